What follows belongs to an exercise in optimizing a design on an open flow for small area and a short achievable clock period; a production flow would make more cautious choices. RTL that was checked went through simulation tests only; none was proved equivalent to the original. Order is by start time. A run may have started before the one above it ended, and the first run may already hold edits. Some runs may be left out. An edit can pass the tests and still lose a function that they never use. Only the layout flow was run in run 1; the RTL was not checked for function there. Power and IR drop assume default switching activity.

[run.sh]
#!/bin/bash
# synth_recipe.tcl (not shown) runs the flow's synth.tcl, then flattens the netlist and writes it again
# the make line also repeats each setting of config.mk as NAME=value (left out here)
make -C /OpenROAD-flow-scripts/flow DESIGN_CONFIG=/design/flow/config.mk WORK_HOME=/design/flow/orfs CLKGATE_MAP_FILE= SYNTH_SCRIPT=/design/flow/synth_recipe.tcl finish
[config.mk]
export PLATFORM = sky130hd
export DESIGN_NAME = a25_execute
export DESIGN_NICKNAME = a25_execute
export VERILOG_FILES = /design/flow/design.v
export SDC_FILE = /design/flow/constraint.sdc
export NUM_CORES = 4
export LEC_CHECK = 0
export ABC_CLOCK_PERIOD_IN_PS = 12000
export CAP_MARGIN = 20
export CORE_MARGIN = 2
export CORE_UTILIZATION = 45
export PLACE_DENSITY = 0.6
export SETUP_SLACK_MARGIN = 5
export SLEW_MARGIN = 20
[constraint.sdc]
create_clock -name core_clock -period 18.0 [get_ports {i_clk}]
set_input_delay 3.6000 -clock core_clock [delete_from_list [all_inputs] [get_ports {i_clk}]]
set_output_delay 3.6000 -clock core_clock [all_outputs]
set_load 0.01 [all_outputs]
[design.v]
localparam [3:0]    REGOP       = 4'h0,  
                    MULT        = 4'h1,  
                    SWAP        = 4'h2,  
                    TRANS       = 4'h3,  
                    MTRANS      = 4'h4,  
                    BRANCH      = 4'h5,  
                    CODTRANS    = 4'h6,  
                    COREGOP     = 4'h7,  
                    CORTRANS    = 4'h8,  
                    SWI         = 4'h9;  
localparam [3:0] AND = 4'h0,         
                 EOR = 4'h1,         
                 SUB = 4'h2,         
                 RSB = 4'h3,         
                 ADD = 4'h4,         
                 ADC = 4'h5,         
                 SBC = 4'h6,         
                 RSC = 4'h7,         
                 TST = 4'h8,         
                 TEQ = 4'h9,         
                 CMP = 4'ha,        
                 CMN = 4'hb,        
                 ORR = 4'hc,        
                 MOV = 4'hd,        
                 BIC = 4'he,        
                 MVN = 4'hf;        
localparam [3:0] EQ  = 4'h0,         
                 NE  = 4'h1,         
                 CS  = 4'h2,         
                 CC  = 4'h3,         
                 MI  = 4'h4,         
                 PL  = 4'h5,         
                 VS  = 4'h6,         
                 VC  = 4'h7,         
                 HI  = 4'h8,         
                 LS  = 4'h9,         
                 GE  = 4'ha,         
                 LT  = 4'hb,         
                 GT  = 4'hc,         
                 LE  = 4'hd,         
                 AL  = 4'he,         
                 NV  = 4'hf;         
localparam [1:0] LSL = 2'h0,
                 LSR = 2'h1,
                 ASR = 2'h2,
                 RRX = 2'h3,
                 ROR = 2'h3; 
localparam [1:0] SVC  =  2'b11,   
                 IRQ  =  2'b10,   
                 FIRQ =  2'b01,   
                 USR  =  2'b00;   
localparam [5:0] OH_USR  = 0,
                 OH_IRQ  = 1,
                 OH_FIRQ = 2,
                 OH_SVC  = 3;
function [3:0] instruction_type;
input [31:0] instruction;
    begin
    casez ({instruction[27:20], instruction[7:4]})
        12'b00010?001001 : instruction_type = SWAP;
        12'b000000??1001 : instruction_type = MULT;
        12'b00?????????? : instruction_type = REGOP;
        12'b01?????????? : instruction_type = TRANS;   
        12'b100????????? : instruction_type = MTRANS;  
        12'b101????????? : instruction_type = BRANCH; 
        12'b110????????? : instruction_type = CODTRANS;
        12'b1110???????0 : instruction_type = COREGOP;         
        12'b1110???????1 : instruction_type = CORTRANS;       
        default:           instruction_type = SWI;
    endcase
    end
endfunction    
function [31:0] sel32_128;
input [1:0] select;
input [127:0] bus;
    begin
    sel32_128 = select==2'd0 ? bus[31:0] : select==2'd1 ? bus[63:32] : select==2'd2 ? bus[95:64] : bus[127:96];
    end
endfunction
function [31:0] pcf;
input [31:0] pc_reg;
    begin
    pcf = {6'd0, pc_reg[25:2], 2'd0};
    end
endfunction
function [14:0] decode;
input [3:0] reg_sel;
begin
case ( reg_sel )
    4'h0:    decode = 15'h0001;
    4'h1:    decode = 15'h0002;
    4'h2:    decode = 15'h0004;
    4'h3:    decode = 15'h0008;
    4'h4:    decode = 15'h0010;
    4'h5:    decode = 15'h0020;
    4'h6:    decode = 15'h0040;
    4'h7:    decode = 15'h0080;
    4'h8:    decode = 15'h0100;
    4'h9:    decode = 15'h0200;
    4'ha:    decode = 15'h0400;
    4'hb:    decode = 15'h0800;
    4'hc:    decode = 15'h1000;
    4'hd:    decode = 15'h2000;
    4'he:    decode = 15'h4000;
    default: decode = 15'h0000;
endcase
end
endfunction
function [3:0] oh_status_bits_mode;
input [1:0] fn_status_bits_mode;
begin
oh_status_bits_mode = 
    fn_status_bits_mode == SVC  ? 1'd1 << OH_SVC  :
    fn_status_bits_mode == IRQ  ? 1'd1 << OH_IRQ  :
    fn_status_bits_mode == FIRQ ? 1'd1 << OH_FIRQ :
                                  1'd1 << OH_USR  ;
end
endfunction
function [(14*8)-1:0]  mode_name;
input [4:0] mode;
begin
mode_name    = mode == USR  ? "User          " :
               mode == SVC  ? "Supervisor    " :
               mode == IRQ  ? "Interrupt     " :
               mode == FIRQ ? "Fast Interrupt" :
                              "UNKNOWN       " ;
end
endfunction
function conditional_execute;
input [3:0] condition;
input [3:0] flags;
begin
conditional_execute  
               = ( condition == AL                                        ) ||
                 ( condition == EQ  &&  flags[2]                          ) ||
                 ( condition == NE  && !flags[2]                          ) ||
                 ( condition == CS  &&  flags[1]                          ) ||
                 ( condition == CC  && !flags[1]                          ) ||
                 ( condition == MI  &&  flags[3]                          ) ||
                 ( condition == PL  && !flags[3]                          ) ||
                 ( condition == VS  &&  flags[0]                          ) ||
                 ( condition == VC  && !flags[0]                          ) ||
                 ( condition == HI  &&    flags[1] && !flags[2]           ) ||
                 ( condition == LS  &&  (!flags[1] ||  flags[2])          ) ||
                 ( condition == GE  &&  flags[3] == flags[0]              ) ||
                 ( condition == LT  &&  flags[3] != flags[0]              ) ||
                 ( condition == GT  &&  !flags[2] && flags[3] == flags[0] ) ||
                 ( condition == LE  &&  (flags[2] || flags[3] != flags[0])) ;
end
endfunction
function [31:0] log2;
input    [31:0] num;
integer i;
begin
  log2 = 32'd0;
  for (i=0; i<30; i=i+1)
    if ((2**i > num) && (log2 == 0))
      log2 = i-1;
end
endfunction
module a25_shifter #(
parameter FULL_BARREL = 1
)(
input       [31:0]          i_in,
input                       i_carry_in,
input       [7:0]           i_shift_amount,      
input                       i_shift_imm_zero,    
input       [1:0]           i_function,
output      [31:0]          o_out,
output                      o_carry_out
);
localparam [3:0]    REGOP       = 4'h0,  
                    MULT        = 4'h1,  
                    SWAP        = 4'h2,  
                    TRANS       = 4'h3,  
                    MTRANS      = 4'h4,  
                    BRANCH      = 4'h5,  
                    CODTRANS    = 4'h6,  
                    COREGOP     = 4'h7,  
                    CORTRANS    = 4'h8,  
                    SWI         = 4'h9;  
localparam [3:0] AND = 4'h0,         
                 EOR = 4'h1,         
                 SUB = 4'h2,         
                 RSB = 4'h3,         
                 ADD = 4'h4,         
                 ADC = 4'h5,         
                 SBC = 4'h6,         
                 RSC = 4'h7,         
                 TST = 4'h8,         
                 TEQ = 4'h9,         
                 CMP = 4'ha,        
                 CMN = 4'hb,        
                 ORR = 4'hc,        
                 MOV = 4'hd,        
                 BIC = 4'he,        
                 MVN = 4'hf;        
localparam [3:0] EQ  = 4'h0,         
                 NE  = 4'h1,         
                 CS  = 4'h2,         
                 CC  = 4'h3,         
                 MI  = 4'h4,         
                 PL  = 4'h5,         
                 VS  = 4'h6,         
                 VC  = 4'h7,         
                 HI  = 4'h8,         
                 LS  = 4'h9,         
                 GE  = 4'ha,         
                 LT  = 4'hb,         
                 GT  = 4'hc,         
                 LE  = 4'hd,         
                 AL  = 4'he,         
                 NV  = 4'hf;         
localparam [1:0] LSL = 2'h0,
                 LSR = 2'h1,
                 ASR = 2'h2,
                 RRX = 2'h3,
                 ROR = 2'h3; 
localparam [1:0] SVC  =  2'b11,   
                 IRQ  =  2'b10,   
                 FIRQ =  2'b01,   
                 USR  =  2'b00;   
localparam [5:0] OH_USR  = 0,
                 OH_IRQ  = 1,
                 OH_FIRQ = 2,
                 OH_SVC  = 3;
wire is_lsl = i_function == LSL;
wire is_lsr = i_function == LSR;
wire is_asr = i_function == ASR;
wire is_ror = i_function == ROR;
wire [32:0] pass_out = {i_carry_in, i_in};
wire [32:0] big_out  = {i_in[31], {32{is_asr & i_in[31]}}};
wire [32:0] rrx_out  = {i_in[0], i_carry_in, i_in[31:1]};
genvar i;
generate
if (FULL_BARREL == 1) begin : full
    wire [31:0] rev_in;
    for (i=0; i<32; i=i+1) begin : g_rev_in
        assign rev_in[i] = i_in[31-i];
    end
    wire [31:0] d    = is_lsl ? rev_in : i_in;
    wire        fill = is_asr & i_in[31];
    wire [32:0] z0 = {d, 1'd0};
    wire [32:0] z1, z2, z3, z4, z5;
    for (i=0; i<33; i=i+1) begin : g_stage
        assign z1[i] = !i_shift_amount[0] ? z0[i] : (i+1  <= 32) ? z0[(i+1 )%33] : is_ror ? z0[(i+1 -32)%33] : fill;
        assign z2[i] = !i_shift_amount[1] ? z1[i] : (i+2  <= 32) ? z1[(i+2 )%33] : is_ror ? z1[(i+2 -32)%33] : fill;
        assign z3[i] = !i_shift_amount[2] ? z2[i] : (i+4  <= 32) ? z2[(i+4 )%33] : is_ror ? z2[(i+4 -32)%33] : fill;
        assign z4[i] = !i_shift_amount[3] ? z3[i] : (i+8  <= 32) ? z3[(i+8 )%33] : is_ror ? z3[(i+8 -32)%33] : fill;
        assign z5[i] = !i_shift_amount[4] ? z4[i] : (i+16 <= 32) ? z4[(i+16)%33] : is_ror ? z4[(i+16-32)%33] : fill;
    end
    wire [31:0] r = z5[32:1];
    wire [31:0] rev_r;
    for (i=0; i<32; i=i+1) begin : g_rev_out
        assign rev_r[i] = r[31-i];
    end
    wire amt_zero = i_shift_amount == 8'd0;
    wire amt_ge32 = |i_shift_amount[7:5];
    wire amt_eq32 = i_shift_amount == 8'd32;
    assign {o_carry_out, o_out} =
        i_shift_imm_zero ? ( is_lsl ? pass_out : is_ror ? rrx_out : big_out ) :
        amt_zero         ? pass_out                                          :
        is_ror           ? {r[31], r}                                        :
        amt_ge32         ? {(is_asr & i_in[31]) | (amt_eq32 & d[31]), {32{fill}}} :
                           {z5[0], is_lsl ? rev_r : r}                       ;
end
else begin : quick
    wire lsl_q0 = i_shift_amount == 8'd0;
    wire lsl_q1 = i_shift_amount == 8'd1;
    wire lsl_q2 = i_shift_amount == 8'd2;
    wire [1:0] q = is_lsl ? ( lsl_q0 ? 2'd0 : lsl_q1 ? 2'd1 : lsl_q2 ? 2'd2 : 2'd3 ) :
                            i_shift_amount[1:0];
    wire        fill = is_asr & i_in[31];
    wire [34:0] rsrc = {is_ror ? i_in[2:0] : {3{fill}}, i_in};    
    wire [34:0] lsrc = {i_in, 3'd0};                               
    wire [31:0] sh_out;
    for (i=0; i<32; i=i+1) begin : g_bit
        assign sh_out[i] = q == 2'd1 ? ( is_lsl ? lsrc[i+2] : rsrc[i+1] ) :
                           q == 2'd2 ? ( is_lsl ? lsrc[i+1] : rsrc[i+2] ) :
                                       ( is_lsl ? lsrc[i  ] : rsrc[i+3] ) ;
    end
    wire sh_carry = q == 2'd1 ? ( is_lsl ? i_in[31] : i_in[0] ) :
                    q == 2'd2 ? ( is_lsl ? i_in[30] : i_in[1] ) :
                                ( is_lsl ? i_in[29] : i_in[2] ) ;
    assign {o_carry_out, o_out} =
        i_shift_imm_zero ? ( is_lsl ? pass_out : is_ror ? rrx_out : big_out ) :
        q == 2'd0        ? pass_out                                          :
                           {sh_carry, sh_out}                                ;
end
endgenerate
endmodule
module a25_barrel_shift (
input                       i_clk,
input                       i_rst,
input       [31:0]          i_in,
input                       i_carry_in,
input       [7:0]           i_shift_amount,      
input                       i_shift_imm_zero,    
input       [1:0]           i_function,
output      [31:0]          o_out,
output                      o_carry_out,
output                      o_stall
);
wire [31:0] quick_out;
wire        quick_carry_out;
wire [31:0] full_out;
wire        full_carry_out;
reg  [31:0] full_out_r;
reg         full_carry_out_r;
reg         use_quick_r;
assign o_stall      = (|i_shift_amount[7:2]) & use_quick_r;
assign o_out        = use_quick_r ? quick_out : full_out_r;
assign o_carry_out  = use_quick_r ? quick_carry_out : full_carry_out_r;
always @(posedge i_clk)
    if (i_rst)
        begin
        full_out_r       <= 'd0;
        full_carry_out_r <= 'd0;
        use_quick_r      <= 1'd1;
        end
    else
    begin
    full_out_r       <= full_out;
    full_carry_out_r <= full_carry_out;
    use_quick_r      <= !o_stall;
    end
a25_shifter #( 
    .FULL_BARREL (1)
    )
u_a25_shifter_full (
    .i_in               ( i_in             ),
    .i_carry_in         ( i_carry_in       ),
    .i_shift_amount     ( i_shift_amount   ),   
    .i_shift_imm_zero   ( i_shift_imm_zero ), 
    .i_function         ( i_function       ),
    .o_out              ( full_out         ),
    .o_carry_out        ( full_carry_out   )
);
a25_shifter #( 
    .FULL_BARREL        ( 0                ) 
    )
u_a25_shifter_quick (
    .i_in               ( i_in             ),
    .i_carry_in         ( i_carry_in       ),
    .i_shift_amount     ( i_shift_amount   ),   
    .i_shift_imm_zero   ( i_shift_imm_zero ), 
    .i_function         ( i_function       ),
    .o_out              ( quick_out        ),
    .o_carry_out        ( quick_carry_out  )
);
endmodule
module a25_alu (
input       [31:0]          i_a_in,
input       [31:0]          i_b_in,
input                       i_barrel_shift_carry,
input                       i_status_bits_carry,
input       [8:0]           i_function,
output      [31:0]          o_out,
output      [3:0]           o_flags,
output      [31:0]          o_out_plus4      
);
wire     [31:0]         a, b, b_not;
wire     [31:0]         and_out, or_out, xor_out;
wire     [31:0]         sign_ex8_out, sign_ex_16_out;
wire     [31:0]         zero_ex8_out, zero_ex_16_out;
wire     [32:0]         fadder_out;
wire                    swap_sel;
wire                    not_sel;
wire     [1:0]          cin_sel;
wire                    cout_sel;
wire     [3:0]          out_sel;
wire                    carry_in;
wire                    carry_out;
wire                    overflow_out;
wire                    fadder_carry_out;
assign  { swap_sel, not_sel, cin_sel, cout_sel, out_sel } = i_function;
assign a     = (swap_sel ) ? i_b_in : i_a_in ;
assign b     = (swap_sel ) ? i_a_in : i_b_in ;
assign b_not     = (not_sel ) ? ~b : b ;
assign carry_in  = (cin_sel==2'd0 ) ? 1'd0                   :
                   (cin_sel==2'd1 ) ? 1'd1                   :
                                      i_status_bits_carry    ;   
assign carry_out = (cout_sel==1'd0 ) ? fadder_carry_out     :
                                       i_barrel_shift_carry ;
assign  overflow_out    = out_sel == 4'd1 &&
                          ( (!a[31] && !b_not[31] && fadder_out[31]) ||
                            (a[31] && b_not[31] && !fadder_out[31])     );
assign fadder_out       = { 1'd0,a} + {1'd0,b_not} + {32'd0,carry_in};
assign fadder_carry_out = fadder_out[32];
assign and_out          = a & b_not;
assign or_out           = a | b_not;
assign xor_out          = a ^ b_not;
assign zero_ex8_out     = {24'd0,  b_not[7:0]};
assign zero_ex_16_out   = {16'd0,  b_not[15:0]};
assign sign_ex8_out     = {{24{b_not[7]}},  b_not[7:0]};
assign sign_ex_16_out   = {{16{b_not[15]}}, b_not[15:0]};
wire [31:0] logic_out   = out_sel == 4'd0 ? b_not            : 
                          out_sel == 4'd2 ? zero_ex_16_out   :
                          out_sel == 4'd3 ? zero_ex8_out     :
                          out_sel == 4'd4 ? sign_ex_16_out   :
                          out_sel == 4'd5 ? sign_ex8_out     :
                          out_sel == 4'd6 ? xor_out          :
                          out_sel == 4'd7 ? or_out           :
                                            and_out          ;
assign o_out = out_sel == 4'd1 ? fadder_out[31:0] : logic_out;
wire [31:0] p_bits = a ^ b_not;
wire [31:0] g_bits = a & b_not;
wire [31:0] t_bits = {p_bits[31:3] ^ g_bits[30:2], fadder_out[2], 2'b11};
wire [31:0] ones;    
wire [31:0] pre0 = t_bits;
wire [31:0] pre1, pre2, pre3, pre4, pre5;
genvar i;
generate
for (i=0; i<32; i=i+1) begin : g_pre
    assign pre1[i] = (i %  2) >=  1 ? pre0[i] & pre0[i - (i %  2) +  0] : pre0[i];
    assign pre2[i] = (i %  4) >=  2 ? pre1[i] & pre1[i - (i %  4) +  1] : pre1[i];
    assign pre3[i] = (i %  8) >=  4 ? pre2[i] & pre2[i - (i %  8) +  3] : pre2[i];
    assign pre4[i] = (i % 16) >=  8 ? pre3[i] & pre3[i - (i % 16) +  7] : pre3[i];
    assign pre5[i] = (i % 32) >= 16 ? pre4[i] & pre4[i - (i % 32) + 15] : pre4[i];
end
endgenerate
assign ones = {pre5[30:2], 3'b100};
wire [31:0] sum_plus4   = {fadder_out[31:2] ^ ones[31:2], fadder_out[1:0]};
wire [31:0] logic_plus4 = logic_out + 32'd4;
assign o_out_plus4 = out_sel == 4'd1 ? sum_plus4 : logic_plus4;
assign o_flags       = {  o_out[31],       
                         |o_out == 1'd0,   
                         carry_out,        
                         overflow_out      
                         };
endmodule
module a25_multiply (
input                       i_clk,
input                       i_rst,
input                       i_core_stall,
input       [31:0]          i_a_in,          
input       [31:0]          i_b_in,          
input       [1:0]           i_function,
input                       i_execute,
output      [31:0]          o_out,
output      [1:0]           o_flags,         
output reg                  o_done     
);
wire        enable;
wire        accumulate;
wire [33:0] multiplier;
wire [33:0] sum;
wire [33:0] sum34_b;
reg  [5:0]  count;
reg  [5:0]  count_nxt;
reg  [67:0] product;
reg  [67:0] product_nxt;
reg  [1:0]  flags_nxt;
wire [32:0] sum_acc1;            
assign enable         = i_function[0];
assign accumulate     = i_function[1];
wire        booth_add = product[1:0] == 2'b01;
wire        booth_sub = product[1:0] == 2'b10;
assign multiplier     = { 2'd0, i_a_in } ;
assign sum34_b        = (booth_add | booth_sub) ? ( multiplier ^ {34{booth_sub}} ) : 34'd0 ;
wire        acc_step = count == 6'd34;
wire [33:0] add_a    = acc_step ? {2'd0, product[32:1]} : product[67:34];
wire [33:0] add_b    = acc_step ? multiplier            : sum34_b;
wire        add_cin  = !acc_step && booth_sub;
wire [16:0] lo_sum, hi_sum0, hi_sum1;
wire        lo_co;
a25_rca #(.W(17)) u_add_lo  (.i_a(add_a[16:0]),  .i_b(add_b[16:0]),  .i_cin(add_cin), .o_sum(lo_sum),  .o_co(lo_co));
a25_rca #(.W(17)) u_add_hi0 (.i_a(add_a[33:17]), .i_b(add_b[33:17]), .i_cin(1'd0),    .o_sum(hi_sum0), .o_co());
a25_rca #(.W(17)) u_add_hi1 (.i_a(add_a[33:17]), .i_b(add_b[33:17]), .i_cin(1'd1),    .o_sum(hi_sum1), .o_co());
assign sum      = {lo_co ? hi_sum1 : hi_sum0, lo_sum};
assign sum_acc1 = sum[32:0];
always @*
    begin
    count_nxt           = count;
    product_nxt         = product;
    flags_nxt   = { product[32], product[32:1] == 32'd0 }; 
    if ( count == 6'd0 )
        product_nxt = {33'd0, 1'd0, i_b_in, 1'd0 } ;
    else if ( count <= 6'd33 )
        product_nxt = { sum[33], sum, product[33:1]} ;
    else if ( count == 6'd34 && accumulate )
        begin
        product_nxt         = { product[64:33], sum_acc1[31:0], 1'd0};  
        end
    if (count == 6'd0)   
        count_nxt   = enable ? 6'd1 : 6'd0;
    else if ((count == 6'd34 && !accumulate) ||   
             (count == 6'd35 &&  accumulate)  )   
        count_nxt   = 6'd0;
    else
        count_nxt   = count + 1'd1;
    end
always @ ( posedge i_clk )
    if ( i_rst )
        begin
        count           <= 'd0;
        product         <= 'd0;
        o_done          <= 'd0;
        end
    else if ( !i_core_stall )
        begin
        count           <= i_execute ? count_nxt          : count;           
        product         <= i_execute ? product_nxt        : product;        
        o_done          <= i_execute ? count == 6'd31     : o_done;          
        end
assign o_out   = product[32:1]; 
assign o_flags = flags_nxt;
endmodule
module a25_rca #(
parameter W = 8
)(
input       [W-1:0]         i_a,
input       [W-1:0]         i_b,
input                       i_cin,
output      [W-1:0]         o_sum,
output                      o_co
);
wire [W:0] carry;
assign carry[0] = i_cin;
genvar i;
generate
for (i=0; i<W; i=i+1) begin : g_bit
    assign o_sum[i]   = i_a[i] ^ i_b[i] ^ carry[i];
    assign carry[i+1] = (i_a[i] & i_b[i]) | (i_a[i] & carry[i]) | (i_b[i] & carry[i]);
end
endgenerate
assign o_co = carry[W];
endmodule
module a25_register_bank (
input                       i_clk,
input                       i_rst,
input                       i_core_stall,
input                       i_mem_stall,
input       [1:0]           i_mode_idec,             
input       [1:0]           i_mode_exec,             
input       [3:0]           i_mode_rds_exec,         
input                       i_firq_not_user_mode,
input       [3:0]           i_rm_sel,
input       [3:0]           i_rs_sel,
input       [3:0]           i_rn_sel,
input                       i_pc_wen,
input       [14:0]          i_reg_bank_wen,
input       [23:0]          i_pc,                    
input       [31:0]          i_reg,
input       [31:0]          i_wb_read_data,
input                       i_wb_read_data_valid,
input       [3:0]           i_wb_read_data_rd,
input       [1:0]           i_wb_mode,
input       [3:0]           i_status_bits_flags,
input                       i_status_bits_irq_mask,
input                       i_status_bits_firq_mask,
output      [31:0]          o_rm,
output      [31:0]          o_rs,
output      [31:0]          o_rd,
output      [31:0]          o_rn,
output      [31:0]          o_pc
);
localparam [3:0]    REGOP       = 4'h0,  
                    MULT        = 4'h1,  
                    SWAP        = 4'h2,  
                    TRANS       = 4'h3,  
                    MTRANS      = 4'h4,  
                    BRANCH      = 4'h5,  
                    CODTRANS    = 4'h6,  
                    COREGOP     = 4'h7,  
                    CORTRANS    = 4'h8,  
                    SWI         = 4'h9;  
localparam [3:0] AND = 4'h0,         
                 EOR = 4'h1,         
                 SUB = 4'h2,         
                 RSB = 4'h3,         
                 ADD = 4'h4,         
                 ADC = 4'h5,         
                 SBC = 4'h6,         
                 RSC = 4'h7,         
                 TST = 4'h8,         
                 TEQ = 4'h9,         
                 CMP = 4'ha,        
                 CMN = 4'hb,        
                 ORR = 4'hc,        
                 MOV = 4'hd,        
                 BIC = 4'he,        
                 MVN = 4'hf;        
localparam [3:0] EQ  = 4'h0,         
                 NE  = 4'h1,         
                 CS  = 4'h2,         
                 CC  = 4'h3,         
                 MI  = 4'h4,         
                 PL  = 4'h5,         
                 VS  = 4'h6,         
                 VC  = 4'h7,         
                 HI  = 4'h8,         
                 LS  = 4'h9,         
                 GE  = 4'ha,         
                 LT  = 4'hb,         
                 GT  = 4'hc,         
                 LE  = 4'hd,         
                 AL  = 4'he,         
                 NV  = 4'hf;         
localparam [1:0] LSL = 2'h0,
                 LSR = 2'h1,
                 ASR = 2'h2,
                 RRX = 2'h3,
                 ROR = 2'h3; 
localparam [1:0] SVC  =  2'b11,   
                 IRQ  =  2'b10,   
                 FIRQ =  2'b01,   
                 USR  =  2'b00;   
localparam [5:0] OH_USR  = 0,
                 OH_IRQ  = 1,
                 OH_FIRQ = 2,
                 OH_SVC  = 3;
function [3:0] instruction_type;
input [31:0] instruction;
    begin
    casez ({instruction[27:20], instruction[7:4]})
        12'b00010?001001 : instruction_type = SWAP;
        12'b000000??1001 : instruction_type = MULT;
        12'b00?????????? : instruction_type = REGOP;
        12'b01?????????? : instruction_type = TRANS;   
        12'b100????????? : instruction_type = MTRANS;  
        12'b101????????? : instruction_type = BRANCH; 
        12'b110????????? : instruction_type = CODTRANS;
        12'b1110???????0 : instruction_type = COREGOP;         
        12'b1110???????1 : instruction_type = CORTRANS;       
        default:           instruction_type = SWI;
    endcase
    end
endfunction    
function [31:0] sel32_128;
input [1:0] select;
input [127:0] bus;
    begin
    sel32_128 = select==2'd0 ? bus[31:0] : select==2'd1 ? bus[63:32] : select==2'd2 ? bus[95:64] : bus[127:96];
    end
endfunction
function [31:0] pcf;
input [31:0] pc_reg;
    begin
    pcf = {6'd0, pc_reg[25:2], 2'd0};
    end
endfunction
function [14:0] decode;
input [3:0] reg_sel;
begin
case ( reg_sel )
    4'h0:    decode = 15'h0001;
    4'h1:    decode = 15'h0002;
    4'h2:    decode = 15'h0004;
    4'h3:    decode = 15'h0008;
    4'h4:    decode = 15'h0010;
    4'h5:    decode = 15'h0020;
    4'h6:    decode = 15'h0040;
    4'h7:    decode = 15'h0080;
    4'h8:    decode = 15'h0100;
    4'h9:    decode = 15'h0200;
    4'ha:    decode = 15'h0400;
    4'hb:    decode = 15'h0800;
    4'hc:    decode = 15'h1000;
    4'hd:    decode = 15'h2000;
    4'he:    decode = 15'h4000;
    default: decode = 15'h0000;
endcase
end
endfunction
function [3:0] oh_status_bits_mode;
input [1:0] fn_status_bits_mode;
begin
oh_status_bits_mode = 
    fn_status_bits_mode == SVC  ? 1'd1 << OH_SVC  :
    fn_status_bits_mode == IRQ  ? 1'd1 << OH_IRQ  :
    fn_status_bits_mode == FIRQ ? 1'd1 << OH_FIRQ :
                                  1'd1 << OH_USR  ;
end
endfunction
function [(14*8)-1:0]  mode_name;
input [4:0] mode;
begin
mode_name    = mode == USR  ? "User          " :
               mode == SVC  ? "Supervisor    " :
               mode == IRQ  ? "Interrupt     " :
               mode == FIRQ ? "Fast Interrupt" :
                              "UNKNOWN       " ;
end
endfunction
function conditional_execute;
input [3:0] condition;
input [3:0] flags;
begin
conditional_execute  
               = ( condition == AL                                        ) ||
                 ( condition == EQ  &&  flags[2]                          ) ||
                 ( condition == NE  && !flags[2]                          ) ||
                 ( condition == CS  &&  flags[1]                          ) ||
                 ( condition == CC  && !flags[1]                          ) ||
                 ( condition == MI  &&  flags[3]                          ) ||
                 ( condition == PL  && !flags[3]                          ) ||
                 ( condition == VS  &&  flags[0]                          ) ||
                 ( condition == VC  && !flags[0]                          ) ||
                 ( condition == HI  &&    flags[1] && !flags[2]           ) ||
                 ( condition == LS  &&  (!flags[1] ||  flags[2])          ) ||
                 ( condition == GE  &&  flags[3] == flags[0]              ) ||
                 ( condition == LT  &&  flags[3] != flags[0]              ) ||
                 ( condition == GT  &&  !flags[2] && flags[3] == flags[0] ) ||
                 ( condition == LE  &&  (flags[2] || flags[3] != flags[0])) ;
end
endfunction
function [31:0] log2;
input    [31:0] num;
integer i;
begin
  log2 = 32'd0;
  for (i=0; i<30; i=i+1)
    if ((2**i > num) && (log2 == 0))
      log2 = i-1;
end
endfunction
reg  [31:0] r0, r1, r2, r3, r4, r5, r6, r7, r8, r9, r10, r11, r12, r13, r14, r8_firq, r9_firq, r10_firq, r11_firq, r12_firq, r13_svc, r14_svc, r13_irq, r14_irq, r13_firq, r14_firq;
reg  [23:0] r15;
wire        usr_exec  = i_mode_exec == USR;
wire        svc_exec  = i_mode_exec == SVC;
wire        irq_exec  = i_mode_exec == IRQ;
wire        firq_exec = i_mode_exec == FIRQ;
wire        usr_idec  = i_mode_idec == USR;
wire        svc_idec  = i_mode_idec == SVC;
wire        irq_idec  = i_mode_idec == IRQ;
wire        firq_idec = i_firq_not_user_mode;
wire [14:0] read_data_wen  = {15{i_wb_read_data_valid & ~i_mem_stall}} & decode (i_wb_read_data_rd);
wire [14:0] reg_bank_wen_c = {15{~i_core_stall}} & i_reg_bank_wen;
wire        pc_wen_c       = ~i_core_stall & i_pc_wen;
wire        pc_dmem_wen    = i_wb_read_data_valid & ~i_mem_stall & i_wb_read_data_rd == 4'd15;
wire [31:0] wdata    = i_rst ? 32'hdead_beef : i_reg;
wire [23:0] wdata_pc = i_rst ? 24'hc0_ffee   : i_pc;
wire r0_w1        = i_rst || (reg_bank_wen_c[0]);
wire r0_w2        = read_data_wen[0];
wire r1_w1        = i_rst || (reg_bank_wen_c[1]);
wire r1_w2        = read_data_wen[1];
wire r2_w1        = i_rst || (reg_bank_wen_c[2]);
wire r2_w2        = read_data_wen[2];
wire r3_w1        = i_rst || (reg_bank_wen_c[3]);
wire r3_w2        = read_data_wen[3];
wire r4_w1        = i_rst || (reg_bank_wen_c[4]);
wire r4_w2        = read_data_wen[4];
wire r5_w1        = i_rst || (reg_bank_wen_c[5]);
wire r5_w2        = read_data_wen[5];
wire r6_w1        = i_rst || (reg_bank_wen_c[6]);
wire r6_w2        = read_data_wen[6];
wire r7_w1        = i_rst || (reg_bank_wen_c[7]);
wire r7_w2        = read_data_wen[7];
wire r8_w1        = i_rst || (reg_bank_wen_c[8] && !firq_idec);
wire r8_w2        = read_data_wen[8] && i_wb_mode != FIRQ;
wire r9_w1        = i_rst || (reg_bank_wen_c[9] && !firq_idec);
wire r9_w2        = read_data_wen[9] && i_wb_mode != FIRQ;
wire r10_w1       = i_rst || (reg_bank_wen_c[10] && !firq_idec);
wire r10_w2       = read_data_wen[10] && i_wb_mode != FIRQ;
wire r11_w1       = i_rst || (reg_bank_wen_c[11] && !firq_idec);
wire r11_w2       = read_data_wen[11] && i_wb_mode != FIRQ;
wire r12_w1       = i_rst || (reg_bank_wen_c[12] && !firq_idec);
wire r12_w2       = read_data_wen[12] && i_wb_mode != FIRQ;
wire r13_w1       = i_rst || (reg_bank_wen_c[13] && usr_idec);
wire r13_w2       = read_data_wen[13] && i_wb_mode == USR;
wire r14_w1       = i_rst || (reg_bank_wen_c[14] && usr_idec);
wire r14_w2       = read_data_wen[14] && i_wb_mode == USR;
wire r8_firq_w1   = i_rst || (reg_bank_wen_c[8] && firq_idec);
wire r8_firq_w2   = read_data_wen[8] && i_wb_mode == FIRQ;
wire r9_firq_w1   = i_rst || (reg_bank_wen_c[9] && firq_idec);
wire r9_firq_w2   = read_data_wen[9] && i_wb_mode == FIRQ;
wire r10_firq_w1  = i_rst || (reg_bank_wen_c[10] && firq_idec);
wire r10_firq_w2  = read_data_wen[10] && i_wb_mode == FIRQ;
wire r11_firq_w1  = i_rst || (reg_bank_wen_c[11] && firq_idec);
wire r11_firq_w2  = read_data_wen[11] && i_wb_mode == FIRQ;
wire r12_firq_w1  = i_rst || (reg_bank_wen_c[12] && firq_idec);
wire r12_firq_w2  = read_data_wen[12] && i_wb_mode == FIRQ;
wire r13_svc_w1   = i_rst || (reg_bank_wen_c[13] && svc_idec);
wire r13_svc_w2   = read_data_wen[13] && i_wb_mode == SVC;
wire r14_svc_w1   = i_rst || (reg_bank_wen_c[14] && svc_idec);
wire r14_svc_w2   = read_data_wen[14] && i_wb_mode == SVC;
wire r13_irq_w1   = i_rst || (reg_bank_wen_c[13] && irq_idec);
wire r13_irq_w2   = read_data_wen[13] && i_wb_mode == IRQ;
wire r14_irq_w1   = i_rst || (reg_bank_wen_c[14] && irq_idec);
wire r14_irq_w2   = read_data_wen[14] && i_wb_mode == IRQ;
wire r13_firq_w1  = i_rst || (reg_bank_wen_c[13] && firq_idec);
wire r13_firq_w2  = read_data_wen[13] && i_wb_mode == FIRQ;
wire r14_firq_w1  = i_rst || (reg_bank_wen_c[14] && firq_idec);
wire r14_firq_w2  = read_data_wen[14] && i_wb_mode == FIRQ;
wire r15_w1       = i_rst || pc_wen_c;
wire r15_w2       = pc_dmem_wen;
always @ ( posedge i_clk )
    begin
    r0       <= ({32{r0_w1}} & wdata) | ({32{!r0_w1 &&  r0_w2}} & i_wb_read_data) | ({32{!r0_w1 && !r0_w2}} & r0);
    r1       <= ({32{r1_w1}} & wdata) | ({32{!r1_w1 &&  r1_w2}} & i_wb_read_data) | ({32{!r1_w1 && !r1_w2}} & r1);
    r2       <= ({32{r2_w1}} & wdata) | ({32{!r2_w1 &&  r2_w2}} & i_wb_read_data) | ({32{!r2_w1 && !r2_w2}} & r2);
    r3       <= ({32{r3_w1}} & wdata) | ({32{!r3_w1 &&  r3_w2}} & i_wb_read_data) | ({32{!r3_w1 && !r3_w2}} & r3);
    r4       <= ({32{r4_w1}} & wdata) | ({32{!r4_w1 &&  r4_w2}} & i_wb_read_data) | ({32{!r4_w1 && !r4_w2}} & r4);
    r5       <= ({32{r5_w1}} & wdata) | ({32{!r5_w1 &&  r5_w2}} & i_wb_read_data) | ({32{!r5_w1 && !r5_w2}} & r5);
    r6       <= ({32{r6_w1}} & wdata) | ({32{!r6_w1 &&  r6_w2}} & i_wb_read_data) | ({32{!r6_w1 && !r6_w2}} & r6);
    r7       <= ({32{r7_w1}} & wdata) | ({32{!r7_w1 &&  r7_w2}} & i_wb_read_data) | ({32{!r7_w1 && !r7_w2}} & r7);
    r8       <= ({32{r8_w1}} & wdata) | ({32{!r8_w1 &&  r8_w2}} & i_wb_read_data) | ({32{!r8_w1 && !r8_w2}} & r8);
    r9       <= ({32{r9_w1}} & wdata) | ({32{!r9_w1 &&  r9_w2}} & i_wb_read_data) | ({32{!r9_w1 && !r9_w2}} & r9);
    r10      <= ({32{r10_w1}} & wdata) | ({32{!r10_w1 &&  r10_w2}} & i_wb_read_data) | ({32{!r10_w1 && !r10_w2}} & r10);
    r11      <= ({32{r11_w1}} & wdata) | ({32{!r11_w1 &&  r11_w2}} & i_wb_read_data) | ({32{!r11_w1 && !r11_w2}} & r11);
    r12      <= ({32{r12_w1}} & wdata) | ({32{!r12_w1 &&  r12_w2}} & i_wb_read_data) | ({32{!r12_w1 && !r12_w2}} & r12);
    r13      <= ({32{r13_w1}} & wdata) | ({32{!r13_w1 &&  r13_w2}} & i_wb_read_data) | ({32{!r13_w1 && !r13_w2}} & r13);
    r14      <= ({32{r14_w1}} & wdata) | ({32{!r14_w1 &&  r14_w2}} & i_wb_read_data) | ({32{!r14_w1 && !r14_w2}} & r14);
    r8_firq  <= ({32{r8_firq_w1}} & wdata) | ({32{!r8_firq_w1 &&  r8_firq_w2}} & i_wb_read_data) | ({32{!r8_firq_w1 && !r8_firq_w2}} & r8_firq);
    r9_firq  <= ({32{r9_firq_w1}} & wdata) | ({32{!r9_firq_w1 &&  r9_firq_w2}} & i_wb_read_data) | ({32{!r9_firq_w1 && !r9_firq_w2}} & r9_firq);
    r10_firq <= ({32{r10_firq_w1}} & wdata) | ({32{!r10_firq_w1 &&  r10_firq_w2}} & i_wb_read_data) | ({32{!r10_firq_w1 && !r10_firq_w2}} & r10_firq);
    r11_firq <= ({32{r11_firq_w1}} & wdata) | ({32{!r11_firq_w1 &&  r11_firq_w2}} & i_wb_read_data) | ({32{!r11_firq_w1 && !r11_firq_w2}} & r11_firq);
    r12_firq <= ({32{r12_firq_w1}} & wdata) | ({32{!r12_firq_w1 &&  r12_firq_w2}} & i_wb_read_data) | ({32{!r12_firq_w1 && !r12_firq_w2}} & r12_firq);
    r13_svc  <= ({32{r13_svc_w1}} & wdata) | ({32{!r13_svc_w1 &&  r13_svc_w2}} & i_wb_read_data) | ({32{!r13_svc_w1 && !r13_svc_w2}} & r13_svc);
    r14_svc  <= ({32{r14_svc_w1}} & wdata) | ({32{!r14_svc_w1 &&  r14_svc_w2}} & i_wb_read_data) | ({32{!r14_svc_w1 && !r14_svc_w2}} & r14_svc);
    r13_irq  <= ({32{r13_irq_w1}} & wdata) | ({32{!r13_irq_w1 &&  r13_irq_w2}} & i_wb_read_data) | ({32{!r13_irq_w1 && !r13_irq_w2}} & r13_irq);
    r14_irq  <= ({32{r14_irq_w1}} & wdata) | ({32{!r14_irq_w1 &&  r14_irq_w2}} & i_wb_read_data) | ({32{!r14_irq_w1 && !r14_irq_w2}} & r14_irq);
    r13_firq <= ({32{r13_firq_w1}} & wdata) | ({32{!r13_firq_w1 &&  r13_firq_w2}} & i_wb_read_data) | ({32{!r13_firq_w1 && !r13_firq_w2}} & r13_firq);
    r14_firq <= ({32{r14_firq_w1}} & wdata) | ({32{!r14_firq_w1 &&  r14_firq_w2}} & i_wb_read_data) | ({32{!r14_firq_w1 && !r14_firq_w2}} & r14_firq);
    r15      <= ({24{r15_w1}} & wdata_pc) | ({24{!r15_w1 &&  r15_w2}} & i_wb_read_data[25:2]) | ({24{!r15_w1 && !r15_w2}} & r15);
    end
wire [31:0] r15_out_rm     = { i_status_bits_flags, 
                              i_status_bits_irq_mask, 
                              i_status_bits_firq_mask, 
                              r15, 
                              i_mode_exec};
wire [31:0] r15_out_rm_nxt = { i_status_bits_flags, 
                              i_status_bits_irq_mask, 
                              i_status_bits_firq_mask, 
                              i_pc, 
                              i_mode_exec};
wire [31:0] r15_out_rn     = {6'd0, r15, 2'd0};
wire        rds_usr  = i_mode_rds_exec[OH_USR];
wire        rds_svc  = !i_mode_rds_exec[OH_USR] &&  i_mode_rds_exec[OH_SVC];
wire        rds_irq  = !i_mode_rds_exec[OH_USR] && !i_mode_rds_exec[OH_SVC] &&  i_mode_rds_exec[OH_IRQ];
wire        rds_firq = !i_mode_rds_exec[OH_USR] && !i_mode_rds_exec[OH_SVC] && !i_mode_rds_exec[OH_IRQ];
wire        rds_f8   = i_mode_rds_exec[OH_FIRQ];
wire [15:0] rm_dec = 16'd1 << i_rm_sel;
wire [31:0] rm_bank = ({32{rm_dec[0]}} & r0)
                     | ({32{rm_dec[1]}} & r1)
                     | ({32{rm_dec[2]}} & r2)
                     | ({32{rm_dec[3]}} & r3)
                     | ({32{rm_dec[4]}} & r4)
                     | ({32{rm_dec[5]}} & r5)
                     | ({32{rm_dec[6]}} & r6)
                     | ({32{rm_dec[7]}} & r7)
                     | ({32{rm_dec[8] & !firq_exec}} & r8)
                     | ({32{rm_dec[8] &  firq_exec}} & r8_firq)
                     | ({32{rm_dec[9] & !firq_exec}} & r9)
                     | ({32{rm_dec[9] &  firq_exec}} & r9_firq)
                     | ({32{rm_dec[10] & !firq_exec}} & r10)
                     | ({32{rm_dec[10] &  firq_exec}} & r10_firq)
                     | ({32{rm_dec[11] & !firq_exec}} & r11)
                     | ({32{rm_dec[11] &  firq_exec}} & r11_firq)
                     | ({32{rm_dec[12] & !firq_exec}} & r12)
                     | ({32{rm_dec[12] &  firq_exec}} & r12_firq)
                     | ({32{rm_dec[13] & usr_exec}} & r13)
                     | ({32{rm_dec[13] & svc_exec}} & r13_svc)
                     | ({32{rm_dec[13] & irq_exec}} & r13_irq)
                     | ({32{rm_dec[13] & firq_exec}} & r13_firq)
                     | ({32{rm_dec[14] & usr_exec}} & r14)
                     | ({32{rm_dec[14] & svc_exec}} & r14_svc)
                     | ({32{rm_dec[14] & irq_exec}} & r14_irq)
                     | ({32{rm_dec[14] & firq_exec}} & r14_firq)
                     | ({32{rm_dec[15]}} & r15_out_rm);
wire [15:0] rn_dec = 16'd1 << i_rn_sel;
wire [31:0] rn_bank = ({32{rn_dec[0]}} & r0)
                     | ({32{rn_dec[1]}} & r1)
                     | ({32{rn_dec[2]}} & r2)
                     | ({32{rn_dec[3]}} & r3)
                     | ({32{rn_dec[4]}} & r4)
                     | ({32{rn_dec[5]}} & r5)
                     | ({32{rn_dec[6]}} & r6)
                     | ({32{rn_dec[7]}} & r7)
                     | ({32{rn_dec[8] & !firq_exec}} & r8)
                     | ({32{rn_dec[8] &  firq_exec}} & r8_firq)
                     | ({32{rn_dec[9] & !firq_exec}} & r9)
                     | ({32{rn_dec[9] &  firq_exec}} & r9_firq)
                     | ({32{rn_dec[10] & !firq_exec}} & r10)
                     | ({32{rn_dec[10] &  firq_exec}} & r10_firq)
                     | ({32{rn_dec[11] & !firq_exec}} & r11)
                     | ({32{rn_dec[11] &  firq_exec}} & r11_firq)
                     | ({32{rn_dec[12] & !firq_exec}} & r12)
                     | ({32{rn_dec[12] &  firq_exec}} & r12_firq)
                     | ({32{rn_dec[13] & usr_exec}} & r13)
                     | ({32{rn_dec[13] & svc_exec}} & r13_svc)
                     | ({32{rn_dec[13] & irq_exec}} & r13_irq)
                     | ({32{rn_dec[13] & firq_exec}} & r13_firq)
                     | ({32{rn_dec[14] & usr_exec}} & r14)
                     | ({32{rn_dec[14] & svc_exec}} & r14_svc)
                     | ({32{rn_dec[14] & irq_exec}} & r14_irq)
                     | ({32{rn_dec[14] & firq_exec}} & r14_firq)
                     | ({32{rn_dec[15]}} & r15_out_rn);
wire [15:0] rs_dec = 16'd1 << i_rs_sel;
wire [31:0] rs_bank = ({32{rs_dec[0]}} & r0)
                     | ({32{rs_dec[1]}} & r1)
                     | ({32{rs_dec[2]}} & r2)
                     | ({32{rs_dec[3]}} & r3)
                     | ({32{rs_dec[4]}} & r4)
                     | ({32{rs_dec[5]}} & r5)
                     | ({32{rs_dec[6]}} & r6)
                     | ({32{rs_dec[7]}} & r7)
                     | ({32{rs_dec[8] & !rds_f8}} & r8)
                     | ({32{rs_dec[8] &  rds_f8}} & r8_firq)
                     | ({32{rs_dec[9] & !rds_f8}} & r9)
                     | ({32{rs_dec[9] &  rds_f8}} & r9_firq)
                     | ({32{rs_dec[10] & !rds_f8}} & r10)
                     | ({32{rs_dec[10] &  rds_f8}} & r10_firq)
                     | ({32{rs_dec[11] & !rds_f8}} & r11)
                     | ({32{rs_dec[11] &  rds_f8}} & r11_firq)
                     | ({32{rs_dec[12] & !rds_f8}} & r12)
                     | ({32{rs_dec[12] &  rds_f8}} & r12_firq)
                     | ({32{rs_dec[13] & rds_usr}} & r13)
                     | ({32{rs_dec[13] & rds_svc}} & r13_svc)
                     | ({32{rs_dec[13] & rds_irq}} & r13_irq)
                     | ({32{rs_dec[13] & rds_firq}} & r13_firq)
                     | ({32{rs_dec[14] & rds_usr}} & r14)
                     | ({32{rs_dec[14] & rds_svc}} & r14_svc)
                     | ({32{rs_dec[14] & rds_irq}} & r14_irq)
                     | ({32{rs_dec[14] & rds_firq}} & r14_firq)
                     | ({32{rs_dec[15]}} & r15_out_rn);
assign o_rm = rm_bank;
assign o_rn = rn_bank;
assign o_rs = rs_bank;
assign o_rd = i_rs_sel == 4'd15 ? r15_out_rm_nxt : rs_bank;
assign o_pc = r15_out_rn;
endmodule
module a25_execute (
input                       i_clk,
input                       i_rst,                       
input                       i_core_stall,                
input                       i_mem_stall,                 
output                      o_exec_stall,                
input       [31:0]          i_wb_read_data,              
input                       i_wb_read_data_valid,        
input       [10:0]          i_wb_load_rd,                
input       [31:0]          i_copro_read_data,           
input                       i_decode_iaccess,            
input                       i_decode_daccess,            
input       [7:0]           i_decode_load_rd,            
output reg  [31:0]          o_copro_write_data,
output reg  [31:0]          o_write_data,
output reg  [31:0]          o_iaddress,
output      [31:0]          o_iaddress_nxt,              
output reg                  o_iaddress_valid,      
output reg  [31:0]          o_daddress,          
output      [31:0]          o_daddress_nxt,              
output reg                  o_daddress_valid,      
output reg                  o_adex,                
output reg                  o_priviledged,         
output reg                  o_exclusive,           
output reg                  o_write_enable,
output reg  [3:0]           o_byte_enable,
output reg  [8:0]           o_exec_load_rd,        
output      [31:0]          o_status_bits,               
output                      o_multiply_done,
input      [1:0]            i_status_bits_mode,
input                       i_status_bits_irq_mask,
input                       i_status_bits_firq_mask,
input      [31:0]           i_imm32,
input      [4:0]            i_imm_shift_amount,
input                       i_shift_imm_zero,
input      [3:0]            i_condition,
input                       i_decode_exclusive,        
input      [3:0]            i_rm_sel,
input      [3:0]            i_rs_sel,
input      [3:0]            i_rn_sel,
input      [1:0]            i_barrel_shift_amount_sel,
input      [1:0]            i_barrel_shift_data_sel,
input      [1:0]            i_barrel_shift_function,
input      [8:0]            i_alu_function,
input      [1:0]            i_multiply_function,
input      [2:0]            i_interrupt_vector_sel,
input      [3:0]            i_iaddress_sel,
input      [3:0]            i_daddress_sel,
input      [2:0]            i_pc_sel,
input      [1:0]            i_byte_enable_sel,
input      [2:0]            i_status_bits_sel,
input      [2:0]            i_reg_write_sel,
input                       i_user_mode_regs_store_nxt,
input                       i_firq_not_user_mode,
input                       i_write_data_wen,
input                       i_base_address_wen,      
input                       i_pc_wen,
input      [14:0]           i_reg_bank_wen,
input                       i_status_bits_flags_wen,
input                       i_status_bits_mode_wen,
input                       i_status_bits_irq_mask_wen,
input                       i_status_bits_firq_mask_wen,
input                       i_copro_write_data_wen,
input                       i_conflict,
input                       i_rn_use_read,
input                       i_rm_use_read,
input                       i_rs_use_read,
input                       i_rd_use_read
);
localparam [3:0]    REGOP       = 4'h0,  
                    MULT        = 4'h1,  
                    SWAP        = 4'h2,  
                    TRANS       = 4'h3,  
                    MTRANS      = 4'h4,  
                    BRANCH      = 4'h5,  
                    CODTRANS    = 4'h6,  
                    COREGOP     = 4'h7,  
                    CORTRANS    = 4'h8,  
                    SWI         = 4'h9;  
localparam [3:0] AND = 4'h0,         
                 EOR = 4'h1,         
                 SUB = 4'h2,         
                 RSB = 4'h3,         
                 ADD = 4'h4,         
                 ADC = 4'h5,         
                 SBC = 4'h6,         
                 RSC = 4'h7,         
                 TST = 4'h8,         
                 TEQ = 4'h9,         
                 CMP = 4'ha,        
                 CMN = 4'hb,        
                 ORR = 4'hc,        
                 MOV = 4'hd,        
                 BIC = 4'he,        
                 MVN = 4'hf;        
localparam [3:0] EQ  = 4'h0,         
                 NE  = 4'h1,         
                 CS  = 4'h2,         
                 CC  = 4'h3,         
                 MI  = 4'h4,         
                 PL  = 4'h5,         
                 VS  = 4'h6,         
                 VC  = 4'h7,         
                 HI  = 4'h8,         
                 LS  = 4'h9,         
                 GE  = 4'ha,         
                 LT  = 4'hb,         
                 GT  = 4'hc,         
                 LE  = 4'hd,         
                 AL  = 4'he,         
                 NV  = 4'hf;         
localparam [1:0] LSL = 2'h0,
                 LSR = 2'h1,
                 ASR = 2'h2,
                 RRX = 2'h3,
                 ROR = 2'h3; 
localparam [1:0] SVC  =  2'b11,   
                 IRQ  =  2'b10,   
                 FIRQ =  2'b01,   
                 USR  =  2'b00;   
localparam [5:0] OH_USR  = 0,
                 OH_IRQ  = 1,
                 OH_FIRQ = 2,
                 OH_SVC  = 3;
function [3:0] instruction_type;
input [31:0] instruction;
    begin
    casez ({instruction[27:20], instruction[7:4]})
        12'b00010?001001 : instruction_type = SWAP;
        12'b000000??1001 : instruction_type = MULT;
        12'b00?????????? : instruction_type = REGOP;
        12'b01?????????? : instruction_type = TRANS;   
        12'b100????????? : instruction_type = MTRANS;  
        12'b101????????? : instruction_type = BRANCH; 
        12'b110????????? : instruction_type = CODTRANS;
        12'b1110???????0 : instruction_type = COREGOP;         
        12'b1110???????1 : instruction_type = CORTRANS;       
        default:           instruction_type = SWI;
    endcase
    end
endfunction    
function [31:0] sel32_128;
input [1:0] select;
input [127:0] bus;
    begin
    sel32_128 = select==2'd0 ? bus[31:0] : select==2'd1 ? bus[63:32] : select==2'd2 ? bus[95:64] : bus[127:96];
    end
endfunction
function [31:0] pcf;
input [31:0] pc_reg;
    begin
    pcf = {6'd0, pc_reg[25:2], 2'd0};
    end
endfunction
function [14:0] decode;
input [3:0] reg_sel;
begin
case ( reg_sel )
    4'h0:    decode = 15'h0001;
    4'h1:    decode = 15'h0002;
    4'h2:    decode = 15'h0004;
    4'h3:    decode = 15'h0008;
    4'h4:    decode = 15'h0010;
    4'h5:    decode = 15'h0020;
    4'h6:    decode = 15'h0040;
    4'h7:    decode = 15'h0080;
    4'h8:    decode = 15'h0100;
    4'h9:    decode = 15'h0200;
    4'ha:    decode = 15'h0400;
    4'hb:    decode = 15'h0800;
    4'hc:    decode = 15'h1000;
    4'hd:    decode = 15'h2000;
    4'he:    decode = 15'h4000;
    default: decode = 15'h0000;
endcase
end
endfunction
function [3:0] oh_status_bits_mode;
input [1:0] fn_status_bits_mode;
begin
oh_status_bits_mode = 
    fn_status_bits_mode == SVC  ? 1'd1 << OH_SVC  :
    fn_status_bits_mode == IRQ  ? 1'd1 << OH_IRQ  :
    fn_status_bits_mode == FIRQ ? 1'd1 << OH_FIRQ :
                                  1'd1 << OH_USR  ;
end
endfunction
function [(14*8)-1:0]  mode_name;
input [4:0] mode;
begin
mode_name    = mode == USR  ? "User          " :
               mode == SVC  ? "Supervisor    " :
               mode == IRQ  ? "Interrupt     " :
               mode == FIRQ ? "Fast Interrupt" :
                              "UNKNOWN       " ;
end
endfunction
function conditional_execute;
input [3:0] condition;
input [3:0] flags;
begin
conditional_execute  
               = ( condition == AL                                        ) ||
                 ( condition == EQ  &&  flags[2]                          ) ||
                 ( condition == NE  && !flags[2]                          ) ||
                 ( condition == CS  &&  flags[1]                          ) ||
                 ( condition == CC  && !flags[1]                          ) ||
                 ( condition == MI  &&  flags[3]                          ) ||
                 ( condition == PL  && !flags[3]                          ) ||
                 ( condition == VS  &&  flags[0]                          ) ||
                 ( condition == VC  && !flags[0]                          ) ||
                 ( condition == HI  &&    flags[1] && !flags[2]           ) ||
                 ( condition == LS  &&  (!flags[1] ||  flags[2])          ) ||
                 ( condition == GE  &&  flags[3] == flags[0]              ) ||
                 ( condition == LT  &&  flags[3] != flags[0]              ) ||
                 ( condition == GT  &&  !flags[2] && flags[3] == flags[0] ) ||
                 ( condition == LE  &&  (flags[2] || flags[3] != flags[0])) ;
end
endfunction
function [31:0] log2;
input    [31:0] num;
integer i;
begin
  log2 = 32'd0;
  for (i=0; i<30; i=i+1)
    if ((2**i > num) && (log2 == 0))
      log2 = i-1;
end
endfunction
wire [31:0]         write_data_nxt;
wire [3:0]          byte_enable_nxt;
wire [31:0]         pc_plus4;
wire [31:0]         pc_minus4;
wire [31:0]         daddress_plus4;
wire [31:0]         alu_plus4;
wire [31:0]         rn_plus4;
wire [31:0]         alu_out;
wire [31:0]         alu_out_plus4;
wire [3:0]          alu_flags;
wire [31:0]         rm;
wire [31:0]         rs;
wire [31:0]         rd;
wire [31:0]         rn;
wire [31:0]         reg_bank_rn;
wire [31:0]         reg_bank_rm;
wire [31:0]         reg_bank_rs;
wire [31:0]         reg_bank_rd;
wire [31:0]         pc;
wire [31:0]         pc_nxt;
wire [31:0]         interrupt_vector;
wire [7:0]          shift_amount;
wire [31:0]         barrel_shift_in;
wire [31:0]         barrel_shift_out;
wire                barrel_shift_carry;
wire                barrel_shift_stall;
wire [3:0]          status_bits_flags_nxt;
reg  [3:0]          status_bits_flags;
wire [1:0]          status_bits_mode_nxt;
reg  [1:0]          status_bits_mode;
wire [3:0]          status_bits_mode_rds_oh_nxt;
reg  [3:0]          status_bits_mode_rds_oh;
wire                status_bits_mode_rds_oh_update;
wire                status_bits_irq_mask_nxt;
reg                 status_bits_irq_mask;
wire                status_bits_firq_mask_nxt;
reg                 status_bits_firq_mask;
wire [8:0]          exec_load_rd_nxt;
wire                execute;                     
wire [31:0]         reg_write_nxt;
wire                pc_wen;
wire [14:0]         reg_bank_wen;
wire [31:0]         multiply_out;
wire [1:0]          multiply_flags;
reg  [31:0]         base_address;              
wire [31:0]         read_data_filtered1;
wire [31:0]         read_data_filtered;
wire [31:0]         read_data_filtered_c;
reg  [31:0]         read_data_filtered_r;
reg  [3:0]          load_rd_r;
wire [3:0]          load_rd_c;
wire                write_enable_nxt;
wire                daddress_valid_nxt;
wire                iaddress_valid_nxt;
wire                priviledged_nxt;      
wire                priviledged_update;
wire                iaddress_update;
wire                daddress_update;
wire                base_address_update;
wire                write_data_update;
wire                copro_write_data_update;
wire                byte_enable_update;
wire                exec_load_rd_update;
wire                write_enable_update;
wire                exclusive_update;
wire                status_bits_flags_update;
wire                status_bits_mode_update;
wire                status_bits_irq_mask_update;
wire                status_bits_firq_mask_update;
wire [31:0]         alu_out_pc_filtered;
wire                adex_nxt;
wire [31:0]         save_int_pc;
wire [31:0]         save_int_pc_m4;
wire                ldm_flags;
wire                ldm_status_bits;
wire [1:0] status_bits_mode_out;
assign status_bits_mode_out = (i_status_bits_mode_wen && i_status_bits_sel == 3'd1 && !ldm_status_bits) ? 
                                    alu_out[1:0] : status_bits_mode ;
assign o_status_bits = {   status_bits_flags,            
                           status_bits_irq_mask,         
                           status_bits_firq_mask,        
                           24'd0,
                           status_bits_mode_out };       
assign ldm_flags                 = i_wb_read_data_valid & ~i_mem_stall & i_wb_load_rd[8];
assign ldm_status_bits           = i_wb_read_data_valid & ~i_mem_stall & i_wb_load_rd[7];
assign status_bits_flags_nxt     = ldm_flags                 ? read_data_filtered[31:28]           :
                                   i_status_bits_sel == 3'd0 ? alu_flags                           :
                                   i_status_bits_sel == 3'd1 ? alu_out          [31:28]            :
                                   i_status_bits_sel == 3'd3 ? i_copro_read_data[31:28]            :
                                                        { multiply_flags, status_bits_flags[1:0] } ;
assign status_bits_mode_nxt      = ldm_status_bits           ? read_data_filtered [1:0] :
                                   i_status_bits_sel == 3'd0 ? i_status_bits_mode       :
                                   i_status_bits_sel == 3'd1 ? alu_out            [1:0] :
                                                               i_copro_read_data  [1:0] ;
assign status_bits_mode_rds_oh_nxt    = i_user_mode_regs_store_nxt ? 1'd1 << OH_USR                            :
                                        status_bits_mode_update    ? oh_status_bits_mode(status_bits_mode_nxt) :
                                                                     oh_status_bits_mode(status_bits_mode)     ;
assign status_bits_irq_mask_nxt  = ldm_status_bits           ? read_data_filtered     [27] :
                                   i_status_bits_sel == 3'd0 ? i_status_bits_irq_mask      :
                                   i_status_bits_sel == 3'd1 ? alu_out                [27] :
                                                               i_copro_read_data      [27] ;
assign status_bits_firq_mask_nxt = ldm_status_bits           ? read_data_filtered     [26] :
                                   i_status_bits_sel == 3'd0 ? i_status_bits_firq_mask     :
                                   i_status_bits_sel == 3'd1 ? alu_out                [26] :
                                                               i_copro_read_data      [26] ;
assign pc_plus4       = pc         + 32'd4;
assign pc_minus4      = pc         - 32'd4;
assign daddress_plus4 = o_daddress + 32'd4;
assign alu_plus4      = alu_out_plus4;
assign rn_plus4       = rn         + 32'd4;
assign shift_amount = i_barrel_shift_amount_sel == 2'd0 ? 8'd0                         :
                      i_barrel_shift_amount_sel == 2'd1 ? rs[7:0]                      :
                                                          {3'd0, i_imm_shift_amount  } ;
assign barrel_shift_in = i_barrel_shift_data_sel == 2'd0 ? i_imm32 : rm ;
assign interrupt_vector =  
                          (i_interrupt_vector_sel == 3'd0) ? 32'h00000000 :  
                          (i_interrupt_vector_sel == 3'd1) ? 32'h00000010 :
                          (i_interrupt_vector_sel == 3'd2) ? 32'h0000001c :
                          (i_interrupt_vector_sel == 3'd3) ? 32'h00000018 :
                          (i_interrupt_vector_sel == 3'd5) ? 32'h0000000c :
                          (i_interrupt_vector_sel == 3'd6) ? 32'h00000004 :
                          (i_interrupt_vector_sel == 3'd7) ? 32'h00000008 :
                                                             32'h00000014 ;
assign pc_dmem_wen    = i_wb_read_data_valid & ~i_mem_stall & i_wb_load_rd[3:0] == 4'd15;
assign alu_out_pc_filtered = pc_wen && i_pc_sel == 3'd1 ? pcf(alu_out) : alu_out;
assign o_iaddress_nxt = (pc_dmem_wen)            ? pcf(read_data_filtered) :
                        (!execute)               ? pc_plus4                : 
                        (i_iaddress_sel == 4'd0) ? pc_plus4                :
                        (i_iaddress_sel == 4'd1) ? alu_out_pc_filtered     :
                        (i_iaddress_sel == 4'd2) ? interrupt_vector        :
                                                   pc                      ;
assign o_daddress_nxt = (i_daddress_sel == 4'd1) ? alu_out_pc_filtered   :
                        (i_daddress_sel == 4'd2) ? interrupt_vector      :
                        (i_daddress_sel == 4'd4) ? rn                    :
                        (i_daddress_sel == 4'd5) ? daddress_plus4        :   
                        (i_daddress_sel == 4'd6) ? alu_plus4             :   
                                                   rn_plus4              ;   
assign adex_nxt      = |o_iaddress_nxt[31:26] && i_decode_iaccess;
assign read_data_filtered1 = i_wb_load_rd[10:9] == 2'd0 ? i_wb_read_data                                :
                             i_wb_load_rd[10:9] == 2'd1 ? {i_wb_read_data[7:0],  i_wb_read_data[31:8]}  :
                             i_wb_load_rd[10:9] == 2'd2 ? {i_wb_read_data[15:0], i_wb_read_data[31:16]} :
                                                          {i_wb_read_data[23:0], i_wb_read_data[31:24]} ;
assign read_data_filtered  = i_wb_load_rd[4] ? {24'd0, read_data_filtered1[7:0]} : read_data_filtered1 ; 
assign pc_nxt = (!execute)       ? pc_plus4                :
                i_pc_sel == 3'd0 ? pc_plus4                :
                i_pc_sel == 3'd1 ? alu_out                 :
                i_pc_sel == 3'd2 ? interrupt_vector        :
                i_pc_sel == 3'd3 ? pcf(read_data_filtered) :
                                   pc_minus4               ;
assign save_int_pc    = { status_bits_flags, 
                          status_bits_irq_mask, 
                          status_bits_firq_mask, 
                          pc[25:2], 
                          status_bits_mode      };
assign save_int_pc_m4 = { status_bits_flags, 
                          status_bits_irq_mask, 
                          status_bits_firq_mask, 
                          pc_minus4[25:2], 
                          status_bits_mode      };
assign reg_write_nxt = i_reg_write_sel == 3'd0 ? alu_out               :
                       i_reg_write_sel == 3'd1 ? save_int_pc_m4        :
                       i_reg_write_sel == 3'd2 ? multiply_out          :
                       i_reg_write_sel == 3'd3 ? o_status_bits         :
                       i_reg_write_sel == 3'd5 ? i_copro_read_data     :   
                       i_reg_write_sel == 3'd6 ? base_address          :
                                                 save_int_pc           ;  
assign byte_enable_nxt = i_byte_enable_sel == 2'd0   ? 4'b1111 :   
                         i_byte_enable_sel == 2'd2   ?             
                         ( o_daddress_nxt[1] == 1'd0 ? 4'b0011 : 
                                                       4'b1100  ) :
                         o_daddress_nxt[1:0] == 2'd0 ? 4'b0001 :   
                         o_daddress_nxt[1:0] == 2'd1 ? 4'b0010 :
                         o_daddress_nxt[1:0] == 2'd2 ? 4'b0100 :
                                                       4'b1000 ;
assign write_data_nxt = i_byte_enable_sel == 2'd0 ? rd            :
                                                    {4{rd[ 7:0]}} ;
assign execute = conditional_execute ( i_condition, status_bits_flags );
assign pc_wen       = (i_pc_wen || !execute) && !i_conflict;
assign reg_bank_wen = {{15{execute}} & i_reg_bank_wen};
assign priviledged_nxt  = ( i_status_bits_mode_wen ? status_bits_mode_nxt : status_bits_mode ) != USR ;
assign write_enable_nxt = execute && i_write_data_wen;
assign daddress_valid_nxt = execute && i_decode_daccess && !i_core_stall;
assign iaddress_valid_nxt = i_decode_iaccess || !execute;
assign rn = i_rn_use_read && i_rn_sel == load_rd_c ? read_data_filtered_c : reg_bank_rn;
assign rm = i_rm_use_read && i_rm_sel == load_rd_c ? read_data_filtered_c : reg_bank_rm;
assign rs = i_rs_use_read && i_rs_sel == load_rd_c ? read_data_filtered_c : reg_bank_rs;
assign rd = i_rd_use_read && i_rs_sel == load_rd_c ? read_data_filtered_c : reg_bank_rd;
always@( posedge i_clk )
    if ( i_rst )
        begin
        read_data_filtered_r <= 'd0;
        load_rd_r            <= 'd0;
        end
    else if ( i_wb_read_data_valid )
        begin
        read_data_filtered_r <= read_data_filtered;
        load_rd_r            <= i_wb_load_rd[3:0];
        end
assign read_data_filtered_c = i_wb_read_data_valid ? read_data_filtered : read_data_filtered_r;
assign load_rd_c            = i_wb_read_data_valid ? i_wb_load_rd[3:0]  : load_rd_r;
assign  exec_load_rd_nxt   = { i_decode_load_rd[7:6], 
                               i_decode_load_rd[5] ? USR : status_bits_mode,   
                               i_decode_load_rd[4:0] };
assign o_exec_stall                    = barrel_shift_stall;
assign daddress_update                 = !i_core_stall;
assign exec_load_rd_update             = !i_core_stall && execute;
assign priviledged_update              = !i_core_stall;       
assign exclusive_update                = !i_core_stall && execute;
assign write_enable_update             = !i_core_stall;
assign write_data_update               = !i_core_stall && execute && i_write_data_wen;
assign byte_enable_update              = !i_core_stall && execute && i_write_data_wen;
assign iaddress_update                 = pc_dmem_wen || (!i_core_stall && !i_conflict);
assign copro_write_data_update         = !i_core_stall && execute && i_copro_write_data_wen;
assign base_address_update             = !i_core_stall && execute && i_base_address_wen; 
assign status_bits_flags_update        = ldm_flags       || (!i_core_stall && execute && i_status_bits_flags_wen);
assign status_bits_mode_update         = ldm_status_bits || (!i_core_stall && execute && i_status_bits_mode_wen);
assign status_bits_mode_rds_oh_update  = !i_core_stall;
assign status_bits_irq_mask_update     = ldm_status_bits || (!i_core_stall && execute && i_status_bits_irq_mask_wen);
assign status_bits_firq_mask_update    = ldm_status_bits || (!i_core_stall && execute && i_status_bits_firq_mask_wen);
always @( posedge i_clk )
    if ( i_rst )
        begin
        o_daddress              <= 32'h0;
        o_daddress_valid        <= 'd0;
        o_exec_load_rd          <= 'd0;
        o_priviledged           <= 'd0;
        o_exclusive             <= 'd0;
        o_write_enable          <= 'd0;
        o_write_data            <= 'd0;
        o_byte_enable           <= 'd0;
        o_iaddress              <= 32'hdead_dead;
        o_iaddress_valid        <= 'd0;
        o_adex                  <= 'd0;
        o_copro_write_data      <= 'd0;
        base_address            <= 'd0;
        status_bits_flags       <= 'd0;
        status_bits_mode        <= SVC;
        status_bits_mode_rds_oh <= 1'd1 << OH_SVC;
        status_bits_irq_mask    <= 1'd1;
        status_bits_firq_mask   <= 1'd1;
        end
    else
    begin                                                                                                             
    o_daddress              <= daddress_update                ? o_daddress_nxt               : o_daddress;    
    o_daddress_valid        <= daddress_update                ? daddress_valid_nxt           : o_daddress_valid;
    o_exec_load_rd          <= exec_load_rd_update            ? exec_load_rd_nxt             : o_exec_load_rd;
    o_priviledged           <= priviledged_update             ? priviledged_nxt              : o_priviledged;
    o_exclusive             <= exclusive_update               ? i_decode_exclusive           : o_exclusive;
    o_write_enable          <= write_enable_update            ? write_enable_nxt             : o_write_enable;
    o_write_data            <= write_data_update              ? write_data_nxt               : o_write_data; 
    o_byte_enable           <= byte_enable_update             ? byte_enable_nxt              : o_byte_enable;
    o_iaddress              <= iaddress_update                ? o_iaddress_nxt               : o_iaddress;    
    o_iaddress_valid        <= iaddress_update                ? iaddress_valid_nxt           : o_iaddress_valid;
    o_adex                  <= iaddress_update                ? adex_nxt                     : o_adex;    
    o_copro_write_data      <= copro_write_data_update        ? write_data_nxt               : o_copro_write_data; 
    base_address            <= base_address_update            ? rn                           : base_address;    
    status_bits_flags       <= status_bits_flags_update       ? status_bits_flags_nxt        : status_bits_flags;
    status_bits_mode        <= status_bits_mode_update        ? status_bits_mode_nxt         : status_bits_mode;
    status_bits_mode_rds_oh <= status_bits_mode_rds_oh_update ? status_bits_mode_rds_oh_nxt  : status_bits_mode_rds_oh;
    status_bits_irq_mask    <= status_bits_irq_mask_update    ? status_bits_irq_mask_nxt     : status_bits_irq_mask;
    status_bits_firq_mask   <= status_bits_firq_mask_update   ? status_bits_firq_mask_nxt    : status_bits_firq_mask;
    end
a25_barrel_shift u_barrel_shift  (
    .i_clk            ( i_clk                     ),
    .i_rst            ( i_rst                     ),
    .i_in             ( barrel_shift_in           ),
    .i_carry_in       ( status_bits_flags[1]      ),
    .i_shift_amount   ( shift_amount              ),
    .i_shift_imm_zero ( i_shift_imm_zero          ),
    .i_function       ( i_barrel_shift_function   ),
    .o_out            ( barrel_shift_out          ),
    .o_carry_out      ( barrel_shift_carry        ),
    .o_stall          ( barrel_shift_stall        )
);
a25_alu u_alu (
    .i_a_in                 ( rn                    ),
    .i_b_in                 ( barrel_shift_out      ),
    .i_barrel_shift_carry   ( barrel_shift_carry    ),
    .i_status_bits_carry    ( status_bits_flags[1]  ),
    .i_function             ( i_alu_function        ),
    .o_out                  ( alu_out               ),
    .o_flags                ( alu_flags             ),
    .o_out_plus4            ( alu_out_plus4         )
);
a25_multiply u_multiply (
    .i_clk          ( i_clk                 ),
    .i_rst          ( i_rst                 ),
    .i_core_stall   ( i_core_stall          ),
    .i_a_in         ( rs                    ),
    .i_b_in         ( rm                    ),
    .i_function     ( i_multiply_function   ),
    .i_execute      ( execute               ),
    .o_out          ( multiply_out          ),
    .o_flags        ( multiply_flags        ),   
    .o_done         ( o_multiply_done       )     
);
a25_register_bank u_register_bank(
    .i_clk                   ( i_clk                     ),
    .i_rst                   ( i_rst                     ),
    .i_core_stall            ( i_core_stall              ),
    .i_mem_stall             ( i_mem_stall               ),
    .i_rm_sel                ( i_rm_sel                  ),
    .i_rs_sel                ( i_rs_sel                  ),
    .i_rn_sel                ( i_rn_sel                  ),
    .i_pc_wen                ( pc_wen                    ),
    .i_reg_bank_wen          ( reg_bank_wen              ),
    .i_pc                    ( pc_nxt[25:2]              ),
    .i_reg                   ( reg_write_nxt             ),
    .i_mode_idec             ( i_status_bits_mode        ),
    .i_mode_exec             ( status_bits_mode          ),
    .i_wb_read_data          ( read_data_filtered        ),
    .i_wb_read_data_valid    ( i_wb_read_data_valid      ),
    .i_wb_read_data_rd       ( i_wb_load_rd[3:0]         ),
    .i_wb_mode               ( i_wb_load_rd[6:5]         ),
    .i_status_bits_flags     ( status_bits_flags         ),
    .i_status_bits_irq_mask  ( status_bits_irq_mask      ),
    .i_status_bits_firq_mask ( status_bits_firq_mask     ),
    .i_firq_not_user_mode    ( i_firq_not_user_mode      ),
    .i_mode_rds_exec         ( status_bits_mode_rds_oh   ),  
    .o_rm                    ( reg_bank_rm               ),
    .o_rs                    ( reg_bank_rs               ),
    .o_rd                    ( reg_bank_rd               ),
    .o_rn                    ( reg_bank_rn               ),
    .o_pc                    ( pc                        )
);
wire    [(2*8)-1:0]    xCONDITION;
wire    [(4*8)-1:0]    xMODE;
assign  xCONDITION           = i_condition == EQ ? "EQ"  :
                               i_condition == NE ? "NE"  :
                               i_condition == CS ? "CS"  :
                               i_condition == CC ? "CC"  :
                               i_condition == MI ? "MI"  :
                               i_condition == PL ? "PL"  :
                               i_condition == VS ? "VS"  :
                               i_condition == VC ? "VC"  :
                               i_condition == HI ? "HI"  :
                               i_condition == LS ? "LS"  :
                               i_condition == GE ? "GE"  :
                               i_condition == LT ? "LT"  :
                               i_condition == GT ? "GT"  :
                               i_condition == LE ? "LE"  :
                               i_condition == AL ? "AL"  :
                                                   "NV " ;
assign  xMODE  =  status_bits_mode == SVC  ? "SVC"  :
                  status_bits_mode == IRQ  ? "IRQ"  :
                  status_bits_mode == FIRQ ? "FIRQ" :
                  status_bits_mode == USR  ? "USR"  :
                                             "XXX"  ;
endmodule
==> results of run 1 <==
stage by stage:
stage | std cells | setup slack [ns] | power, mW | hold WS (ns) | util, %
detailed placement | 15141 | 0.702 | 7.62 | 0.443 | 50.9
global placement | 15137 | 0.642 | 7.59 | 0.438 | 50.9
floorplan | 12453 | 3.33 | 5.35 | 0.431 | -
CTS | 15644 | 2.84 | 11.1 | 0.451 | 56.1
cell usage after synthesis, drive strengths merged (49+ instances only):
cell | number | area, µm²
and2 | 80 | 505
a22oi | 531 | 4000
a31oi | 102 | 659
or3 | 50 | 313
a21o | 49 | 375
and3 | 299 | 1880
o21a | 61 | 458
nor3 | 190 | 1000
o22ai | 269 | 1680
a311oi | 51 | 447
a22o | 128 | 1120
a21oi | 1406 | 7040
mux2 | 101 | 1140
o21ai | 462 | 2320
nor2 | 1627 | 6110
nor4 | 62 | 437
a221oi | 145 | 1290
xor2 | 87 | 762
a2111oi | 72 | 671
clkbuf | 1053 | 3950
ha | 93 | 1160
nand2 | 951 | 3570
nand2b | 66 | 413
a211oi | 759 | 5750
inv | 167 | 627
buf | 265 | 1500
o211ai | 103 | 778
a222oi | 111 | 1110
nand4 | 210 | 1310
dfxtp | 1191 | 23800
nand3b | 52 | 394
mux2i | 284 | 2860
nor2b | 53 | 332
nand3 | 351 | 1760
xnor2 | 171 | 1500
worst max-delay path by stage:
stage | from | endpoint | slack, ns
global placement | i_rm_sel[1] | o_daddress_nxt[31] | 0.64
CTS | i_rs_sel[0] | o_daddress_nxt[28] | 2.84
floorplan | i_wb_read_data_valid | o_daddress_nxt[31] | 3.33
detailed placement | i_rm_sel[1] | o_daddress_nxt[31] | 0.70
layer usage:
metal / GRT overflow / track usage, %
met1: 0 / 78.2
met3: 4 / 60.8
met2: 41 / 93.3
met5: 1 / 37.3
met4: 35 / 78.5
logic make-up after synthesis:
| group | synth area share [%] |
|---|---|
| multiplexers | 5.16 |
| adder cells (fa/ha/maj) | 2.31 |
| other | 0.00412 |
| buffers and inverters | 6.70 |
| AO/OA/AOI/OAI | 35.2 |
| flip-flops | 26.2 |
| AND/OR/NAND/NOR | 21.9 |
| XOR/XNOR | 2.49 |
power by group through the flow:
stage | clock network, mW | registers [mW] | logic (mW)
4_1_cts | 3.12 | 3.38 | 4.63
3_5_place_dp | 0 | 3.43 | 4.19
3_3_place_gp | 0 | 3.44 | 4.16
2_1_floorplan | 0 | 3.18 | 2.18
repair_timing:
action / in CTS
pin swaps: 186
setup buffers: 231
endpoints found under the setup margin: 96
gates resized for setup: 825
cloned: 14
==> flow_metrics.py, run 1 <==
metrics = {
    "place": {
        "placed_area_mm2": 0.102,
        "dp_hpwl_um": 551000,
        "finalWeightedCongestion": 1.25,
        "portBuffers": 438,
    },
    "outcome": {
        "error": "[ERROR GRT-0116] Global routing finished with congestion. Check the congestion regions in the DRC Viewer.",
        "status": "aborted with a tool error",
        "haltStage": "5_1_grt",
    },
    "yosys": {
        "ys_ff_latch": 1191,
        "synth_edf_count": 0,
        "synth_cells": 12430,
        "synth_area_mm2": 0.0909,
        "yosys_most_used_dff": "dfxtp_1",
        "ys_warn_count": 5,
        "async_flop_share_pct": 0,
        "syn_area_per_cell_um2": 7.32,
        "yosysSeqAreaShare_pct": 26.2,
        "synth.distinct_cells": 132,
    },
    "global_routing": {
        "grt.overflow.total": 81,
        "grt_max_degree": 81,
        "groute.usage.overall_pct": 77.6,
        "grt_pass1_vias": 126536,
        "grt_pass1_wl_um": 1120000,
    },
    "cts": {
        "cts.path.max_buffers": 3,
        "cts_buffers": 142,
        "clock_sinks": 1191,
        "root_buffer": "clkbuf_16",
        "cts_hold_buf": 0,
        "htree_levels": 4,
    },
    "die": {
        "row_count": 164,
        "dieHeight_um": 454,
        "die_w_um": 454,
        "start_util_pct": 45.4,
        "ios": 463,
    },
}
==> run 2, diff against run 1 <==
--- a/design.v
+++ b/design.v
@@ -387,3 +387,4 @@
                             (a[31] && b_not[31] && !fadder_out[31])     );
-assign fadder_out       = { 1'd0,a} + {1'd0,b_not} + {32'd0,carry_in};
+wire [33:0] fadder_wide  = {1'd0, a, 1'd1} + {1'd0, b_not, carry_in};
+assign fadder_out       = fadder_wide[33:1];
 assign fadder_carry_out = fadder_out[32];
@@ -528,2 +529,20 @@
 endmodule
+module a25_inc #(
+parameter W = 8
+)(
+input       [W-1:0]         i_a,
+output      [W-1:0]         o_sum,
+output                      o_co
+);
+wire [W:0] carry;
+assign carry[0] = 1'd1;
+genvar i;
+generate
+for (i=0; i<W; i=i+1) begin : g_bit
+    assign o_sum[i]   = i_a[i] ^ carry[i];
+    assign carry[i+1] = i_a[i] & carry[i];
+end
+endgenerate
+assign o_co = carry[W];
+endmodule
 module a25_register_bank (
@@ -551,2 +570,5 @@
 input                       i_status_bits_firq_mask,
+input       [31:0]          i_fwd_data,              
+input                       i_fwd_rm,                
+input                       i_fwd_rn,                
 output      [31:0]          o_rm,
@@ -833,3 +855,3 @@
 wire        rds_f8   = i_mode_rds_exec[OH_FIRQ];
-wire [15:0] rm_dec = 16'd1 << i_rm_sel;
+wire [15:0] rm_dec = (16'd1 << i_rm_sel) & {16{!i_fwd_rm}};
 wire [31:0] rm_bank = ({32{rm_dec[0]}} & r0)
@@ -861,3 +883,3 @@
                      | ({32{rm_dec[15]}} & r15_out_rm);
-wire [15:0] rn_dec = 16'd1 << i_rn_sel;
+wire [15:0] rn_dec = (16'd1 << i_rn_sel) & {16{!i_fwd_rn}};
 wire [31:0] rn_bank = ({32{rn_dec[0]}} & r0)
@@ -917,4 +939,4 @@
                      | ({32{rs_dec[15]}} & r15_out_rn);
-assign o_rm = rm_bank;
-assign o_rn = rn_bank;
+assign o_rm = rm_bank | ({32{i_fwd_rm}} & i_fwd_data);
+assign o_rn = rn_bank | ({32{i_fwd_rn}} & i_fwd_data);
 assign o_rs = rs_bank;
@@ -1257,5 +1279,11 @@
                                                                i_copro_read_data      [26] ;
-assign pc_plus4       = pc         + 32'd4;
-assign pc_minus4      = pc         - 32'd4;
-assign daddress_plus4 = o_daddress + 32'd4;
+wire [23:0] pc_inc, pc_dec_n;
+wire        pc_inc_co, pc_dec_co;
+wire [29:0] daddress_inc;
+a25_inc #(.W(24)) u_pc_inc       (.i_a( pc[25:2]),         .o_sum(pc_inc),       .o_co(pc_inc_co));
+a25_inc #(.W(24)) u_pc_dec       (.i_a(~pc[25:2]),         .o_sum(pc_dec_n),     .o_co(pc_dec_co));
+a25_inc #(.W(30)) u_daddress_inc (.i_a(o_daddress[31:2]),  .o_sum(daddress_inc), .o_co());
+assign pc_plus4       = {5'd0, pc_inc_co, pc_inc, 2'd0};
+assign pc_minus4      = {{6{pc_dec_co}}, ~pc_dec_n, 2'd0};      
+assign daddress_plus4 = {daddress_inc, o_daddress[1:0]};
 assign alu_plus4      = alu_out_plus4;
@@ -1335,4 +1363,6 @@
 assign iaddress_valid_nxt = i_decode_iaccess || !execute;
-assign rn = i_rn_use_read && i_rn_sel == load_rd_c ? read_data_filtered_c : reg_bank_rn;
-assign rm = i_rm_use_read && i_rm_sel == load_rd_c ? read_data_filtered_c : reg_bank_rm;
+wire   fwd_rn = i_rn_use_read && i_rn_sel == load_rd_c;
+wire   fwd_rm = i_rm_use_read && i_rm_sel == load_rd_c;
+assign rn = reg_bank_rn;
+assign rm = reg_bank_rm;
 assign rs = i_rs_use_read && i_rs_sel == load_rd_c ? read_data_filtered_c : reg_bank_rs;
@@ -1471,2 +1501,5 @@
     .i_mode_rds_exec         ( status_bits_mode_rds_oh   ),  
+    .i_fwd_data              ( read_data_filtered_c      ),
+    .i_fwd_rm                ( fwd_rm                    ),
+    .i_fwd_rn                ( fwd_rn                    ),
     .o_rm                    ( reg_bank_rm               ),
--- a/config.mk
+++ b/config.mk
@@ -7,3 +7,2 @@
 export LEC_CHECK = 0
-export ABC_CLOCK_PERIOD_IN_PS = 12000
 export CAP_MARGIN = 20
==> flow_metrics.py, run 2 <==
metrics = {
    "place": {
        "dp_hpwl_um": 600000,
        "placed_cells": 15217,
        "place_ws_ns": 0.518,
        "finalWeightedCongestion": 1.35,
        "portBuffers": 438,
    },
    "global_routing": {
        "grt_pass1_wl_um": 1240000,
        "grt_max_degree": 81,
        "grt.overflow.total": 1184,
        "grt_pass1_vias": 134260,
        "groute.usage.overall_pct": 84.6,
    },
    "cts": {
        "htree_levels": 4,
        "root_buffer": "clkbuf_16",
        "cts_buffers": 143,
        "clock_sinks": 1191,
        "cts_hold_buf": 0,
        "cts.path.max_buffers": 3,
    },
    "yosys": {
        "synth_mux_area_share_pct": 6.36,
        "yosysSeqAreaShare_pct": 26.4,
        "synth_fa_ha_area_share_pct": 3.28,
        "synth_top_cell_by_area": "dfxtp_1",
        "yosys.cell_count.top_type": "nor2_1",
        "synth_top_area_share_pct": 26.4,
        "synth.distinct_cells": 120,
        "synth_xor_area_share_pct": 1.90,
        "async_flop_share_pct": 0,
        "syn_area_per_cell_um2": 7.36,
        "synth_compound_area_share_pct": 36.1,
        "synth_area_mm2": 0.0903,
        "ys_ff_latch": 1191,
        "ys_warn_count": 5,
        "synth_top_family_by_area": "compound AO/OA/AOI/OAI gates",
        "synth_cells": 12260,
        "yosys-top-cells-count": "1730 x nor2_1, 1407 x a21oi_1, 1191 x dfxtp_1",
        "synth.area.top_cells": "dfxtp_1 26%, a21oi_1 7.8%, nor2_1 7.2%, a211oi_1 6.6%, clkbuf_1 4.3%",
        "synth_edf_count": 0,
        "synth_simple_gate_area_share_pct": 19.5,
        "yosys_most_used_dff": "dfxtp_1",
    },
    "die": {
        "ios": 463,
        "start_util_pct": 45.2,
        "row_count": 164,
        "die_w_um": 452,
        "dieHeight_um": 452,
    },
    "outcome": {
        "haltStage": "5_1_grt",
        "error": "[ERROR GRT-0116] Global routing finished with congestion. Check the congestion regions in the DRC Viewer.",
        "status": "aborted with a tool error",
    },
}
[run 2: cell count changes after synthesis, sizes merged, moves of 73 or more]
cell / previous run / this run
nor2: 1627 / 1730
and3: 299 / 128
a22oi: 531 / 435
nand4: 210 / 131
nor3: 190 / 263
mux2i: 284 / 360
[run 2: how the worst min path moves through the flow]
stage / from / depth (start not counted) / slack, ns / to
CTS: u_multiply.product[46] / 2 / 0.45 / u_multiply.product[46]
detailed placement: u_multiply.product[46] / 2 / 0.45 / u_multiply.product[46]
global placement: u_multiply.product[0] / 2 / 0.44 / u_multiply.product[0]
floorplan: u_multiply.product[34] / 2 / 0.43 / u_multiply.product[34]
[run 2: through the flow]
step / hold WS (ns) / power [mW] / cell area [µm²]
CTS: 0.453 / 11.3 / 115000
global placement: 0.437 / 7.60 / 103000
detailed placement: 0.447 / 7.64 / 104000
floorplan: 0.431 / 5.27 / 90900
[run 2: cells by family after synthesis]
group / count (synthesis)
compound gates: 4793
fa+ha+maj: 209
other cells: 1
buf+inv: 1455
simple gates: 3910
xor+xnor: 192
mux: 509
flops: 1191
[run 2: layer usage]
metal	global-route usage [%]	overflow
met1	86.4	78
met3	74.0	97
met2	95.4	568
met4	82.0	430
met5	48.7	11
[run 2: what timing repair did]
item,4_1_cts
setup endpoints to repair,93
cloned,14
pin swaps,188
setup buffers,309
resized for setup,865
[run 2: power by group through the flow]
| stage | sequential [mW] | clock, mW | combinational [mW] |
|---|---|---|---|
| 3_3_place_gp | 3.40 | 0 | 4.19 |
| 2_1_floorplan | 3.17 | 0 | 2.10 |
| 3_5_place_dp | 3.41 | 0 | 4.24 |
| 4_1_cts | 3.35 | 3.21 | 4.70 |
==> run 3, diff against run 2 <==
--- a/config.mk
+++ b/config.mk
@@ -7,2 +7,3 @@
 export LEC_CHECK = 0
+export ABC_AREA = 1
 export CAP_MARGIN = 20
==> flow_metrics.py, run 3 <==
metrics = {
    "die": {
        "start_util_pct": 45.3,
        "row_count": 163,
        "die_w_um": 450,
        "ios": 463,
        "dieHeight_um": 450,
    },
    "outcome": {
        "error": "[ERROR GRT-0232] Routing congestion too high. Check the congestion heatmap in the GUI.",
        "haltStage": "5_1_grt",
        "status": "aborted with a tool error",
    },
    "cts": {
        "cts_hold_buf": 0,
        "htree_levels": 4,
        "cts.path.max_buffers": 3,
        "root_buffer": "clkbuf_16",
        "clock_sinks": 1191,
        "cts_buffers": 146,
    },
    "place": {
        "placed_cells": 17425,
        "finalWeightedCongestion": 1.34,
        "dp_hpwl_um": 548000,
        "portBuffers": 438,
    },
    "yosys": {
        "async_flop_share_pct": 0,
        "syn_area_per_cell_um2": 6.11,
        "yosys-top-cells-count": "4642 x nand2_1, 1375 x inv_1, 1191 x dfxtp_1",
        "synth_top_area_share_pct": 26.7,
        "synth_cells": 14615,
        "ys_ff_latch": 1191,
        "ys_warn_count": 5,
        "synth.area.top_cells": "dfxtp_1 27%, nand2_1 19%, inv_1 5.8%, o21ai_0 5.4%, nand3_1 5.1%",
        "synth_top_cell_by_area": "dfxtp_1",
        "synth_edf_count": 0,
        "yosys_most_used_dff": "dfxtp_1",
        "synth.distinct_cells": 77,
        "yosysSeqAreaShare_pct": 26.7,
        "synth_area_mm2": 0.0894,
        "yosys.cell_count.top_type": "nand2_1",
    },
    "global_routing": {
        "grt.overflow.total": 3,
        "groute.usage.overall_pct": 76.1,
        "grt_max_degree": 88,
    },
}
==> run 3: changes by cell type after synthesis, moves of 533 or more <==
cell,change
o21ai_0,+533
a21oi_1,-946
nor2_1,-591
nand3_1,+619
inv_1,+1183
a211oi_1,-745
nand2_1,+3727
==> run 3: layer usage <==
layer  GRT usage, %  GRT overflow
met1           79.0             1
met2           86.9             0
met3           64.5             1
met4           70.6             1
met5           47.6             0
==> run 3: worst max-delay path by stage <==
stage,end,slack [ns],cells past startpoint
2_1_floorplan,o_daddress_nxt[31],4.67,62
3_3_place_gp,o_iaddress_nxt[28],0.71,50
3_5_place_dp,o_iaddress_nxt[28],0.66,50
4_1_cts,o_daddress_nxt[30],3.45,63
==> run 3: power groups by stage <==
stage	clock, mW	sequential (mW)	combinational, mW
after detailed placement	0	3.29	3.76
after global placement	0	3.29	3.73
after floorplan	0	3.14	1.88
after CTS	3.22	3.23	4.20
==> run 3: logic make-up after synthesis <==
kind of cell	synth area share, %
xor+xnor	0.734
compound gates	24.0
simple gates	34.1
buf+inv	11.0
fa+ha+maj	3.31
mux	0.179
flops	26.7
other cells	0.00420
==> run 3: per-stage QoR <==
step	area (µm²)	worst slack, ns
2_1_floorplan	89900	4.67
3_3_place_gp	99100	0.706
3_5_place_dp	99200	0.664
4_1_cts	112000	3.45
==> run 3: repair_timing <==
action / 4_1_cts
buffers inserted: 426
pin swaps: 295
cloned: 18
endpoints found under the setup margin: 103
gates resized for setup: 1260
==> run 4, diff against run 3 <==
--- a/design.v
+++ b/design.v
@@ -465,8 +465,4 @@
 wire        add_cin  = !acc_step && booth_sub;
-wire [16:0] lo_sum, hi_sum0, hi_sum1;
-wire        lo_co;
-a25_rca #(.W(17)) u_add_lo  (.i_a(add_a[16:0]),  .i_b(add_b[16:0]),  .i_cin(add_cin), .o_sum(lo_sum),  .o_co(lo_co));
-a25_rca #(.W(17)) u_add_hi0 (.i_a(add_a[33:17]), .i_b(add_b[33:17]), .i_cin(1'd0),    .o_sum(hi_sum0), .o_co());
-a25_rca #(.W(17)) u_add_hi1 (.i_a(add_a[33:17]), .i_b(add_b[33:17]), .i_cin(1'd1),    .o_sum(hi_sum1), .o_co());
-assign sum      = {lo_co ? hi_sum1 : hi_sum0, lo_sum};
+wire [35:0] add_wide = {1'd0, add_a, 1'd1} + {1'd0, add_b, add_cin};
+assign sum      = add_wide[34:1];
 assign sum_acc1 = sum[32:0];
@@ -855,2 +851,16 @@
 wire        rds_f8   = i_mode_rds_exec[OH_FIRQ];
+wire [31:0] r8_out  = firq_exec ? r8_firq : r8;
+wire [31:0] r9_out  = firq_exec ? r9_firq : r9;
+wire [31:0] r10_out  = firq_exec ? r10_firq : r10;
+wire [31:0] r11_out  = firq_exec ? r11_firq : r11;
+wire [31:0] r12_out  = firq_exec ? r12_firq : r12;
+wire [31:0] r13_out  = ({32{usr_exec}} & r13) | ({32{svc_exec}} & r13_svc) | ({32{irq_exec}} & r13_irq) | ({32{firq_exec}} & r13_firq);
+wire [31:0] r14_out  = ({32{usr_exec}} & r14) | ({32{svc_exec}} & r14_svc) | ({32{irq_exec}} & r14_irq) | ({32{firq_exec}} & r14_firq);
+wire [31:0] r8_rds  = rds_f8 ? r8_firq : r8;
+wire [31:0] r9_rds  = rds_f8 ? r9_firq : r9;
+wire [31:0] r10_rds  = rds_f8 ? r10_firq : r10;
+wire [31:0] r11_rds  = rds_f8 ? r11_firq : r11;
+wire [31:0] r12_rds  = rds_f8 ? r12_firq : r12;
+wire [31:0] r13_rds  = ({32{rds_usr}} & r13) | ({32{rds_svc}} & r13_svc) | ({32{rds_irq}} & r13_irq) | ({32{rds_firq}} & r13_firq);
+wire [31:0] r14_rds  = ({32{rds_usr}} & r14) | ({32{rds_svc}} & r14_svc) | ({32{rds_irq}} & r14_irq) | ({32{rds_firq}} & r14_firq);
 wire [15:0] rm_dec = (16'd1 << i_rm_sel) & {16{!i_fwd_rm}};
@@ -864,20 +874,9 @@
                      | ({32{rm_dec[7]}} & r7)
-                     | ({32{rm_dec[8] & !firq_exec}} & r8)
-                     | ({32{rm_dec[8] &  firq_exec}} & r8_firq)
-                     | ({32{rm_dec[9] & !firq_exec}} & r9)
-                     | ({32{rm_dec[9] &  firq_exec}} & r9_firq)
-                     | ({32{rm_dec[10] & !firq_exec}} & r10)
-                     | ({32{rm_dec[10] &  firq_exec}} & r10_firq)
-                     | ({32{rm_dec[11] & !firq_exec}} & r11)
-                     | ({32{rm_dec[11] &  firq_exec}} & r11_firq)
-                     | ({32{rm_dec[12] & !firq_exec}} & r12)
-                     | ({32{rm_dec[12] &  firq_exec}} & r12_firq)
-                     | ({32{rm_dec[13] & usr_exec}} & r13)
-                     | ({32{rm_dec[13] & svc_exec}} & r13_svc)
-                     | ({32{rm_dec[13] & irq_exec}} & r13_irq)
-                     | ({32{rm_dec[13] & firq_exec}} & r13_firq)
-                     | ({32{rm_dec[14] & usr_exec}} & r14)
-                     | ({32{rm_dec[14] & svc_exec}} & r14_svc)
-                     | ({32{rm_dec[14] & irq_exec}} & r14_irq)
-                     | ({32{rm_dec[14] & firq_exec}} & r14_firq)
+                     | ({32{rm_dec[8]}} & r8_out)
+                     | ({32{rm_dec[9]}} & r9_out)
+                     | ({32{rm_dec[10]}} & r10_out)
+                     | ({32{rm_dec[11]}} & r11_out)
+                     | ({32{rm_dec[12]}} & r12_out)
+                     | ({32{rm_dec[13]}} & r13_out)
+                     | ({32{rm_dec[14]}} & r14_out)
                      | ({32{rm_dec[15]}} & r15_out_rm);
@@ -892,20 +891,9 @@
                      | ({32{rn_dec[7]}} & r7)
-                     | ({32{rn_dec[8] & !firq_exec}} & r8)
-                     | ({32{rn_dec[8] &  firq_exec}} & r8_firq)
-                     | ({32{rn_dec[9] & !firq_exec}} & r9)
-                     | ({32{rn_dec[9] &  firq_exec}} & r9_firq)
-                     | ({32{rn_dec[10] & !firq_exec}} & r10)
-                     | ({32{rn_dec[10] &  firq_exec}} & r10_firq)
-                     | ({32{rn_dec[11] & !firq_exec}} & r11)
-                     | ({32{rn_dec[11] &  firq_exec}} & r11_firq)
-                     | ({32{rn_dec[12] & !firq_exec}} & r12)
-                     | ({32{rn_dec[12] &  firq_exec}} & r12_firq)
-                     | ({32{rn_dec[13] & usr_exec}} & r13)
-                     | ({32{rn_dec[13] & svc_exec}} & r13_svc)
-                     | ({32{rn_dec[13] & irq_exec}} & r13_irq)
-                     | ({32{rn_dec[13] & firq_exec}} & r13_firq)
-                     | ({32{rn_dec[14] & usr_exec}} & r14)
-                     | ({32{rn_dec[14] & svc_exec}} & r14_svc)
-                     | ({32{rn_dec[14] & irq_exec}} & r14_irq)
-                     | ({32{rn_dec[14] & firq_exec}} & r14_firq)
+                     | ({32{rn_dec[8]}} & r8_out)
+                     | ({32{rn_dec[9]}} & r9_out)
+                     | ({32{rn_dec[10]}} & r10_out)
+                     | ({32{rn_dec[11]}} & r11_out)
+                     | ({32{rn_dec[12]}} & r12_out)
+                     | ({32{rn_dec[13]}} & r13_out)
+                     | ({32{rn_dec[14]}} & r14_out)
                      | ({32{rn_dec[15]}} & r15_out_rn);
@@ -920,20 +908,9 @@
                      | ({32{rs_dec[7]}} & r7)
-                     | ({32{rs_dec[8] & !rds_f8}} & r8)
-                     | ({32{rs_dec[8] &  rds_f8}} & r8_firq)
-                     | ({32{rs_dec[9] & !rds_f8}} & r9)
-                     | ({32{rs_dec[9] &  rds_f8}} & r9_firq)
-                     | ({32{rs_dec[10] & !rds_f8}} & r10)
-                     | ({32{rs_dec[10] &  rds_f8}} & r10_firq)
-                     | ({32{rs_dec[11] & !rds_f8}} & r11)
-                     | ({32{rs_dec[11] &  rds_f8}} & r11_firq)
-                     | ({32{rs_dec[12] & !rds_f8}} & r12)
-                     | ({32{rs_dec[12] &  rds_f8}} & r12_firq)
-                     | ({32{rs_dec[13] & rds_usr}} & r13)
-                     | ({32{rs_dec[13] & rds_svc}} & r13_svc)
-                     | ({32{rs_dec[13] & rds_irq}} & r13_irq)
-                     | ({32{rs_dec[13] & rds_firq}} & r13_firq)
-                     | ({32{rs_dec[14] & rds_usr}} & r14)
-                     | ({32{rs_dec[14] & rds_svc}} & r14_svc)
-                     | ({32{rs_dec[14] & rds_irq}} & r14_irq)
-                     | ({32{rs_dec[14] & rds_firq}} & r14_firq)
+                     | ({32{rs_dec[8]}} & r8_rds)
+                     | ({32{rs_dec[9]}} & r9_rds)
+                     | ({32{rs_dec[10]}} & r10_rds)
+                     | ({32{rs_dec[11]}} & r11_rds)
+                     | ({32{rs_dec[12]}} & r12_rds)
+                     | ({32{rs_dec[13]}} & r13_rds)
+                     | ({32{rs_dec[14]}} & r14_rds)
                      | ({32{rs_dec[15]}} & r15_out_rn);
@@ -1288,3 +1265,3 @@
 assign daddress_plus4 = {daddress_inc, o_daddress[1:0]};
-assign alu_plus4      = alu_out_plus4;
+assign alu_plus4      = alu_out + 32'd4;
 assign rn_plus4       = rn         + 32'd4;
--- a/config.mk
+++ b/config.mk
@@ -10,5 +10,6 @@
 export CORE_MARGIN = 2
-export CORE_UTILIZATION = 45
-export PLACE_DENSITY = 0.6
-export SETUP_SLACK_MARGIN = 5
+export CORE_UTILIZATION = 35
+export PLACE_DENSITY = 0.5
+export SETUP_SLACK_MARGIN = 4
 export SLEW_MARGIN = 20
+export TNS_END_PERCENT = 20
==> flow_metrics.py, run 4 <==
metrics = {
    "cts": {
        "cts.path.max_buffers": 3,
        "htree_levels": 4,
        "clk_latency_ns": 0.91,
        "root_buffer": "clkbuf_16",
        "cts_tree": "yes",
        "clk_pin_slew_ns": 0.06,
        "clock_sinks": 1191,
        "cts_buffers": 153,
    },
    "yosys": {
        "yosys.cell_count.top_type": "nand2_1",
        "yosys-top-cells-count": "4389 x nand2_1, 1349 x inv_1, 1191 x dfxtp_1",
        "synth_top_cell_by_area": "dfxtp_1",
        "synth_edf_count": 0,
        "synth_top_area_share_pct": 27.4,
        "async_flop_share_pct": 0,
        "ys_ff_latch": 1191,
        "syn_area_per_cell_um2": 6.14,
        "yosys_most_used_dff": "dfxtp_1",
        "synth.area.top_cells": "dfxtp_1 27%, nand2_1 19%, o21ai_0 6.4%, nand3_1 6.0%, inv_1 5.8%",
        "ys_warn_count": 5,
        "synth.distinct_cells": 76,
        "synth_area_mm2": 0.0870,
        "synth_cells": 14164,
        "yosysSeqAreaShare_pct": 27.4,
    },
    "die": {
        "die-area_mm2": 0.252,
        "row_count": 182,
        "die_w_um": 502,
        "start_util_pct": 35.3,
        "fp.coreArea_mm2": 0.246,
        "ios": 463,
        "dieHeight_um": 502,
    },
    "timing": {
        "rsz0062_at_grt": "true",
        "finalSetupViolCount": 0,
        "hold_violations": 0,
        "min_period_over_period_pct": 81.4,
        "worst_slack_ns": 3.34,
        "fmax_ghz": 0.0682,
        "min_period_ns": 14.66,
        "drv_slew": 2,
        "skew_ns": 0.0876,
        "tns_ns": 0,
        "slew_headroom_pct": -3.94,
        "tightest_slew_ns": 1.54,
    },
    "finish": {
        "nFillCells": 25761,
        "mostFrequentLayoutCells": "4227 x nand2_1, 1305 x inv_1, 1189 x dfxtp_1",
        "layout.area.seq_mm2": 0.0238,
        "finalNonFillerCells": 18275,
        "drive_gt1_share_pct": 14.8,
        "multi_input_area_mm2": 0.0571,
        "largest_reg_flops": 67,
        "area_delta_synth_final_pct": 25.4,
        "largest-register": "u_multiply.product",
        "final_common_cell": "nand2_1",
        "fin_nets": 15169,
    },
    "outcome": {
        "check-failures": "capacitance limit, slew limit",
        "status": "failed layout checks",
    },
    "global_routing": {
        "grt_pass1_vias": 107290,
        "antenna_found_initial": 87,
        "grtUsageMet2_pct": 74.9,
        "grt_max_degree": 122,
        "use_met3_pct": 25.8,
        "met1_usage_pct": 62.6,
        "top_usage_layer": "met2",
        "grt_pass1_wl_um": 961000,
        "groute.usage.overall_pct": 55.4,
        "grt.overflow.total": 0,
    },
    "setup_path": {
        "crit_path_end_kind": "flip-flop",
        "worst-endpoint-required_ns": 18.81,
        "crit_type": "primary input to flip-flop",
        "cp_slowest_cell": "nand4_1",
        "reg2reg_slack_ns": 3.83,
        "reg2reg_from": "status_bits_mode[0]",
        "worst_ep_arrival_time_ns": 15.47,
        "critPathMaxFanout": 14,
        "cpMostUsedCell": "buf_4",
        "r2r_end": "o_daddress[29]",
        "cpPeakStageDelay_ns": 0.56,
        "timing.reg2reg.worst_path_depth": 88,
        "start_kind": "primary input",
    },
    "place": {
        "finalWeightedCongestion": 1.18,
        "placed_cells": 17612,
        "dp_hpwl_um": 544000,
        "portBuffers": 438,
        "place_ws_ns": 0.886,
    },
    "detailed_routing": {
        "num_vias": 120806,
        "drc": 0,
        "wl_um": 734000,
        "drt-pass1-iter-count": 10,
        "post_drt_wl_per_cell_um": 40.2,
        "first_iter_violations": 21988,
        "drtAntennaViolNets": 0,
        "viasPerCell": 6.61,
    },
    "pwr": {
        "power.density_mw_per_mm2": 107,
        "p_leak_nw": 49.0,
        "vdd_drop_max_mv": 0.102,
    },
    "run": {
        "drv_cap": 1,
    },
    "min_path": {
        "hold_end": "u_multiply.product[38]",
        "min_path_cells": 2,
        "hp-class": "flip-flop to flip-flop",
        "hp-start": "u_multiply.product[38]",
    },
}
[run 4: cell count changes after synthesis, moves of 117 or more]
cell / delta
nand2_1: -253
nand3_1: +130
nand4_1: -148
nor2_1: -235
o21ai_0: +148
o22ai_1: -117
[run 4: what timing repair did]
action	in CTS	in global routing
hold buffers	0	0
resized for setup	746	313
setup endpoints to repair	63	74
hold endpoints to repair	0	0
setup buffers	235	60
pin swaps	135	153
gates cloned	11	3
[run 4: per-layer routing]
layer / share of wire (%) / up-vias / wire length (µm)
li1: - / 48972 / -
met1: 34 / 57044 / 250000
met2: 38 / 11436 / 277000
met3: 16 / 3318 / 114000
met4: 12 / 36 / 91700
met5: 0.13 / - / 937
[run 4: how the worst max path moves through the flow]
stage / start / endpoint / slack [ns] / cells past startpoint
3_3_place_gp: i_wb_load_rd[0] / o_daddress_nxt[30] / 0.53 / 49
4_1_cts: i_rn_sel[3] / o_daddress_nxt[19] / 3.80 / 51
6_report: i_wb_load_rd[0] / o_daddress[29] / 3.34 / 91
2_1_floorplan: i_wb_read_data_valid / o_daddress_nxt[31] / 4.55 / 53
3_5_place_dp: i_wb_load_rd[0] / o_daddress_nxt[30] / 0.89 / 57
5_1_grt: i_rs_sel[2] / o_daddress_nxt[28] / 3.14 / 63
[run 4: kinds of logic after synthesis]
group,share of synthesized area [%]
other,0.00431
XOR/XNOR,0.734
multiplexers,0.128
buffers and inverters,11.4
flip-flops,27.4
AND/OR/NAND/NOR,32.3
AO/OA/AOI/OAI,25.4
adder cells (fa/ha/maj),2.61
[run 4: area by class of cell]
cell class / instances / area share (%)
diodes: 70 / 0.161
clock buffers: 216 / 4.07
clock inverters: 61 / 0.886
inverters: 1428 / 5.01
multi-input cells: 10548 / 52.4
flip-flops and latches: 1191 / 21.9
well taps: 3312 / 3.80
repair buffers: 1449 / 11.8
[run 4: report_power, final]
group / total (mW) / switching, mW / internal (mW) / leakage [nW]
sequential: 3.21 / 0.255 / 2.95 / 9.92
clock: 3.42 / 1.49 / 1.93 / 2.62
combinational: 5.02 / 3.66 / 1.36 / 36.5
[run 4: worst max-delay path, delay by kind of cell]
kind / cells / cell delay (ns)
buf+inv: 50 / 6.38
simple gates: 34 / 3.99
compound gates: 6 / 1.05
fa+ha+maj: 1 / 0.41
[run 4: per-stage QoR]
stage	util, %	hold WS, ns	power [mW]	cell area (µm²)
after floorplan	-	0.436	5.12	87100
after global placement	39.4	0.446	7.44	97100
after detailed placement	39.5	0.452	7.45	97200
after CTS	43.4	0.459	11.1	107000
after global routing	44.2	0.482	11.7	109000
final	44.2	0.460	11.6	109000
==> run 5, diff against run 4 <==
--- a/config.mk
+++ b/config.mk
@@ -10,6 +10,5 @@
 export CORE_MARGIN = 2
-export CORE_UTILIZATION = 35
-export PLACE_DENSITY = 0.5
-export SETUP_SLACK_MARGIN = 4
+export CORE_UTILIZATION = 30
+export PLACE_DENSITY = 0.45
+export SETUP_SLACK_MARGIN = 2
 export SLEW_MARGIN = 20
-export TNS_END_PERCENT = 20
==> flow_metrics.py, run 5 <==
metrics = {
    "outcome": {
        "status": "no timing/DRC/antenna violations",
    },
    "yosys": {
        "ys_ff_latch": 1191,
        "synth_cells": 14164,
        "synth_area_mm2": 0.0870,
        "yosysSeqAreaShare_pct": 27.4,
        "yosys.cell_count.top_type": "nand2_1",
        "synth_edf_count": 0,
        "syn_area_per_cell_um2": 6.14,
        "yosys-top-cells-count": "4389 x nand2_1, 1349 x inv_1, 1191 x dfxtp_1",
        "synth_top_area_share_pct": 27.4,
        "async_flop_share_pct": 0,
        "ys_warn_count": 5,
        "synth.distinct_cells": 76,
        "synth_top_cell_by_area": "dfxtp_1",
        "yosys_most_used_dff": "dfxtp_1",
        "synth.area.top_cells": "dfxtp_1 27%, nand2_1 19%, o21ai_0 6.4%, nand3_1 6.0%, inv_1 5.8%",
    },
    "die": {
        "dieHeight_um": 542,
        "die_w_um": 542,
        "fp.coreArea_mm2": 0.288,
        "die-area_mm2": 0.294,
        "start_util_pct": 30.2,
        "ios": 463,
        "row_count": 197,
    },
    "timing": {
        "worst_slack_ns": 1.95,
        "rsz0062_at_grt": "true",
        "tightest_slew_ns": 1.39,
        "slew_headroom_pct": 7.49,
        "min_period_ns": 16.05,
        "hold_violations": 0,
        "tns_ns": 0,
        "finalSetupViolCount": 0,
        "hold-worst-slack_ns": 0.466,
        "min_period_over_period_pct": 89.2,
        "drv_slew": 0,
        "skew_ns": 0.0723,
        "fmax_ghz": 0.0623,
    },
    "pwr": {
        "power_mw": 11.4,
        "p_leak_nw": 46.9,
        "p_clk_share_pct": 31.0,
        "swShare_pct": 46.2,
        "p_switching_mw": 5.25,
        "p_seq_share_pct": 28.2,
        "vdd_drop_max_mv": 0.0933,
        "power.density_mw_per_mm2": 109,
        "pwr-share-comb_pct": 40.8,
        "p_int_mw": 6.11,
    },
    "finish": {
        "final_util_pct": 36.2,
        "drive_gt1_share_pct": 10.2,
        "largest-register": "u_multiply.product",
        "fin_nets": 14889,
        "nFillCells": 32026,
        "mostFrequentLayoutCells": "4368 x nand2_1, 1331 x inv_1, 1189 x dfxtp_1",
        "area_delta_synth_final_pct": 19.9,
        "postLayoutCellArea_mm2": 0.104,
        "finalNonFillerCells": 18471,
        "largest_reg_flops": 67,
        "multi_input_area_mm2": 0.0546,
        "final_common_cell": "nand2_1",
        "layout.area.seq_mm2": 0.0238,
    },
    "detailed_routing": {
        "drc": 0,
        "drtAntennaViolNets": 0,
        "wl_um": 743000,
        "viasPerCell": 6.23,
        "drt-pass1-iter-count": 9,
        "first_iter_violations": 18531,
        "post_drt_wl_per_cell_um": 40.2,
        "num_vias": 115003,
    },
    "setup_path": {
        "reg2reg_from": "status_bits_mode[0]",
        "crit_path_end_kind": "output port",
        "crit_type": "flip-flop to output port",
        "cpPeakStageDelay_ns": 1.22,
        "timing.reg2reg.worst_path_depth": 54,
        "reg2reg_slack_ns": 5.46,
        "worst-endpoint-required_ns": 14.40,
        "cpMostUsedCell": "nand2_1",
        "r2r_end": "u_register_bank.r1[29]",
        "worst_ep_arrival_time_ns": 12.45,
        "crit_start": "status_bits_mode[0]",
        "cp_slowest_cell": "clkinv_1",
        "start_kind": "flip-flop",
        "critPathMaxFanout": 30,
    },
    "place": {
        "placed_cells": 18093,
        "dp_hpwl_um": 566000,
        "finalWeightedCongestion": 1.13,
        "portBuffers": 438,
        "place_ws_ns": 0.686,
        "placed_area_mm2": 0.0980,
    },
    "cts": {
        "clock_sinks": 1191,
        "cts.path.max_buffers": 4,
        "clk_latency_ns": 0.93,
        "cts_buffers": 164,
        "root_buffer": "clkbuf_16",
        "htree_levels": 4,
        "clk_pin_slew_ns": 0.06,
        "cts_tree": "yes",
    },
    "global_routing": {
        "grt.overflow.total": 0,
        "groute.usage.overall_pct": 48.4,
        "antenna_found_initial": 89,
        "grt_max_degree": 123,
        "grt_pass1_wl_um": 968000,
        "grt_pass1_vias": 101435,
    },
    "min_path": {
        "min_path_cells": 2,
        "hp-class": "flip-flop to flip-flop",
        "hp-start": "o_iaddress[1]",
        "hold_end": "o_iaddress[1]",
    },
    "run": {
        "drv_cap": 0,
    },
}
[run 5: how the worst max path moves through the flow]
stage               slack [ns]                 end
global placement          0.73  o_daddress_nxt[29]
floorplan                 4.55  o_daddress_nxt[31]
global route              1.74  o_daddress_nxt[30]
detailed placement        0.69  o_daddress_nxt[29]
finish                    1.95  o_daddress_nxt[30]
CTS                       2.01  o_daddress_nxt[25]
[run 5: area by class of cell]
| class | count | area share (%) |
|---|---|---|
| timing repair buffer | 1159 | 9.69 |
| tap | 3781 | 4.54 |
| sequential | 1191 | 22.9 |
| antenna | 79 | 0.190 |
| clock buffer | 239 | 4.53 |
| clock inverter | 47 | 0.726 |
| multi-input combinational | 10547 | 52.3 |
| inverter | 1428 | 5.17 |
[run 5: routing by layer]
| metal | routed length [µm] | part of all wire [%] | global-route usage [%] | vias up |
|---|---|---|---|---|
| li1 | - | - | - | 48432 |
| met1 | 276000 | 37 | 58.3 | 55311 |
| met2 | 295000 | 40 | 68.0 | 9064 |
| met3 | 92000 | 12 | 15.9 | 2180 |
| met4 | 79700 | 11 | 43.6 | 16 |
| met5 | 114 | 0.015 | 0.164 | - |
[run 5: logic make-up (layout without fill, tap and decap cells)]
logic type | Yosys count | after routing | share of synthesized area [%]
and+or+nand+nor | 6788 | 6788 | 32.3
AOI/OAI and AO/OA | 3472 | 3472 | 25.4
buffers and inverters | 2449 | 2873 | 11.4
DFF | 1191 | 1191 | 27.4
adders and majority gates | 180 | 180 | 2.61
xor gates and xnor gates | 72 | 72 | 0.734
muxes | 11 | 11 | 0.128
other | 1 | 103 | 0.00431
[run 5: repair_timing]
item / in CTS / in global routing
endpoints found under the setup margin: 44 / 32
hold buffers: 0 / 0
setup buffers: 4 / 4
hold endpoints to repair: 0 / 0
gates resized for setup: 75 / 88
pin swaps: 8 / 9
gates cloned: 0 / 0
[run 5: worst max-delay path, delay by kind of cell, from the launching register on]
kind	cells	cell delay, ns
flip-flops	1	0.91
buffers and inverters	11	3.24
AND/OR/NAND/NOR	36	5.47
AO/OA/AOI/OAI	11	1.58
adder cells (fa/ha/maj)	1	0.28
[run 5: power groups by stage]
stage	registers (mW)	clock network [mW]	logic, mW
detailed placement	3.24	0	4.31
CTS	3.18	3.52	4.34
global route	3.22	3.60	4.66
finish	3.20	3.52	4.63
floorplan	3.15	0	1.97
global placement	3.24	0	4.34
==> run 6, diff against run 5 <==
--- a/config.mk
+++ b/config.mk
@@ -9,2 +9,4 @@
 export CAP_MARGIN = 20
+export CELL_PAD_IN_SITES_DETAIL_PLACEMENT = 1
+export CELL_PAD_IN_SITES_GLOBAL_PLACEMENT = 2
 export CORE_MARGIN = 2
@@ -12,3 +14,4 @@
 export PLACE_DENSITY = 0.45
-export SETUP_SLACK_MARGIN = 2
+export SETUP_SLACK_MARGIN = 4
 export SLEW_MARGIN = 20
+export TNS_END_PERCENT = 20
==> flow_metrics.py, run 6 <==
metrics = {
    "die": {
        "start_util_pct": 30.2,
        "ios": 463,
        "die-area_mm2": 0.294,
        "dieHeight_um": 542,
        "die_w_um": 542,
        "fp.coreArea_mm2": 0.288,
        "row_count": 197,
    },
    "setup_path": {
        "start_kind": "primary input",
        "crit_path_end_kind": "output port",
        "reg2reg_from": "status_bits_mode[0]",
        "critPathMaxFanout": 9,
        "cpPeakStageDelay_ns": 0.68,
        "worst_ep_arrival_time_ns": 11.10,
        "r2r_end": "u_register_bank.r1[20]",
        "worst-endpoint-required_ns": 14.40,
        "cpMostUsedCell": "nand2_1",
        "timing.reg2reg.worst_path_depth": 52,
        "reg2reg_slack_ns": 6.66,
        "crit_type": "primary input to output port",
        "cp_slowest_cell": "clkdlybuf4s50_1",
    },
    "outcome": {
        "status": "no timing/DRC/antenna violations",
    },
    "yosys": {
        "synth_top_family_by_area": "simple AND/OR/NAND/NOR gates",
        "synth.area.top_cells": "dfxtp_1 27%, nand2_1 19%, o21ai_0 6.4%, nand3_1 6.0%, inv_1 5.8%",
        "yosys-top-cells-count": "4389 x nand2_1, 1349 x inv_1, 1191 x dfxtp_1",
        "synth_top_area_share_pct": 27.4,
        "synth_simple_gate_area_share_pct": 32.3,
        "syn_area_per_cell_um2": 6.14,
        "synth_cells": 14164,
        "synth_compound_area_share_pct": 25.4,
        "synth_mux_area_share_pct": 0.128,
        "async_flop_share_pct": 0,
        "yosys.cell_count.top_type": "nand2_1",
        "synth.distinct_cells": 76,
        "yosysSeqAreaShare_pct": 27.4,
        "ys_warn_count": 5,
        "yosys_most_used_dff": "dfxtp_1",
        "synth_area_mm2": 0.0870,
        "synth_xor_area_share_pct": 0.734,
        "synth_fa_ha_area_share_pct": 2.61,
        "synth_edf_count": 0,
        "ys_ff_latch": 1191,
        "synth_top_cell_by_area": "dfxtp_1",
    },
    "detailed_routing": {
        "topRoutingLayerUsed": "met5",
        "drtAntennaViolNets": 0,
        "first_iter_violations": 18876,
        "num_vias": 120264,
        "route.met3.wl_um": 99300,
        "wl_um": 787000,
        "viasPerCell": 6.48,
        "drt-pass1-iter-count": 6,
        "met2_length_um": 307000,
        "drc": 0,
        "routedLengthMet1_um": 294000,
        "post_drt_wl_per_cell_um": 42.4,
    },
    "cts": {
        "htree_levels": 4,
        "clk_latency_ns": 0.94,
        "root_buffer": "clkbuf_16",
        "cts_hold_buf": 0,
        "clock_sinks": 1191,
        "clk_pin_slew_ns": 0.06,
        "cts.path.max_buffers": 4,
        "cts_buffers": 163,
        "cts_tree": "yes",
    },
    "finish": {
        "mostFrequentLayoutCells": "4225 x nand2_1, 1305 x inv_1, 1190 x dfxtp_1",
        "area_delta_synth_final_pct": 24.3,
        "nFillCells": 36822,
        "largest_reg_flops": 67,
        "final_common_cell": "nand2_1",
        "final_util_pct": 37.5,
        "drive_gt1_share_pct": 13.7,
        "postLayoutCellArea_mm2": 0.108,
        "fin_nets": 15010,
        "largest-register": "u_multiply.product",
        "finalNonFillerCells": 18569,
    },
    "min_path": {
        "hold_end": "u_multiply.o_done",
        "hp-start": "u_multiply.o_done",
        "min_path_cells": 2,
        "hp-class": "flip-flop to flip-flop",
    },
    "timing": {
        "rsz0062_at_grt": "true",
        "tightest_slew_ns": 1.37,
        "hold-worst-slack_ns": 0.466,
        "finalSetupViolCount": 0,
        "tns_ns": 0,
        "fmax_ghz": 0.0680,
        "drv_slew": 0,
        "hold_violations": 0,
        "min_period_over_period_pct": 81.7,
        "skew_ns": 0.0525,
        "slew_headroom_pct": 7.65,
        "min_period_ns": 14.70,
    },
    "place": {
        "portBuffers": 438,
        "placed_area_mm2": 0.0974,
        "placed_cells": 18033,
        "finalWeightedCongestion": 1.14,
        "dp_hpwl_um": 587000,
    },
    "global_routing": {
        "grt_pass1_vias": 112381,
        "antenna_found_initial": 96,
        "groute.usage.overall_pct": 51.2,
        "grt_max_degree": 126,
        "grt.overflow.total": 0,
        "grt_pass1_wl_um": 1030000,
    },
    "pwr": {
        "p_leak_nw": 48.4,
        "vdd_drop_max_mv": 0.0764,
        "power.density_mw_per_mm2": 109,
    },
    "run": {
        "drv_cap": 0,
    },
}
-- run 6: cell counts after synthesis --
Identical to the previous run, type by type.
-- run 6: area by class of cell --
class | count | area (µm²) | share of cell area [%]
clock inverter | 49 | 648 | 0.600
sequential | 1191 | 23800 | 22.1
timing repair inverter | 1 | 7.51 | 0.00695
antenna | 52 | 130 | 0.120
tap | 3781 | 4730 | 4.38
inverter | 1428 | 5460 | 5.05
multi-input combinational | 10547 | 56600 | 52.4
timing repair buffer | 1280 | 11700 | 10.9
clock buffer | 240 | 4950 | 4.58
-- run 6: stage by stage --
| stage | total power, mW | setup WS, ns |
|---|---|---|
| 3_5_place_dp | 7.63 | 0.805 |
| 3_3_place_gp | 7.57 | -0.165 |
| 6_report | 11.8 | 3.30 |
| 5_1_grt | 11.9 | 3.18 |
| 4_1_cts | 11.3 | 3.52 |
| 2_1_floorplan | 5.12 | 4.55 |
-- run 6: worst max-delay path by stage --
stage                         startpoint                  to  slack [ns]  depth (start not counted)
floorplan           i_wb_read_data_valid  o_daddress_nxt[31]        4.55                         53
CTS                 i_wb_read_data_valid  o_iaddress_nxt[30]        3.52                         38
global route                 i_rs_sel[2]  o_daddress_nxt[28]        3.18                         60
detailed placement       i_wb_load_rd[3]  o_daddress_nxt[31]        0.81                         53
finish                       i_rn_sel[1]  o_iaddress_nxt[19]        3.30                         30
global placement         i_wb_load_rd[3]  o_daddress_nxt[30]       -0.16                         49
-- run 6: critical path, delay by kind of cell --
| kind | cells | cell delay [ns] |
|---|---|---|
| adders and majority gates | 1 | 0.41 |
| AOI/OAI and AO/OA | 6 | 1.48 |
| and+or+nand+nor | 13 | 2.89 |
| xor gates and xnor gates | 1 | 0.14 |
| buffers and inverters | 9 | 2.52 |
-- run 6: report_power, final --
group / internal, mW / switching, mW / total [mW]
Clock: 2.08 / 1.52 / 3.59
Combinational: 1.25 / 3.73 / 4.98
Sequential: 2.95 / 0.277 / 3.23
Total: 6.28 / 5.52 / 11.8
-- run 6: logic make-up (layout without fill, tap and decap cells) --
kind of cell | after synthesis | after routing
muxes | 11 | 11
DFF | 1191 | 1191
xor gates and xnor gates | 72 | 72
adders and majority gates | 180 | 180
buffers and inverters | 2449 | 2998
other | 1 | 76
AOI/OAI and AO/OA | 3472 | 3472
and+or+nand+nor | 6788 | 6788
-- run 6: per-layer routing --
layer,track usage (%),up-vias
li1,-,48635
met1,61.7,59818
met2,71.1,9277
met3,17.8,2488
met4,45.8,46
met5,0.0329,-
-- run 6: what timing repair did --
action | in CTS | in global routing
gates cloned | 12 | 10
buffers inserted | 106 | 62
gates resized for setup | 654 | 238
pin swaps | 101 | 133
setup endpoints to repair | 65 | 56
==> run 7, diff against run 6 <==
--- a/config.mk
+++ b/config.mk
@@ -16,2 +16,2 @@
 export SLEW_MARGIN = 20
-export TNS_END_PERCENT = 20
+export TNS_END_PERCENT = 5
==> flow_metrics.py, run 7 <==
metrics = {
    "outcome": {
        "status": "no timing/DRC/antenna violations",
    },
    "min_path": {
        "hp-class": "flip-flop to flip-flop",
        "hp-start": "u_multiply.o_done",
    },
    "cts": {
        "clk_latency_ns": 0.93,
        "cts.path.max_buffers": 4,
        "root_buffer": "clkbuf_16",
        "cts_tree": "yes",
        "clk_pin_slew_ns": 0.06,
        "clock_sinks": 1191,
        "cts_buffers": 163,
        "htree_levels": 4,
    },
    "yosys": {
        "ys_ff_latch": 1191,
        "synth_top_area_share_pct": 27.4,
        "yosys-top-cells-count": "4389 x nand2_1, 1349 x inv_1, 1191 x dfxtp_1",
        "synth_top_cell_by_area": "dfxtp_1",
        "syn_area_per_cell_um2": 6.14,
        "async_flop_share_pct": 0,
        "yosys.cell_count.top_type": "nand2_1",
        "synth_cells": 14164,
        "yosysSeqAreaShare_pct": 27.4,
        "synth_area_mm2": 0.0870,
        "yosys_most_used_dff": "dfxtp_1",
        "ys_warn_count": 5,
        "synth_edf_count": 0,
        "synth.area.top_cells": "dfxtp_1 27%, nand2_1 19%, o21ai_0 6.4%, nand3_1 6.0%, inv_1 5.8%",
        "synth.distinct_cells": 76,
    },
    "place": {
        "place_ws_ns": 0.805,
        "dp_hpwl_um": 587000,
        "finalWeightedCongestion": 1.14,
        "portBuffers": 438,
    },
    "die": {
        "die-area_mm2": 0.294,
        "dieHeight_um": 542,
        "fp.coreArea_mm2": 0.288,
        "die_w_um": 542,
        "row_count": 197,
        "ios": 463,
        "start_util_pct": 30.2,
    },
    "timing": {
        "skew_ns": 0.0543,
        "worst_slack_ns": 3.30,
        "fmax_ghz": 0.0680,
        "hold_violations": 0,
        "min_period_over_period_pct": 81.7,
        "tns_ns": 0,
        "slew_headroom_pct": 6.15,
        "drv_slew": 0,
        "rsz0062_at_grt": "true",
        "hold-worst-slack_ns": 0.467,
        "finalSetupViolCount": 0,
        "min_period_ns": 14.70,
        "tightest_slew_ns": 1.39,
    },
    "global_routing": {
        "groute.usage.overall_pct": 51.2,
        "grt_max_degree": 126,
        "grt_pass1_wl_um": 1030000,
        "grt.overflow.total": 0,
        "grt_pass1_vias": 112422,
        "antenna_found_initial": 99,
    },
    "finish": {
        "largest_reg_flops": 67,
        "nFillCells": 36806,
        "area_delta_synth_final_pct": 24.4,
        "fin_nets": 15013,
        "drive_gt1_share_pct": 13.5,
        "largest-register": "u_multiply.product",
        "final_common_cell": "nand2_1",
        "mostFrequentLayoutCells": "4242 x nand2_1, 1305 x inv_1, 1190 x dfxtp_1",
    },
    "setup_path": {
        "start_kind": "primary input",
        "cpPeakStageDelay_ns": 0.62,
        "reg2reg_from": "status_bits_mode[0]",
        "cp_slowest_cell": "clkdlybuf4s50_1",
        "worst-endpoint-required_ns": 14.40,
        "crit_type": "primary input to output port",
        "worst_ep_arrival_time_ns": 11.10,
        "crit_path_end_kind": "output port",
        "crit_start": "i_rn_sel[3]",
        "critPathMaxFanout": 14,
    },
    "run": {
        "drv_cap": 0,
    },
    "pwr": {
        "vdd_drop_max_mv": 0.0742,
        "p_leak_nw": 48.4,
        "power.density_mw_per_mm2": 109,
    },
    "detailed_routing": {
        "post_drt_wl_per_cell_um": 42.4,
        "num_vias": 120352,
        "drc": 0,
        "viasPerCell": 6.48,
        "first_iter_violations": 18335,
        "drtAntennaViolNets": 0,
        "wl_um": 787000,
        "drt-pass1-iter-count": 7,
    },
}
run 7: cell counts after synthesis:
Identical to the previous run, type by type.
run 7: final cells by class:
type | count | area, µm² | share of cell area, %
Antenna cell | 64 | 160 | 0.148
Clock buffer | 240 | 4950 | 4.57
Clock inverter | 49 | 648 | 0.599
Inverter | 1428 | 5450 | 5.04
Multi-Input combinational cell | 10547 | 56600 | 52.3
Sequential cell | 1191 | 23800 | 22.0
Tap cell | 3781 | 4730 | 4.37
Timing Repair Buffer | 1283 | 11800 | 10.9
Timing Repair inverter | 1 | 7.51 | 0.00694
run 7: what timing repair did:
| action | 4_1_cts | 5_1_grt |
|---|---|---|
| gates cloned | 12 | 8 |
| setup endpoints to repair | 65 | 56 |
| endpoints found under the hold margin | 0 | 0 |
| pin swaps | 100 | 128 |
| setup buffers | 105 | 67 |
| hold buffers | 0 | 0 |
| gates resized for setup | 651 | 228 |
run 7: per-layer routing:
metal	routed length, µm	up-vias	track usage, %
li1	-	48659	-
met1	294000	59724	61.9
met2	308000	9386	71.2
met3	98700	2539	17.5
met4	86200	44	46.1
met5	1000	-	0.115
run 7: cells by family (layout without fill, tap and decap cells):
kind of cell               count (synthesis)  after routing  share of synthesized area [%]
other                                      1             88                        0.00431
buffers and inverters                   2449           3001                           11.4
AOI/OAI and AO/OA                       3472           3472                           25.4
adders and majority gates                180            180                           2.61
muxes                                     11             11                          0.128
DFF                                     1191           1191                           27.4
xor gates and xnor gates                  72             72                          0.734
and+or+nand+nor                         6788           6788                           32.3
run 7: worst max-delay path: cells and delay by family:
kind | cells | cell delay [ns]
xor+xnor | 1 | 0.21
buf+inv | 11 | 2.57
compound gates | 11 | 1.76
fa+ha+maj | 1 | 0.29
simple gates | 14 | 2.62
run 7: stage by stage:
step	instances	instance area (µm²)	util, %	power [mW]
5_1_grt	18528	108000	37.5	11.9
6_report	18584	108000	37.6	11.8
3_5_place_dp	18033	97400	33.8	7.63
2_1_floorplan	14187	87100	-	5.12
3_3_place_gp	18028	97300	33.8	7.57
4_1_cts	18439	106000	36.9	11.3
run 7: final timing paths:
| check | to | slack [ns] | cells past startpoint |
|---|---|---|---|
| worst max register to register | u_register_bank.r1[20] | 6.64 | 52 |
| worst max-delay path | o_iaddress_nxt[21] | 3.30 | 38 |
| worst min-delay path | u_multiply.o_done | 0.47 | 2 |
| worst min register to register | u_multiply.o_done | 0.47 | 2 |
run 7: where the power goes:
group	internal (mW)	switching, mW	leakage (nW)
Sequential	2.95	0.277	9.92
Combinational	1.25	3.73	35.7
Clock	2.08	1.52	2.76

[port drivers added, routing unchanged]
The results above use ideal ports. As a check the final layouts listed here were re-extracted and re-timed, cells and wires unchanged.
Step 1: set_driving_cell puts a clkbuf_16 on i_clk and a buf_2 on each other input, an assumption about the parent block.
Step 2 times the ports against the registers' clock, not the clock port: input delays grow and output delays shrink by t, the midpoint of the rising clock arrivals with the driver on.
Three values: no drivers, after step 1, after step 2; two values: the first two.
run	shift t [ns]	setup WS [ns]	worst setup path at the end
run 4	0.985	3.342 / 3.340 / 2.402	input to register
run 5	1.014	1.950 / 1.831 / 1.851	input to output
run 6	1.035	3.297 / 3.180 / 3.180	input to output
run 7	1.024	3.296 / 3.167 / 3.167	input to output
For run 4, which loses most, drivers alone change the setup slack by -0.002 ns; drivers and shift together by -0.940 ns.
